Source: an optimization exercise on an open RTL-to-GDS flow (aim: small area and a short achievable clock period). Production flows keep margins and buffers that such runs may drop. Only simulation tests tie the RTL to the original design; equivalence was not proved. Order is by start time. A run may have started before the one above it ended, and the first run may already hold edits. Not every run is shown, and edits may drop behaviour that the tests do not exercise. Power figures rest on the tool's default switching activity, not on a simulated workload.

==> flow/design.v <==
module address_decode_4_2
(
input wire[3:0] addr_raw,
input wire selector_enabled,
output wire[15:0] addr_selector
);
wire[4:0] r_0_addr;
wire[4:0] r_1_addr;
assign r_0_addr[0] = (addr_raw[1:0]==2'b00) ?1'b1:1'b0;
assign r_0_addr[1] = (addr_raw[1:0]==2'b01) ?1'b1:1'b0;
assign r_0_addr[2] = (addr_raw[1:0]==2'b10) ?1'b1:1'b0;
assign r_0_addr[3] = (addr_raw[1:0]==2'b11) ?1'b1:1'b0;
assign r_1_addr[0] = (addr_raw[3:2]==2'b00) ?1'b1:1'b0;
assign r_1_addr[1] = (addr_raw[3:2]==2'b01) ?1'b1:1'b0;
assign r_1_addr[2] = (addr_raw[3:2]==2'b10) ?1'b1:1'b0;
assign r_1_addr[3] = (addr_raw[3:2]==2'b11) ?1'b1:1'b0;
assign addr_selector = {r_1_addr[3]&r_0_addr[3]&selector_enabled,
r_1_addr[3]&r_0_addr[2]&selector_enabled,
r_1_addr[3]&r_0_addr[1]&selector_enabled,
r_1_addr[3]&r_0_addr[0]&selector_enabled,
r_1_addr[2]&r_0_addr[3]&selector_enabled,
r_1_addr[2]&r_0_addr[2]&selector_enabled,
r_1_addr[2]&r_0_addr[1]&selector_enabled,
r_1_addr[2]&r_0_addr[0]&selector_enabled,
r_1_addr[1]&r_0_addr[3]&selector_enabled,
r_1_addr[1]&r_0_addr[2]&selector_enabled,
r_1_addr[1]&r_0_addr[1]&selector_enabled,
r_1_addr[1]&r_0_addr[0]&selector_enabled,
r_1_addr[0]&r_0_addr[3]&selector_enabled,
r_1_addr[0]&r_0_addr[2]&selector_enabled,
r_1_addr[0]&r_0_addr[1]&selector_enabled,
r_1_addr[0]&r_0_addr[0]&selector_enabled};
endmodule
module memory_4
(input wire clk,
input wire write_en,
input wire[15:0] addr_selector_1,
input wire[15:0] addr_selector_2,
input wire[15:0] data_in,
output reg[15:0] data_out
);
reg[15:0] r_0_0;
reg[15:0] r_0_1;
reg[15:0] r_0_2;
reg[15:0] r_0_3;
reg[15:0] r_0_4;
reg[15:0] r_0_5;
reg[15:0] r_0_6;
reg[15:0] r_0_7;
reg[15:0] r_0_8;
reg[15:0] r_0_9;
reg[15:0] r_0_10;
reg[15:0] r_0_11;
reg[15:0] r_0_12;
reg[15:0] r_0_13;
reg[15:0] r_0_14;
reg[15:0] r_0_15;
reg[15:0] r_1_0;
reg[15:0] r_1_1;
reg[15:0] r_1_2;
reg[15:0] r_1_3;
reg[15:0] r_1_4;
reg[15:0] r_1_5;
reg[15:0] r_1_6;
reg[15:0] r_1_7;
reg[15:0] r_1_8;
reg[15:0] r_1_9;
reg[15:0] r_1_10;
reg[15:0] r_1_11;
reg[15:0] r_1_12;
reg[15:0] r_1_13;
reg[15:0] r_1_14;
reg[15:0] r_1_15;
reg[15:0] r_2_0;
reg[15:0] r_2_1;
reg[15:0] r_2_2;
reg[15:0] r_2_3;
reg[15:0] r_2_4;
reg[15:0] r_2_5;
reg[15:0] r_2_6;
reg[15:0] r_2_7;
reg[15:0] r_2_8;
reg[15:0] r_2_9;
reg[15:0] r_2_10;
reg[15:0] r_2_11;
reg[15:0] r_2_12;
reg[15:0] r_2_13;
reg[15:0] r_2_14;
reg[15:0] r_2_15;
reg[15:0] r_3_0;
reg[15:0] r_3_1;
reg[15:0] r_3_2;
reg[15:0] r_3_3;
reg[15:0] r_3_4;
reg[15:0] r_3_5;
reg[15:0] r_3_6;
reg[15:0] r_3_7;
reg[15:0] r_3_8;
reg[15:0] r_3_9;
reg[15:0] r_3_10;
reg[15:0] r_3_11;
reg[15:0] r_3_12;
reg[15:0] r_3_13;
reg[15:0] r_3_14;
reg[15:0] r_3_15;
reg[15:0] r_4_0;
reg[15:0] r_4_1;
reg[15:0] r_4_2;
reg[15:0] r_4_3;
reg[15:0] r_4_4;
reg[15:0] r_4_5;
reg[15:0] r_4_6;
reg[15:0] r_4_7;
reg[15:0] r_4_8;
reg[15:0] r_4_9;
reg[15:0] r_4_10;
reg[15:0] r_4_11;
reg[15:0] r_4_12;
reg[15:0] r_4_13;
reg[15:0] r_4_14;
reg[15:0] r_4_15;
reg[15:0] r_5_0;
reg[15:0] r_5_1;
reg[15:0] r_5_2;
reg[15:0] r_5_3;
reg[15:0] r_5_4;
reg[15:0] r_5_5;
reg[15:0] r_5_6;
reg[15:0] r_5_7;
reg[15:0] r_5_8;
reg[15:0] r_5_9;
reg[15:0] r_5_10;
reg[15:0] r_5_11;
reg[15:0] r_5_12;
reg[15:0] r_5_13;
reg[15:0] r_5_14;
reg[15:0] r_5_15;
reg[15:0] r_6_0;
reg[15:0] r_6_1;
reg[15:0] r_6_2;
reg[15:0] r_6_3;
reg[15:0] r_6_4;
reg[15:0] r_6_5;
reg[15:0] r_6_6;
reg[15:0] r_6_7;
reg[15:0] r_6_8;
reg[15:0] r_6_9;
reg[15:0] r_6_10;
reg[15:0] r_6_11;
reg[15:0] r_6_12;
reg[15:0] r_6_13;
reg[15:0] r_6_14;
reg[15:0] r_6_15;
reg[15:0] r_7_0;
reg[15:0] r_7_1;
reg[15:0] r_7_2;
reg[15:0] r_7_3;
reg[15:0] r_7_4;
reg[15:0] r_7_5;
reg[15:0] r_7_6;
reg[15:0] r_7_7;
reg[15:0] r_7_8;
reg[15:0] r_7_9;
reg[15:0] r_7_10;
reg[15:0] r_7_11;
reg[15:0] r_7_12;
reg[15:0] r_7_13;
reg[15:0] r_7_14;
reg[15:0] r_7_15;
reg[15:0] r_8_0;
reg[15:0] r_8_1;
reg[15:0] r_8_2;
reg[15:0] r_8_3;
reg[15:0] r_8_4;
reg[15:0] r_8_5;
reg[15:0] r_8_6;
reg[15:0] r_8_7;
reg[15:0] r_8_8;
reg[15:0] r_8_9;
reg[15:0] r_8_10;
reg[15:0] r_8_11;
reg[15:0] r_8_12;
reg[15:0] r_8_13;
reg[15:0] r_8_14;
reg[15:0] r_8_15;
reg[15:0] r_9_0;
reg[15:0] r_9_1;
reg[15:0] r_9_2;
reg[15:0] r_9_3;
reg[15:0] r_9_4;
reg[15:0] r_9_5;
reg[15:0] r_9_6;
reg[15:0] r_9_7;
reg[15:0] r_9_8;
reg[15:0] r_9_9;
reg[15:0] r_9_10;
reg[15:0] r_9_11;
reg[15:0] r_9_12;
reg[15:0] r_9_13;
reg[15:0] r_9_14;
reg[15:0] r_9_15;
reg[15:0] r_10_0;
reg[15:0] r_10_1;
reg[15:0] r_10_2;
reg[15:0] r_10_3;
reg[15:0] r_10_4;
reg[15:0] r_10_5;
reg[15:0] r_10_6;
reg[15:0] r_10_7;
reg[15:0] r_10_8;
reg[15:0] r_10_9;
reg[15:0] r_10_10;
reg[15:0] r_10_11;
reg[15:0] r_10_12;
reg[15:0] r_10_13;
reg[15:0] r_10_14;
reg[15:0] r_10_15;
reg[15:0] r_11_0;
reg[15:0] r_11_1;
reg[15:0] r_11_2;
reg[15:0] r_11_3;
reg[15:0] r_11_4;
reg[15:0] r_11_5;
reg[15:0] r_11_6;
reg[15:0] r_11_7;
reg[15:0] r_11_8;
reg[15:0] r_11_9;
reg[15:0] r_11_10;
reg[15:0] r_11_11;
reg[15:0] r_11_12;
reg[15:0] r_11_13;
reg[15:0] r_11_14;
reg[15:0] r_11_15;
reg[15:0] r_12_0;
reg[15:0] r_12_1;
reg[15:0] r_12_2;
reg[15:0] r_12_3;
reg[15:0] r_12_4;
reg[15:0] r_12_5;
reg[15:0] r_12_6;
reg[15:0] r_12_7;
reg[15:0] r_12_8;
reg[15:0] r_12_9;
reg[15:0] r_12_10;
reg[15:0] r_12_11;
reg[15:0] r_12_12;
reg[15:0] r_12_13;
reg[15:0] r_12_14;
reg[15:0] r_12_15;
reg[15:0] r_13_0;
reg[15:0] r_13_1;
reg[15:0] r_13_2;
reg[15:0] r_13_3;
reg[15:0] r_13_4;
reg[15:0] r_13_5;
reg[15:0] r_13_6;
reg[15:0] r_13_7;
reg[15:0] r_13_8;
reg[15:0] r_13_9;
reg[15:0] r_13_10;
reg[15:0] r_13_11;
reg[15:0] r_13_12;
reg[15:0] r_13_13;
reg[15:0] r_13_14;
reg[15:0] r_13_15;
reg[15:0] r_14_0;
reg[15:0] r_14_1;
reg[15:0] r_14_2;
reg[15:0] r_14_3;
reg[15:0] r_14_4;
reg[15:0] r_14_5;
reg[15:0] r_14_6;
reg[15:0] r_14_7;
reg[15:0] r_14_8;
reg[15:0] r_14_9;
reg[15:0] r_14_10;
reg[15:0] r_14_11;
reg[15:0] r_14_12;
reg[15:0] r_14_13;
reg[15:0] r_14_14;
reg[15:0] r_14_15;
reg[15:0] r_15_0;
reg[15:0] r_15_1;
reg[15:0] r_15_2;
reg[15:0] r_15_3;
reg[15:0] r_15_4;
reg[15:0] r_15_5;
reg[15:0] r_15_6;
reg[15:0] r_15_7;
reg[15:0] r_15_8;
reg[15:0] r_15_9;
reg[15:0] r_15_10;
reg[15:0] r_15_11;
reg[15:0] r_15_12;
reg[15:0] r_15_13;
reg[15:0] r_15_14;
reg[15:0] r_15_15;
always@(posedge clk)
begin
	data_out <= 16'd0;
	if (addr_selector_1[0]&addr_selector_2[0])
	begin
		data_out <= r_0_0;
		if (write_en==1'b1)
			r_0_0 <= data_in;
	end
	if (addr_selector_1[0]&addr_selector_2[1])
	begin
		data_out <= r_0_1;
		if (write_en==1'b1)
			r_0_1 <= data_in;
	end
	if (addr_selector_1[0]&addr_selector_2[2])
	begin
		data_out <= r_0_2;
		if (write_en==1'b1)
			r_0_2 <= data_in;
	end
	if (addr_selector_1[0]&addr_selector_2[3])
	begin
		data_out <= r_0_3;
		if (write_en==1'b1)
			r_0_3 <= data_in;
	end
	if (addr_selector_1[0]&addr_selector_2[4])
	begin
		data_out <= r_0_4;
		if (write_en==1'b1)
			r_0_4 <= data_in;
	end
	if (addr_selector_1[0]&addr_selector_2[5])
	begin
		data_out <= r_0_5;
		if (write_en==1'b1)
			r_0_5 <= data_in;
	end
	if (addr_selector_1[0]&addr_selector_2[6])
	begin
		data_out <= r_0_6;
		if (write_en==1'b1)
			r_0_6 <= data_in;
	end
	if (addr_selector_1[0]&addr_selector_2[7])
	begin
		data_out <= r_0_7;
		if (write_en==1'b1)
			r_0_7 <= data_in;
	end
	if (addr_selector_1[0]&addr_selector_2[8])
	begin
		data_out <= r_0_8;
		if (write_en==1'b1)
			r_0_8 <= data_in;
	end
	if (addr_selector_1[0]&addr_selector_2[9])
	begin
		data_out <= r_0_9;
		if (write_en==1'b1)
			r_0_9 <= data_in;
	end
	if (addr_selector_1[0]&addr_selector_2[10])
	begin
		data_out <= r_0_10;
		if (write_en==1'b1)
			r_0_10 <= data_in;
	end
	if (addr_selector_1[0]&addr_selector_2[11])
	begin
		data_out <= r_0_11;
		if (write_en==1'b1)
			r_0_11 <= data_in;
	end
	if (addr_selector_1[0]&addr_selector_2[12])
	begin
		data_out <= r_0_12;
		if (write_en==1'b1)
			r_0_12 <= data_in;
	end
	if (addr_selector_1[0]&addr_selector_2[13])
	begin
		data_out <= r_0_13;
		if (write_en==1'b1)
			r_0_13 <= data_in;
	end
	if (addr_selector_1[0]&addr_selector_2[14])
	begin
		data_out <= r_0_14;
		if (write_en==1'b1)
			r_0_14 <= data_in;
	end
	if (addr_selector_1[0]&addr_selector_2[15])
	begin
		data_out <= r_0_15;
		if (write_en==1'b1)
			r_0_15 <= data_in;
	end
	if (addr_selector_1[1]&addr_selector_2[0])
	begin
		data_out <= r_1_0;
		if (write_en==1'b1)
			r_1_0 <= data_in;
	end
	if (addr_selector_1[1]&addr_selector_2[1])
	begin
		data_out <= r_1_1;
		if (write_en==1'b1)
			r_1_1 <= data_in;
	end
	if (addr_selector_1[1]&addr_selector_2[2])
	begin
		data_out <= r_1_2;
		if (write_en==1'b1)
			r_1_2 <= data_in;
	end
	if (addr_selector_1[1]&addr_selector_2[3])
	begin
		data_out <= r_1_3;
		if (write_en==1'b1)
			r_1_3 <= data_in;
	end
	if (addr_selector_1[1]&addr_selector_2[4])
	begin
		data_out <= r_1_4;
		if (write_en==1'b1)
			r_1_4 <= data_in;
	end
	if (addr_selector_1[1]&addr_selector_2[5])
	begin
		data_out <= r_1_5;
		if (write_en==1'b1)
			r_1_5 <= data_in;
	end
	if (addr_selector_1[1]&addr_selector_2[6])
	begin
		data_out <= r_1_6;
		if (write_en==1'b1)
			r_1_6 <= data_in;
	end
	if (addr_selector_1[1]&addr_selector_2[7])
	begin
		data_out <= r_1_7;
		if (write_en==1'b1)
			r_1_7 <= data_in;
	end
	if (addr_selector_1[1]&addr_selector_2[8])
	begin
		data_out <= r_1_8;
		if (write_en==1'b1)
			r_1_8 <= data_in;
	end
	if (addr_selector_1[1]&addr_selector_2[9])
	begin
		data_out <= r_1_9;
		if (write_en==1'b1)
			r_1_9 <= data_in;
	end
	if (addr_selector_1[1]&addr_selector_2[10])
	begin
		data_out <= r_1_10;
		if (write_en==1'b1)
			r_1_10 <= data_in;
	end
	if (addr_selector_1[1]&addr_selector_2[11])
	begin
		data_out <= r_1_11;
		if (write_en==1'b1)
			r_1_11 <= data_in;
	end
	if (addr_selector_1[1]&addr_selector_2[12])
	begin
		data_out <= r_1_12;
		if (write_en==1'b1)
			r_1_12 <= data_in;
	end
	if (addr_selector_1[1]&addr_selector_2[13])
	begin
		data_out <= r_1_13;
		if (write_en==1'b1)
			r_1_13 <= data_in;
	end
	if (addr_selector_1[1]&addr_selector_2[14])
	begin
		data_out <= r_1_14;
		if (write_en==1'b1)
			r_1_14 <= data_in;
	end
	if (addr_selector_1[1]&addr_selector_2[15])
	begin
		data_out <= r_1_15;
		if (write_en==1'b1)
			r_1_15 <= data_in;
	end
	if (addr_selector_1[2]&addr_selector_2[0])
	begin
		data_out <= r_2_0;
		if (write_en==1'b1)
			r_2_0 <= data_in;
	end
	if (addr_selector_1[2]&addr_selector_2[1])
	begin
		data_out <= r_2_1;
		if (write_en==1'b1)
			r_2_1 <= data_in;
	end
	if (addr_selector_1[2]&addr_selector_2[2])
	begin
		data_out <= r_2_2;
		if (write_en==1'b1)
			r_2_2 <= data_in;
	end
	if (addr_selector_1[2]&addr_selector_2[3])
	begin
		data_out <= r_2_3;
		if (write_en==1'b1)
			r_2_3 <= data_in;
	end
	if (addr_selector_1[2]&addr_selector_2[4])
	begin
		data_out <= r_2_4;
		if (write_en==1'b1)
			r_2_4 <= data_in;
	end
	if (addr_selector_1[2]&addr_selector_2[5])
	begin
		data_out <= r_2_5;
		if (write_en==1'b1)
			r_2_5 <= data_in;
	end
	if (addr_selector_1[2]&addr_selector_2[6])
	begin
		data_out <= r_2_6;
		if (write_en==1'b1)
			r_2_6 <= data_in;
	end
	if (addr_selector_1[2]&addr_selector_2[7])
	begin
		data_out <= r_2_7;
		if (write_en==1'b1)
			r_2_7 <= data_in;
	end
	if (addr_selector_1[2]&addr_selector_2[8])
	begin
		data_out <= r_2_8;
		if (write_en==1'b1)
			r_2_8 <= data_in;
	end
	if (addr_selector_1[2]&addr_selector_2[9])
	begin
		data_out <= r_2_9;
		if (write_en==1'b1)
			r_2_9 <= data_in;
	end
	if (addr_selector_1[2]&addr_selector_2[10])
	begin
		data_out <= r_2_10;
		if (write_en==1'b1)
			r_2_10 <= data_in;
	end
	if (addr_selector_1[2]&addr_selector_2[11])
	begin
		data_out <= r_2_11;
		if (write_en==1'b1)
			r_2_11 <= data_in;
	end
	if (addr_selector_1[2]&addr_selector_2[12])
	begin
		data_out <= r_2_12;
		if (write_en==1'b1)
			r_2_12 <= data_in;
	end
	if (addr_selector_1[2]&addr_selector_2[13])
	begin
		data_out <= r_2_13;
		if (write_en==1'b1)
			r_2_13 <= data_in;
	end
	if (addr_selector_1[2]&addr_selector_2[14])
	begin
		data_out <= r_2_14;
		if (write_en==1'b1)
			r_2_14 <= data_in;
	end
	if (addr_selector_1[2]&addr_selector_2[15])
	begin
		data_out <= r_2_15;
		if (write_en==1'b1)
			r_2_15 <= data_in;
	end
	if (addr_selector_1[3]&addr_selector_2[0])
	begin
		data_out <= r_3_0;
		if (write_en==1'b1)
			r_3_0 <= data_in;
	end
	if (addr_selector_1[3]&addr_selector_2[1])
	begin
		data_out <= r_3_1;
		if (write_en==1'b1)
			r_3_1 <= data_in;
	end
	if (addr_selector_1[3]&addr_selector_2[2])
	begin
		data_out <= r_3_2;
		if (write_en==1'b1)
			r_3_2 <= data_in;
	end
	if (addr_selector_1[3]&addr_selector_2[3])
	begin
		data_out <= r_3_3;
		if (write_en==1'b1)
			r_3_3 <= data_in;
	end
	if (addr_selector_1[3]&addr_selector_2[4])
	begin
		data_out <= r_3_4;
		if (write_en==1'b1)
			r_3_4 <= data_in;
	end
	if (addr_selector_1[3]&addr_selector_2[5])
	begin
		data_out <= r_3_5;
		if (write_en==1'b1)
			r_3_5 <= data_in;
	end
	if (addr_selector_1[3]&addr_selector_2[6])
	begin
		data_out <= r_3_6;
		if (write_en==1'b1)
			r_3_6 <= data_in;
	end
	if (addr_selector_1[3]&addr_selector_2[7])
	begin
		data_out <= r_3_7;
		if (write_en==1'b1)
			r_3_7 <= data_in;
	end
	if (addr_selector_1[3]&addr_selector_2[8])
	begin
		data_out <= r_3_8;
		if (write_en==1'b1)
			r_3_8 <= data_in;
	end
	if (addr_selector_1[3]&addr_selector_2[9])
	begin
		data_out <= r_3_9;
		if (write_en==1'b1)
			r_3_9 <= data_in;
	end
	if (addr_selector_1[3]&addr_selector_2[10])
	begin
		data_out <= r_3_10;
		if (write_en==1'b1)
			r_3_10 <= data_in;
	end
	if (addr_selector_1[3]&addr_selector_2[11])
	begin
		data_out <= r_3_11;
		if (write_en==1'b1)
			r_3_11 <= data_in;
	end
	if (addr_selector_1[3]&addr_selector_2[12])
	begin
		data_out <= r_3_12;
		if (write_en==1'b1)
			r_3_12 <= data_in;
	end
	if (addr_selector_1[3]&addr_selector_2[13])
	begin
		data_out <= r_3_13;
		if (write_en==1'b1)
			r_3_13 <= data_in;
	end
	if (addr_selector_1[3]&addr_selector_2[14])
	begin
		data_out <= r_3_14;
		if (write_en==1'b1)
			r_3_14 <= data_in;
	end
	if (addr_selector_1[3]&addr_selector_2[15])
	begin
		data_out <= r_3_15;
		if (write_en==1'b1)
			r_3_15 <= data_in;
	end
	if (addr_selector_1[4]&addr_selector_2[0])
	begin
		data_out <= r_4_0;
		if (write_en==1'b1)
			r_4_0 <= data_in;
	end
	if (addr_selector_1[4]&addr_selector_2[1])
	begin
		data_out <= r_4_1;
		if (write_en==1'b1)
			r_4_1 <= data_in;
	end
	if (addr_selector_1[4]&addr_selector_2[2])
	begin
		data_out <= r_4_2;
		if (write_en==1'b1)
			r_4_2 <= data_in;
	end
	if (addr_selector_1[4]&addr_selector_2[3])
	begin
		data_out <= r_4_3;
		if (write_en==1'b1)
			r_4_3 <= data_in;
	end
	if (addr_selector_1[4]&addr_selector_2[4])
	begin
		data_out <= r_4_4;
		if (write_en==1'b1)
			r_4_4 <= data_in;
	end
	if (addr_selector_1[4]&addr_selector_2[5])
	begin
		data_out <= r_4_5;
		if (write_en==1'b1)
			r_4_5 <= data_in;
	end
	if (addr_selector_1[4]&addr_selector_2[6])
	begin
		data_out <= r_4_6;
		if (write_en==1'b1)
			r_4_6 <= data_in;
	end
	if (addr_selector_1[4]&addr_selector_2[7])
	begin
		data_out <= r_4_7;
		if (write_en==1'b1)
			r_4_7 <= data_in;
	end
	if (addr_selector_1[4]&addr_selector_2[8])
	begin
		data_out <= r_4_8;
		if (write_en==1'b1)
			r_4_8 <= data_in;
	end
	if (addr_selector_1[4]&addr_selector_2[9])
	begin
		data_out <= r_4_9;
		if (write_en==1'b1)
			r_4_9 <= data_in;
	end
	if (addr_selector_1[4]&addr_selector_2[10])
	begin
		data_out <= r_4_10;
		if (write_en==1'b1)
			r_4_10 <= data_in;
	end
	if (addr_selector_1[4]&addr_selector_2[11])
	begin
		data_out <= r_4_11;
		if (write_en==1'b1)
			r_4_11 <= data_in;
	end
	if (addr_selector_1[4]&addr_selector_2[12])
	begin
		data_out <= r_4_12;
		if (write_en==1'b1)
			r_4_12 <= data_in;
	end
	if (addr_selector_1[4]&addr_selector_2[13])
	begin
		data_out <= r_4_13;
		if (write_en==1'b1)
			r_4_13 <= data_in;
	end
	if (addr_selector_1[4]&addr_selector_2[14])
	begin
		data_out <= r_4_14;
		if (write_en==1'b1)
			r_4_14 <= data_in;
	end
	if (addr_selector_1[4]&addr_selector_2[15])
	begin
		data_out <= r_4_15;
		if (write_en==1'b1)
			r_4_15 <= data_in;
	end
	if (addr_selector_1[5]&addr_selector_2[0])
	begin
		data_out <= r_5_0;
		if (write_en==1'b1)
			r_5_0 <= data_in;
	end
	if (addr_selector_1[5]&addr_selector_2[1])
	begin
		data_out <= r_5_1;
		if (write_en==1'b1)
			r_5_1 <= data_in;
	end
	if (addr_selector_1[5]&addr_selector_2[2])
	begin
		data_out <= r_5_2;
		if (write_en==1'b1)
			r_5_2 <= data_in;
	end
	if (addr_selector_1[5]&addr_selector_2[3])
	begin
		data_out <= r_5_3;
		if (write_en==1'b1)
			r_5_3 <= data_in;
	end
	if (addr_selector_1[5]&addr_selector_2[4])
	begin
		data_out <= r_5_4;
		if (write_en==1'b1)
			r_5_4 <= data_in;
	end
	if (addr_selector_1[5]&addr_selector_2[5])
	begin
		data_out <= r_5_5;
		if (write_en==1'b1)
			r_5_5 <= data_in;
	end
	if (addr_selector_1[5]&addr_selector_2[6])
	begin
		data_out <= r_5_6;
		if (write_en==1'b1)
			r_5_6 <= data_in;
	end
	if (addr_selector_1[5]&addr_selector_2[7])
	begin
		data_out <= r_5_7;
		if (write_en==1'b1)
			r_5_7 <= data_in;
	end
	if (addr_selector_1[5]&addr_selector_2[8])
	begin
		data_out <= r_5_8;
		if (write_en==1'b1)
			r_5_8 <= data_in;
	end
	if (addr_selector_1[5]&addr_selector_2[9])
	begin
		data_out <= r_5_9;
		if (write_en==1'b1)
			r_5_9 <= data_in;
	end
	if (addr_selector_1[5]&addr_selector_2[10])
	begin
		data_out <= r_5_10;
		if (write_en==1'b1)
			r_5_10 <= data_in;
	end
	if (addr_selector_1[5]&addr_selector_2[11])
	begin
		data_out <= r_5_11;
		if (write_en==1'b1)
			r_5_11 <= data_in;
	end
	if (addr_selector_1[5]&addr_selector_2[12])
	begin
		data_out <= r_5_12;
		if (write_en==1'b1)
			r_5_12 <= data_in;
	end
	if (addr_selector_1[5]&addr_selector_2[13])
	begin
		data_out <= r_5_13;
		if (write_en==1'b1)
			r_5_13 <= data_in;
	end
	if (addr_selector_1[5]&addr_selector_2[14])
	begin
		data_out <= r_5_14;
		if (write_en==1'b1)
			r_5_14 <= data_in;
	end
	if (addr_selector_1[5]&addr_selector_2[15])
	begin
		data_out <= r_5_15;
		if (write_en==1'b1)
			r_5_15 <= data_in;
	end
	if (addr_selector_1[6]&addr_selector_2[0])
	begin
		data_out <= r_6_0;
		if (write_en==1'b1)
			r_6_0 <= data_in;
	end
	if (addr_selector_1[6]&addr_selector_2[1])
	begin
		data_out <= r_6_1;
		if (write_en==1'b1)
			r_6_1 <= data_in;
	end
	if (addr_selector_1[6]&addr_selector_2[2])
	begin
		data_out <= r_6_2;
		if (write_en==1'b1)
			r_6_2 <= data_in;
	end
	if (addr_selector_1[6]&addr_selector_2[3])
	begin
		data_out <= r_6_3;
		if (write_en==1'b1)
			r_6_3 <= data_in;
	end
	if (addr_selector_1[6]&addr_selector_2[4])
	begin
		data_out <= r_6_4;
		if (write_en==1'b1)
			r_6_4 <= data_in;
	end
	if (addr_selector_1[6]&addr_selector_2[5])
	begin
		data_out <= r_6_5;
		if (write_en==1'b1)
			r_6_5 <= data_in;
	end
	if (addr_selector_1[6]&addr_selector_2[6])
	begin
		data_out <= r_6_6;
		if (write_en==1'b1)
			r_6_6 <= data_in;
	end
	if (addr_selector_1[6]&addr_selector_2[7])
	begin
		data_out <= r_6_7;
		if (write_en==1'b1)
			r_6_7 <= data_in;
	end
	if (addr_selector_1[6]&addr_selector_2[8])
	begin
		data_out <= r_6_8;
		if (write_en==1'b1)
			r_6_8 <= data_in;
	end
	if (addr_selector_1[6]&addr_selector_2[9])
	begin
		data_out <= r_6_9;
		if (write_en==1'b1)
			r_6_9 <= data_in;
	end
	if (addr_selector_1[6]&addr_selector_2[10])
	begin
		data_out <= r_6_10;
		if (write_en==1'b1)
			r_6_10 <= data_in;
	end
	if (addr_selector_1[6]&addr_selector_2[11])
	begin
		data_out <= r_6_11;
		if (write_en==1'b1)
			r_6_11 <= data_in;
	end
	if (addr_selector_1[6]&addr_selector_2[12])
	begin
		data_out <= r_6_12;
		if (write_en==1'b1)
			r_6_12 <= data_in;
	end
	if (addr_selector_1[6]&addr_selector_2[13])
	begin
		data_out <= r_6_13;
		if (write_en==1'b1)
			r_6_13 <= data_in;
	end
	if (addr_selector_1[6]&addr_selector_2[14])
	begin
		data_out <= r_6_14;
		if (write_en==1'b1)
			r_6_14 <= data_in;
	end
	if (addr_selector_1[6]&addr_selector_2[15])
	begin
		data_out <= r_6_15;
		if (write_en==1'b1)
			r_6_15 <= data_in;
	end
	if (addr_selector_1[7]&addr_selector_2[0])
	begin
		data_out <= r_7_0;
		if (write_en==1'b1)
			r_7_0 <= data_in;
	end
	if (addr_selector_1[7]&addr_selector_2[1])
	begin
		data_out <= r_7_1;
		if (write_en==1'b1)
			r_7_1 <= data_in;
	end
	if (addr_selector_1[7]&addr_selector_2[2])
	begin
		data_out <= r_7_2;
		if (write_en==1'b1)
			r_7_2 <= data_in;
	end
	if (addr_selector_1[7]&addr_selector_2[3])
	begin
		data_out <= r_7_3;
		if (write_en==1'b1)
			r_7_3 <= data_in;
	end
	if (addr_selector_1[7]&addr_selector_2[4])
	begin
		data_out <= r_7_4;
		if (write_en==1'b1)
			r_7_4 <= data_in;
	end
	if (addr_selector_1[7]&addr_selector_2[5])
	begin
		data_out <= r_7_5;
		if (write_en==1'b1)
			r_7_5 <= data_in;
	end
	if (addr_selector_1[7]&addr_selector_2[6])
	begin
		data_out <= r_7_6;
		if (write_en==1'b1)
			r_7_6 <= data_in;
	end
	if (addr_selector_1[7]&addr_selector_2[7])
	begin
		data_out <= r_7_7;
		if (write_en==1'b1)
			r_7_7 <= data_in;
	end
	if (addr_selector_1[7]&addr_selector_2[8])
	begin
		data_out <= r_7_8;
		if (write_en==1'b1)
			r_7_8 <= data_in;
	end
	if (addr_selector_1[7]&addr_selector_2[9])
	begin
		data_out <= r_7_9;
		if (write_en==1'b1)
			r_7_9 <= data_in;
	end
	if (addr_selector_1[7]&addr_selector_2[10])
	begin
		data_out <= r_7_10;
		if (write_en==1'b1)
			r_7_10 <= data_in;
	end
	if (addr_selector_1[7]&addr_selector_2[11])
	begin
		data_out <= r_7_11;
		if (write_en==1'b1)
			r_7_11 <= data_in;
	end
	if (addr_selector_1[7]&addr_selector_2[12])
	begin
		data_out <= r_7_12;
		if (write_en==1'b1)
			r_7_12 <= data_in;
	end
	if (addr_selector_1[7]&addr_selector_2[13])
	begin
		data_out <= r_7_13;
		if (write_en==1'b1)
			r_7_13 <= data_in;
	end
	if (addr_selector_1[7]&addr_selector_2[14])
	begin
		data_out <= r_7_14;
		if (write_en==1'b1)
			r_7_14 <= data_in;
	end
	if (addr_selector_1[7]&addr_selector_2[15])
	begin
		data_out <= r_7_15;
		if (write_en==1'b1)
			r_7_15 <= data_in;
	end
	if (addr_selector_1[8]&addr_selector_2[0])
	begin
		data_out <= r_8_0;
		if (write_en==1'b1)
			r_8_0 <= data_in;
	end
	if (addr_selector_1[8]&addr_selector_2[1])
	begin
		data_out <= r_8_1;
		if (write_en==1'b1)
			r_8_1 <= data_in;
	end
	if (addr_selector_1[8]&addr_selector_2[2])
	begin
		data_out <= r_8_2;
		if (write_en==1'b1)
			r_8_2 <= data_in;
	end
	if (addr_selector_1[8]&addr_selector_2[3])
	begin
		data_out <= r_8_3;
		if (write_en==1'b1)
			r_8_3 <= data_in;
	end
	if (addr_selector_1[8]&addr_selector_2[4])
	begin
		data_out <= r_8_4;
		if (write_en==1'b1)
			r_8_4 <= data_in;
	end
	if (addr_selector_1[8]&addr_selector_2[5])
	begin
		data_out <= r_8_5;
		if (write_en==1'b1)
			r_8_5 <= data_in;
	end
	if (addr_selector_1[8]&addr_selector_2[6])
	begin
		data_out <= r_8_6;
		if (write_en==1'b1)
			r_8_6 <= data_in;
	end
	if (addr_selector_1[8]&addr_selector_2[7])
	begin
		data_out <= r_8_7;
		if (write_en==1'b1)
			r_8_7 <= data_in;
	end
	if (addr_selector_1[8]&addr_selector_2[8])
	begin
		data_out <= r_8_8;
		if (write_en==1'b1)
			r_8_8 <= data_in;
	end
	if (addr_selector_1[8]&addr_selector_2[9])
	begin
		data_out <= r_8_9;
		if (write_en==1'b1)
			r_8_9 <= data_in;
	end
	if (addr_selector_1[8]&addr_selector_2[10])
	begin
		data_out <= r_8_10;
		if (write_en==1'b1)
			r_8_10 <= data_in;
	end
	if (addr_selector_1[8]&addr_selector_2[11])
	begin
		data_out <= r_8_11;
		if (write_en==1'b1)
			r_8_11 <= data_in;
	end
	if (addr_selector_1[8]&addr_selector_2[12])
	begin
		data_out <= r_8_12;
		if (write_en==1'b1)
			r_8_12 <= data_in;
	end
	if (addr_selector_1[8]&addr_selector_2[13])
	begin
		data_out <= r_8_13;
		if (write_en==1'b1)
			r_8_13 <= data_in;
	end
	if (addr_selector_1[8]&addr_selector_2[14])
	begin
		data_out <= r_8_14;
		if (write_en==1'b1)
			r_8_14 <= data_in;
	end
	if (addr_selector_1[8]&addr_selector_2[15])
	begin
		data_out <= r_8_15;
		if (write_en==1'b1)
			r_8_15 <= data_in;
	end
	if (addr_selector_1[9]&addr_selector_2[0])
	begin
		data_out <= r_9_0;
		if (write_en==1'b1)
			r_9_0 <= data_in;
	end
	if (addr_selector_1[9]&addr_selector_2[1])
	begin
		data_out <= r_9_1;
		if (write_en==1'b1)
			r_9_1 <= data_in;
	end
	if (addr_selector_1[9]&addr_selector_2[2])
	begin
		data_out <= r_9_2;
		if (write_en==1'b1)
			r_9_2 <= data_in;
	end
	if (addr_selector_1[9]&addr_selector_2[3])
	begin
		data_out <= r_9_3;
		if (write_en==1'b1)
			r_9_3 <= data_in;
	end
	if (addr_selector_1[9]&addr_selector_2[4])
	begin
		data_out <= r_9_4;
		if (write_en==1'b1)
			r_9_4 <= data_in;
	end
	if (addr_selector_1[9]&addr_selector_2[5])
	begin
		data_out <= r_9_5;
		if (write_en==1'b1)
			r_9_5 <= data_in;
	end
	if (addr_selector_1[9]&addr_selector_2[6])
	begin
		data_out <= r_9_6;
		if (write_en==1'b1)
			r_9_6 <= data_in;
	end
	if (addr_selector_1[9]&addr_selector_2[7])
	begin
		data_out <= r_9_7;
		if (write_en==1'b1)
			r_9_7 <= data_in;
	end
	if (addr_selector_1[9]&addr_selector_2[8])
	begin
		data_out <= r_9_8;
		if (write_en==1'b1)
			r_9_8 <= data_in;
	end
	if (addr_selector_1[9]&addr_selector_2[9])
	begin
		data_out <= r_9_9;
		if (write_en==1'b1)
			r_9_9 <= data_in;
	end
	if (addr_selector_1[9]&addr_selector_2[10])
	begin
		data_out <= r_9_10;
		if (write_en==1'b1)
			r_9_10 <= data_in;
	end
	if (addr_selector_1[9]&addr_selector_2[11])
	begin
		data_out <= r_9_11;
		if (write_en==1'b1)
			r_9_11 <= data_in;
	end
	if (addr_selector_1[9]&addr_selector_2[12])
	begin
		data_out <= r_9_12;
		if (write_en==1'b1)
			r_9_12 <= data_in;
	end
	if (addr_selector_1[9]&addr_selector_2[13])
	begin
		data_out <= r_9_13;
		if (write_en==1'b1)
			r_9_13 <= data_in;
	end
	if (addr_selector_1[9]&addr_selector_2[14])
	begin
		data_out <= r_9_14;
		if (write_en==1'b1)
			r_9_14 <= data_in;
	end
	if (addr_selector_1[9]&addr_selector_2[15])
	begin
		data_out <= r_9_15;
		if (write_en==1'b1)
			r_9_15 <= data_in;
	end
	if (addr_selector_1[10]&addr_selector_2[0])
	begin
		data_out <= r_10_0;
		if (write_en==1'b1)
			r_10_0 <= data_in;
	end
	if (addr_selector_1[10]&addr_selector_2[1])
	begin
		data_out <= r_10_1;
		if (write_en==1'b1)
			r_10_1 <= data_in;
	end
	if (addr_selector_1[10]&addr_selector_2[2])
	begin
		data_out <= r_10_2;
		if (write_en==1'b1)
			r_10_2 <= data_in;
	end
	if (addr_selector_1[10]&addr_selector_2[3])
	begin
		data_out <= r_10_3;
		if (write_en==1'b1)
			r_10_3 <= data_in;
	end
	if (addr_selector_1[10]&addr_selector_2[4])
	begin
		data_out <= r_10_4;
		if (write_en==1'b1)
			r_10_4 <= data_in;
	end
	if (addr_selector_1[10]&addr_selector_2[5])
	begin
		data_out <= r_10_5;
		if (write_en==1'b1)
			r_10_5 <= data_in;
	end
	if (addr_selector_1[10]&addr_selector_2[6])
	begin
		data_out <= r_10_6;
		if (write_en==1'b1)
			r_10_6 <= data_in;
	end
	if (addr_selector_1[10]&addr_selector_2[7])
	begin
		data_out <= r_10_7;
		if (write_en==1'b1)
			r_10_7 <= data_in;
	end
	if (addr_selector_1[10]&addr_selector_2[8])
	begin
		data_out <= r_10_8;
		if (write_en==1'b1)
			r_10_8 <= data_in;
	end
	if (addr_selector_1[10]&addr_selector_2[9])
	begin
		data_out <= r_10_9;
		if (write_en==1'b1)
			r_10_9 <= data_in;
	end
	if (addr_selector_1[10]&addr_selector_2[10])
	begin
		data_out <= r_10_10;
		if (write_en==1'b1)
			r_10_10 <= data_in;
	end
	if (addr_selector_1[10]&addr_selector_2[11])
	begin
		data_out <= r_10_11;
		if (write_en==1'b1)
			r_10_11 <= data_in;
	end
	if (addr_selector_1[10]&addr_selector_2[12])
	begin
		data_out <= r_10_12;
		if (write_en==1'b1)
			r_10_12 <= data_in;
	end
	if (addr_selector_1[10]&addr_selector_2[13])
	begin
		data_out <= r_10_13;
		if (write_en==1'b1)
			r_10_13 <= data_in;
	end
	if (addr_selector_1[10]&addr_selector_2[14])
	begin
		data_out <= r_10_14;
		if (write_en==1'b1)
			r_10_14 <= data_in;
	end
	if (addr_selector_1[10]&addr_selector_2[15])
	begin
		data_out <= r_10_15;
		if (write_en==1'b1)
			r_10_15 <= data_in;
	end
	if (addr_selector_1[11]&addr_selector_2[0])
	begin
		data_out <= r_11_0;
		if (write_en==1'b1)
			r_11_0 <= data_in;
	end
	if (addr_selector_1[11]&addr_selector_2[1])
	begin
		data_out <= r_11_1;
		if (write_en==1'b1)
			r_11_1 <= data_in;
	end
	if (addr_selector_1[11]&addr_selector_2[2])
	begin
		data_out <= r_11_2;
		if (write_en==1'b1)
			r_11_2 <= data_in;
	end
	if (addr_selector_1[11]&addr_selector_2[3])
	begin
		data_out <= r_11_3;
		if (write_en==1'b1)
			r_11_3 <= data_in;
	end
	if (addr_selector_1[11]&addr_selector_2[4])
	begin
		data_out <= r_11_4;
		if (write_en==1'b1)
			r_11_4 <= data_in;
	end
	if (addr_selector_1[11]&addr_selector_2[5])
	begin
		data_out <= r_11_5;
		if (write_en==1'b1)
			r_11_5 <= data_in;
	end
	if (addr_selector_1[11]&addr_selector_2[6])
	begin
		data_out <= r_11_6;
		if (write_en==1'b1)
			r_11_6 <= data_in;
	end
	if (addr_selector_1[11]&addr_selector_2[7])
	begin
		data_out <= r_11_7;
		if (write_en==1'b1)
			r_11_7 <= data_in;
	end
	if (addr_selector_1[11]&addr_selector_2[8])
	begin
		data_out <= r_11_8;
		if (write_en==1'b1)
			r_11_8 <= data_in;
	end
	if (addr_selector_1[11]&addr_selector_2[9])
	begin
		data_out <= r_11_9;
		if (write_en==1'b1)
			r_11_9 <= data_in;
	end
	if (addr_selector_1[11]&addr_selector_2[10])
	begin
		data_out <= r_11_10;
		if (write_en==1'b1)
			r_11_10 <= data_in;
	end
	if (addr_selector_1[11]&addr_selector_2[11])
	begin
		data_out <= r_11_11;
		if (write_en==1'b1)
			r_11_11 <= data_in;
	end
	if (addr_selector_1[11]&addr_selector_2[12])
	begin
		data_out <= r_11_12;
		if (write_en==1'b1)
			r_11_12 <= data_in;
	end
	if (addr_selector_1[11]&addr_selector_2[13])
	begin
		data_out <= r_11_13;
		if (write_en==1'b1)
			r_11_13 <= data_in;
	end
	if (addr_selector_1[11]&addr_selector_2[14])
	begin
		data_out <= r_11_14;
		if (write_en==1'b1)
			r_11_14 <= data_in;
	end
	if (addr_selector_1[11]&addr_selector_2[15])
	begin
		data_out <= r_11_15;
		if (write_en==1'b1)
			r_11_15 <= data_in;
	end
	if (addr_selector_1[12]&addr_selector_2[0])
	begin
		data_out <= r_12_0;
		if (write_en==1'b1)
			r_12_0 <= data_in;
	end
	if (addr_selector_1[12]&addr_selector_2[1])
	begin
		data_out <= r_12_1;
		if (write_en==1'b1)
			r_12_1 <= data_in;
	end
	if (addr_selector_1[12]&addr_selector_2[2])
	begin
		data_out <= r_12_2;
		if (write_en==1'b1)
			r_12_2 <= data_in;
	end
	if (addr_selector_1[12]&addr_selector_2[3])
	begin
		data_out <= r_12_3;
		if (write_en==1'b1)
			r_12_3 <= data_in;
	end
	if (addr_selector_1[12]&addr_selector_2[4])
	begin
		data_out <= r_12_4;
		if (write_en==1'b1)
			r_12_4 <= data_in;
	end
	if (addr_selector_1[12]&addr_selector_2[5])
	begin
		data_out <= r_12_5;
		if (write_en==1'b1)
			r_12_5 <= data_in;
	end
	if (addr_selector_1[12]&addr_selector_2[6])
	begin
		data_out <= r_12_6;
		if (write_en==1'b1)
			r_12_6 <= data_in;
	end
	if (addr_selector_1[12]&addr_selector_2[7])
	begin
		data_out <= r_12_7;
		if (write_en==1'b1)
			r_12_7 <= data_in;
	end
	if (addr_selector_1[12]&addr_selector_2[8])
	begin
		data_out <= r_12_8;
		if (write_en==1'b1)
			r_12_8 <= data_in;
	end
	if (addr_selector_1[12]&addr_selector_2[9])
	begin
		data_out <= r_12_9;
		if (write_en==1'b1)
			r_12_9 <= data_in;
	end
	if (addr_selector_1[12]&addr_selector_2[10])
	begin
		data_out <= r_12_10;
		if (write_en==1'b1)
			r_12_10 <= data_in;
	end
	if (addr_selector_1[12]&addr_selector_2[11])
	begin
		data_out <= r_12_11;
		if (write_en==1'b1)
			r_12_11 <= data_in;
	end
	if (addr_selector_1[12]&addr_selector_2[12])
	begin
		data_out <= r_12_12;
		if (write_en==1'b1)
			r_12_12 <= data_in;
	end
	if (addr_selector_1[12]&addr_selector_2[13])
	begin
		data_out <= r_12_13;
		if (write_en==1'b1)
			r_12_13 <= data_in;
	end
	if (addr_selector_1[12]&addr_selector_2[14])
	begin
		data_out <= r_12_14;
		if (write_en==1'b1)
			r_12_14 <= data_in;
	end
	if (addr_selector_1[12]&addr_selector_2[15])
	begin
		data_out <= r_12_15;
		if (write_en==1'b1)
			r_12_15 <= data_in;
	end
	if (addr_selector_1[13]&addr_selector_2[0])
	begin
		data_out <= r_13_0;
		if (write_en==1'b1)
			r_13_0 <= data_in;
	end
	if (addr_selector_1[13]&addr_selector_2[1])
	begin
		data_out <= r_13_1;
		if (write_en==1'b1)
			r_13_1 <= data_in;
	end
	if (addr_selector_1[13]&addr_selector_2[2])
	begin
		data_out <= r_13_2;
		if (write_en==1'b1)
			r_13_2 <= data_in;
	end
	if (addr_selector_1[13]&addr_selector_2[3])
	begin
		data_out <= r_13_3;
		if (write_en==1'b1)
			r_13_3 <= data_in;
	end
	if (addr_selector_1[13]&addr_selector_2[4])
	begin
		data_out <= r_13_4;
		if (write_en==1'b1)
			r_13_4 <= data_in;
	end
	if (addr_selector_1[13]&addr_selector_2[5])
	begin
		data_out <= r_13_5;
		if (write_en==1'b1)
			r_13_5 <= data_in;
	end
	if (addr_selector_1[13]&addr_selector_2[6])
	begin
		data_out <= r_13_6;
		if (write_en==1'b1)
			r_13_6 <= data_in;
	end
	if (addr_selector_1[13]&addr_selector_2[7])
	begin
		data_out <= r_13_7;
		if (write_en==1'b1)
			r_13_7 <= data_in;
	end
	if (addr_selector_1[13]&addr_selector_2[8])
	begin
		data_out <= r_13_8;
		if (write_en==1'b1)
			r_13_8 <= data_in;
	end
	if (addr_selector_1[13]&addr_selector_2[9])
	begin
		data_out <= r_13_9;
		if (write_en==1'b1)
			r_13_9 <= data_in;
	end
	if (addr_selector_1[13]&addr_selector_2[10])
	begin
		data_out <= r_13_10;
		if (write_en==1'b1)
			r_13_10 <= data_in;
	end
	if (addr_selector_1[13]&addr_selector_2[11])
	begin
		data_out <= r_13_11;
		if (write_en==1'b1)
			r_13_11 <= data_in;
	end
	if (addr_selector_1[13]&addr_selector_2[12])
	begin
		data_out <= r_13_12;
		if (write_en==1'b1)
			r_13_12 <= data_in;
	end
	if (addr_selector_1[13]&addr_selector_2[13])
	begin
		data_out <= r_13_13;
		if (write_en==1'b1)
			r_13_13 <= data_in;
	end
	if (addr_selector_1[13]&addr_selector_2[14])
	begin
		data_out <= r_13_14;
		if (write_en==1'b1)
			r_13_14 <= data_in;
	end
	if (addr_selector_1[13]&addr_selector_2[15])
	begin
		data_out <= r_13_15;
		if (write_en==1'b1)
			r_13_15 <= data_in;
	end
	if (addr_selector_1[14]&addr_selector_2[0])
	begin
		data_out <= r_14_0;
		if (write_en==1'b1)
			r_14_0 <= data_in;
	end
	if (addr_selector_1[14]&addr_selector_2[1])
	begin
		data_out <= r_14_1;
		if (write_en==1'b1)
			r_14_1 <= data_in;
	end
	if (addr_selector_1[14]&addr_selector_2[2])
	begin
		data_out <= r_14_2;
		if (write_en==1'b1)
			r_14_2 <= data_in;
	end
	if (addr_selector_1[14]&addr_selector_2[3])
	begin
		data_out <= r_14_3;
		if (write_en==1'b1)
			r_14_3 <= data_in;
	end
	if (addr_selector_1[14]&addr_selector_2[4])
	begin
		data_out <= r_14_4;
		if (write_en==1'b1)
			r_14_4 <= data_in;
	end
	if (addr_selector_1[14]&addr_selector_2[5])
	begin
		data_out <= r_14_5;
		if (write_en==1'b1)
			r_14_5 <= data_in;
	end
	if (addr_selector_1[14]&addr_selector_2[6])
	begin
		data_out <= r_14_6;
		if (write_en==1'b1)
			r_14_6 <= data_in;
	end
	if (addr_selector_1[14]&addr_selector_2[7])
	begin
		data_out <= r_14_7;
		if (write_en==1'b1)
			r_14_7 <= data_in;
	end
	if (addr_selector_1[14]&addr_selector_2[8])
	begin
		data_out <= r_14_8;
		if (write_en==1'b1)
			r_14_8 <= data_in;
	end
	if (addr_selector_1[14]&addr_selector_2[9])
	begin
		data_out <= r_14_9;
		if (write_en==1'b1)
			r_14_9 <= data_in;
	end
	if (addr_selector_1[14]&addr_selector_2[10])
	begin
		data_out <= r_14_10;
		if (write_en==1'b1)
			r_14_10 <= data_in;
	end
	if (addr_selector_1[14]&addr_selector_2[11])
	begin
		data_out <= r_14_11;
		if (write_en==1'b1)
			r_14_11 <= data_in;
	end
	if (addr_selector_1[14]&addr_selector_2[12])
	begin
		data_out <= r_14_12;
		if (write_en==1'b1)
			r_14_12 <= data_in;
	end
	if (addr_selector_1[14]&addr_selector_2[13])
	begin
		data_out <= r_14_13;
		if (write_en==1'b1)
			r_14_13 <= data_in;
	end
	if (addr_selector_1[14]&addr_selector_2[14])
	begin
		data_out <= r_14_14;
		if (write_en==1'b1)
			r_14_14 <= data_in;
	end
	if (addr_selector_1[14]&addr_selector_2[15])
	begin
		data_out <= r_14_15;
		if (write_en==1'b1)
			r_14_15 <= data_in;
	end
	if (addr_selector_1[15]&addr_selector_2[0])
	begin
		data_out <= r_15_0;
		if (write_en==1'b1)
			r_15_0 <= data_in;
	end
	if (addr_selector_1[15]&addr_selector_2[1])
	begin
		data_out <= r_15_1;
		if (write_en==1'b1)
			r_15_1 <= data_in;
	end
	if (addr_selector_1[15]&addr_selector_2[2])
	begin
		data_out <= r_15_2;
		if (write_en==1'b1)
			r_15_2 <= data_in;
	end
	if (addr_selector_1[15]&addr_selector_2[3])
	begin
		data_out <= r_15_3;
		if (write_en==1'b1)
			r_15_3 <= data_in;
	end
	if (addr_selector_1[15]&addr_selector_2[4])
	begin
		data_out <= r_15_4;
		if (write_en==1'b1)
			r_15_4 <= data_in;
	end
	if (addr_selector_1[15]&addr_selector_2[5])
	begin
		data_out <= r_15_5;
		if (write_en==1'b1)
			r_15_5 <= data_in;
	end
	if (addr_selector_1[15]&addr_selector_2[6])
	begin
		data_out <= r_15_6;
		if (write_en==1'b1)
			r_15_6 <= data_in;
	end
	if (addr_selector_1[15]&addr_selector_2[7])
	begin
		data_out <= r_15_7;
		if (write_en==1'b1)
			r_15_7 <= data_in;
	end
	if (addr_selector_1[15]&addr_selector_2[8])
	begin
		data_out <= r_15_8;
		if (write_en==1'b1)
			r_15_8 <= data_in;
	end
	if (addr_selector_1[15]&addr_selector_2[9])
	begin
		data_out <= r_15_9;
		if (write_en==1'b1)
			r_15_9 <= data_in;
	end
	if (addr_selector_1[15]&addr_selector_2[10])
	begin
		data_out <= r_15_10;
		if (write_en==1'b1)
			r_15_10 <= data_in;
	end
	if (addr_selector_1[15]&addr_selector_2[11])
	begin
		data_out <= r_15_11;
		if (write_en==1'b1)
			r_15_11 <= data_in;
	end
	if (addr_selector_1[15]&addr_selector_2[12])
	begin
		data_out <= r_15_12;
		if (write_en==1'b1)
			r_15_12 <= data_in;
	end
	if (addr_selector_1[15]&addr_selector_2[13])
	begin
		data_out <= r_15_13;
		if (write_en==1'b1)
			r_15_13 <= data_in;
	end
	if (addr_selector_1[15]&addr_selector_2[14])
	begin
		data_out <= r_15_14;
		if (write_en==1'b1)
			r_15_14 <= data_in;
	end
	if (addr_selector_1[15]&addr_selector_2[15])
	begin
		data_out <= r_15_15;
		if (write_en==1'b1)
			r_15_15 <= data_in;
	end
end
endmodule
module block_address_decode_2
(
input wire[1:0] addr_raw,
output wire[3:0] addr_selector
);
wire[4:0] r_0_addr;
assign r_0_addr[0] = (addr_raw[1:0]==2'b00) ?1'b1:1'b0;
assign r_0_addr[1] = (addr_raw[1:0]==2'b01) ?1'b1:1'b0;
assign r_0_addr[2] = (addr_raw[1:0]==2'b10) ?1'b1:1'b0;
assign r_0_addr[3] = (addr_raw[1:0]==2'b11) ?1'b1:1'b0;
assign addr_selector = {r_0_addr[3],
r_0_addr[2],
r_0_addr[1],
r_0_addr[0]};
endmodule
module memory_bulk_4
(input wire clk,
input wire write_en,
input wire[9:0] addr_selector,
input wire[15:0] data_in,
output wire[15:0] data_out
);
wire[1:0] block_addr = addr_selector[9:8];
wire[3:0] addr_1 = addr_selector[7:4];
wire[3:0] addr_2 = addr_selector[3:0];
wire[3:0] block_addr_sel;
wire[15:0] addr_sel_1_0;
wire[15:0] addr_sel_1_1;
wire[15:0] addr_sel_1_2;
wire[15:0] addr_sel_1_3;
wire[15:0] addr_sel_2;
block_address_decode_2 block_addr_decode(block_addr, block_addr_sel);
address_decode_4_2  column_addr_decode   (addr_2,1'b1,addr_sel_2);
address_decode_4_2  decod_0 (addr_1,block_addr_sel[0],addr_sel_1_0);
address_decode_4_2  decod_1 (addr_1,block_addr_sel[1],addr_sel_1_1);
address_decode_4_2  decod_2 (addr_1,block_addr_sel[2],addr_sel_1_2);
address_decode_4_2  decod_3 (addr_1,block_addr_sel[3],addr_sel_1_3);
wire[15:0] data_out_0;
wire[15:0] data_out_1;
wire[15:0] data_out_2;
wire[15:0] data_out_3;
memory_4 mem_0 (clk, write_en,addr_sel_1_0,addr_sel_2, data_in, data_out_0);
memory_4 mem_1 (clk, write_en,addr_sel_1_1,addr_sel_2, data_in, data_out_1);
memory_4 mem_2 (clk, write_en,addr_sel_1_2,addr_sel_2, data_in, data_out_2);
memory_4 mem_3 (clk, write_en,addr_sel_1_3,addr_sel_2, data_in, data_out_3);
assign data_out = {data_out_0[15]|data_out_1[15]|data_out_2[15]|data_out_3[15],
data_out_0[14]|data_out_1[14]|data_out_2[14]|data_out_3[14],
data_out_0[13]|data_out_1[13]|data_out_2[13]|data_out_3[13],
data_out_0[12]|data_out_1[12]|data_out_2[12]|data_out_3[12],
data_out_0[11]|data_out_1[11]|data_out_2[11]|data_out_3[11],
data_out_0[10]|data_out_1[10]|data_out_2[10]|data_out_3[10],
data_out_0[9]|data_out_1[9]|data_out_2[9]|data_out_3[9],
data_out_0[8]|data_out_1[8]|data_out_2[8]|data_out_3[8],
data_out_0[7]|data_out_1[7]|data_out_2[7]|data_out_3[7],
data_out_0[6]|data_out_1[6]|data_out_2[6]|data_out_3[6],
data_out_0[5]|data_out_1[5]|data_out_2[5]|data_out_3[5],
data_out_0[4]|data_out_1[4]|data_out_2[4]|data_out_3[4],
data_out_0[3]|data_out_1[3]|data_out_2[3]|data_out_3[3],
data_out_0[2]|data_out_1[2]|data_out_2[2]|data_out_3[2],
data_out_0[1]|data_out_1[1]|data_out_2[1]|data_out_3[1],
data_out_0[0]|data_out_1[0]|data_out_2[0]|data_out_3[0]};
endmodule
==> flow/run.sh <==
#!/bin/bash
# synth_recipe.tcl (not shown) runs the flow's synth.tcl, then flattens the netlist and writes it again
# the make line also repeats each setting of config.mk as NAME=value (left out here)
make -C /OpenROAD-flow-scripts/flow DESIGN_CONFIG=/design/flow/config.mk WORK_HOME=/design/flow/orfs CLKGATE_MAP_FILE= SYNTH_SCRIPT=/design/flow/synth_recipe.tcl finish
==> flow/config.mk <==
export PLATFORM = sky130hd
export DESIGN_NAME = memory_bulk_4
export DESIGN_NICKNAME = memory_bulk_4
export VERILOG_FILES = /design/flow/design.v
export SDC_FILE = /design/flow/constraint.sdc
export NUM_CORES = 8
export LEC_CHECK = 0
export CAP_MARGIN = 40
export CORE_MARGIN = 2
export CORE_UTILIZATION = 30
export PLACE_DENSITY = 0.35
export SETUP_SLACK_MARGIN = 0.5
export SLEW_MARGIN = 40
==> flow/constraint.sdc <==
create_clock -name core_clock -period 8.0 [get_ports {clk}]
set_input_delay 1.6000 -clock core_clock [delete_from_list [all_inputs] [get_ports {clk}]]
set_output_delay 1.6000 -clock core_clock [all_outputs]
set_load 0.01 [all_outputs]
==> reports/results.tsv, run 1 <==
metric	value	unit
share of cells above drive strength 1	19.0	%
crit path capture type	register	
VDD IR max	0.260	mV
Worst-path clk slew	0.06	ns
Final Util	36.5	%
Routed Antenna Nets	0	
WHS	0.342	ns
Switching Power	50300	µW
compound-cell area share of the yosys netlist	15.7	%
Synth Instances	46400	
WL/cell	52.8	µm
switching share of power	25.2	%
number of core rows	548	
Cell variety after synth	115	
first-pass GRT wire length	5490000	µm
die area	2240000	µm²
worst path buffer plus inverter count	7	
via count	531000	
simple-gate share of the synthesized area	7.12	%
placed cells	77900	
Iter 0 DRT Violations	97000	
CTS resizes	0	
I/O Buffers	43	
Int Power	149000	µW
Worst Path Class, Setup	in2reg	
CTS H-tree lvls	8	
outcome	finished clean	
number of setup buffers added after CTS	0	
Fmax achieved	0.137	GHz
post-route clock period utilization	90.9	%
XOR/XNOR share of the synthesized area	0.00374	%
CTS tree	built	
setup violators final	0	
cell taking the most area after synthesis	edfxtp_1	
Clock Latency Late Sink	1.67	ns
global route overflow	0	
clock root buffer	clkbuf_16	
cell breakdown of the critical path	clkdlybuf4s50_1 > buf_4 > nand2_4 > buf_4 > nor2_4 > buf_4 > nand2_1 > o22a_1 > nand4_1 > inv_1 > a21oi_1 > o2111ai_2 > o221ai_2 > buf_4 > nor3b_2 > buf_4 > a211o_1	
number of global-route vias before repair	490000	
R2R depth	14	
hold depth	1	
die width	1500	µm
dpl hpwl	3010000	µm
Yosys Warn Count	1	
DR DRC count	0	
IO Pins	44	
Gate power share	6.3	%
Post-Syn Area per Cell	14.4	µm²
Critical Path RT	9.57	ns
DR pass1 iterations	8	
core area	2230000	µm²
Critical Path Stages	17	
fin. max-slew vios	0	
Slowest cell on crit path	o221ai_2	
# clock sinks	16400	
Tmin final	7.27	ns
Die Span Y	1500	µm
Hold Path Class	in2reg	
final setup margin	0.725	ns
Seq cells post-synth	16400	
clock share of power	46.1	%
Layout Cells excl Fill	82400	
final layout net count	50300	
worst relative slew slack	13.5	%
Mapped Area	669000	µm²
critical path peak fanout	35	
top-count cell post-synth	edfxtp_1	
max-cap viol count	0	
RSZ-0062 raised after global routing	no	
routability-driven placement congestion ratio	0.942	
main combinational cell family by area after synthesis	compound AO/OA/AOI/OAI gates	
initial core utilization	30.1	%
share of the synthesized area in the top cell type	73.5	%
Setup WS pre-CTS	-0.804	ns
clock tree buffer depth	6	
Final Skew	0.0910	ns
Worst setup SP type	input port	
vias per std cell	6.44	
Pwr Density	246	nW/µm²
post-synth net total	46400	
slew at the pin closest to its max-slew limit	1.30	ns
max incr delay on CP	0.76	ns
Post-Synth Adder-Cell Area	0	%
Hold-fix buffers, CTS	0	
initial antenna violation count	843	
gr usage total	37.2	%
Post-synth EDFFs	16400	
total wire length	4350000	µm
fraction of synthesized area in multiplexers	1.27	%
largest net degree at the start of global routing	123	
total negative setup slack	0	ns
Hold Vio Cnt, Final	0	
post-synthesis sequential area ratio	73.7	%
CTS buffer count	2072	
top cells by count, synth	edfxtp_1 (16400), nor2_1 (3418), o21ai_0 (3373), a21oi_1 (2973), nand2_1 (2805)	
top_reg_cell synth	edfxtp_1	
async set-or-reset flop fraction in the synthesized netlist	0	%
Area Growth Syn to Fin	21.5	%
Lkg Pwr	0.261	µW
share of power burned in registers	47.6	%
largest cells by area after synthesis	edfxtp_1 (74%), o21ai_0 (2.5%), a21oi_1 (2.2%)	
CP delay by family, top	buffers and inverters	
Data arrival, critical path	8.85	ns
cell mode on critical path	buf_4	
-- cells by family after synthesis --
group / after synthesis
compound gates: 15600
xor+xnor: 2
buf+inv: 3284
flops: 16400
mux: 788
simple gates: 10200
-- worst reg2reg max path, delay by kind of cell, from the launching register on --
kind                   cells  cell delay (ns)
AO/OA/AOI/OAI              9             3.63
buffers and inverters      4             1.21
flip-flops                 1             0.35
AND/OR/NAND/NOR            1             0.12
-- worst paths after layout --
check / start / endpoint / slack, ns
max reg2reg: mem_3.r_2_6[12]$_DFFE_PP_ / mem_3.data_out[12]$_DFF_P_ / 2.55
min reg2reg: mem_1.r_15_14[14]$_DFFE_PP_ / mem_1.data_out[14]$_DFF_P_ / 0.49
min: data_in[7] / mem_1.r_14_2[7]$_DFFE_PP_ / 0.34
max: addr_selector[5] / mem_0.data_out[9]$_DFF_P_ / 0.73
-- stage by stage --
stage               cell area [µm²]  total power (µW)
finish                       813000            200000
CTS                          810000            200000
global placement             741000            109000
detailed placement           746000            109000
floorplan                    669000             99500
global route                 812000            203000
-- final cells by class --
class	count	area [µm²]
diodes	914	2290
clock inverters	952	8420
well taps	29700	37200
clock buffers	2684	55500
repair buffers	5022	48800
inverters	42	193
multi-input cells	26700	168000
fillers	213000	1410000
flip-flops and latches	16400	493000
-- power groups by stage --
stage | clock network, µW | registers (µW) | logic (µW)
after floorplan | 0 | 96700 | 2800
after global routing | 95600 | 95100 | 12100
after detailed placement | 0 | 96900 | 11900
after CTS | 92500 | 95100 | 12000
after global placement | 0 | 96900 | 11800
final | 92100 | 95100 | 12500
-- layout by cell type, fill, tap and decap left out, drive strengths merged, types with 93 or more instances in the layout --
cell type	instances
o22ai	1911
and2	203
nor4	301
or3	143
a211o	107
inv	141
edfxtp	16400
a2111oi	303
o221ai	709
o22a	160
o2111ai	278
a22o	234
diode	914
buf	4996
mux2i	514
nand4	306
nor2b	206
o31ai	172
a31oi	381
nand2b	93
a21oi	2973
a21o	170
mux2	252
o21a	136
bufinv	97
clkbuf	2689
nor3	807
nand3	781
nand2	2815
a22oi	1239
and3	708
a211oi	591
nor2	3452
o211ai	509
a221o	307
clkinv	738
a221oi	986
a222oi	166
o21ai	3390
-- routing by layer --
layer	global-route usage, %	up-vias	wire length, µm
met5	0	-	1710
met4	20.0	252	256000
met3	9.06	7493	445000
met2	55.9	39700	1910000
met1	49.8	285000	1730000
li1	-	198000	-
==> run 2: changes to the inputs <==
==> flow/design.v (replaced) <==
module mb_ao22 (input wire a1, input wire a2, input wire b1, input wire b2, output wire y);
  assign y = (a1 & a2) | (b1 & b2);
endmodule
module mb_hold16 (input wire [15:0] a1, input wire a2, input wire [15:0] b1, input wire b2, output wire [15:0] y);
  genvar i;
  generate for (i = 0; i < 16; i = i + 1) begin : h
    mb_ao22 u (a1[i], a2, b1[i], b2, y[i]);
  end endgenerate
endmodule
module mb_wdec (input wire a, input wire b, input wire a_n, input wire b_n, output wire y, output wire y_n);
  assign y = ~(a_n | b_n);
  assign y_n = ~(a & b);
endmodule
module mb_dec5 (input wire [4:0] a, output wire [31:0] y);
  assign y = 32'd1 << a;
endmodule
module mb_aoi222 (input wire a1, input wire a2, input wire b1, input wire b2,
                  input wire c1, input wire c2, output wire y);
  assign y = ~((a1 & a2) | (b1 & b2) | (c1 & c2));
endmodule
module mb_aoi22 (input wire a1, input wire a2, input wire b1, input wire b2, output wire y);
  assign y = ~((a1 & a2) | (b1 & b2));
endmodule
module mb_nand4 (input wire a, input wire b, input wire c, input wire d, output wire y);
  assign y = ~(a & b & c & d);
endmodule
module mb_nand3 (input wire a, input wire b, input wire c, output wire y);
  assign y = ~(a & b & c);
endmodule
module mb_nand2 (input wire a, input wire b, output wire y);
  assign y = ~(a & b);
endmodule
module mb_nor2 (input wire a, input wire b, output wire y);
  assign y = ~(a | b);
endmodule
module mb_oai31 (input wire a1, input wire a2, input wire a3, input wire b1, output wire y);
  assign y = ~((a1 | a2 | a3) & b1);
endmodule
module mb_rowbit (input wire [31:0] d, input wire [31:0] col, input wire row, output wire y_n);
  wire [10:0] g;
  genvar i;
  generate for (i = 0; i < 10; i = i + 1) begin : t
    mb_aoi222 u (d[3*i], col[3*i], d[3*i+1], col[3*i+1], d[3*i+2], col[3*i+2], g[i]);
  end endgenerate
  mb_aoi22 u10 (d[30], col[30], d[31], col[31], g[10]);
  wire p0, p1, p2;
  mb_nand4 n0 (g[0], g[1], g[2], g[3], p0);
  mb_nand4 n1 (g[4], g[5], g[6], g[7], p1);
  mb_nand3 n2 (g[8], g[9], g[10], p2);
  mb_oai31 o (p0, p1, p2, row, y_n);
endmodule
module mb_or32n (input wire [31:0] x_n, output wire y);
  wire [15:0] l1;
  wire [7:0] l2;
  wire [3:0] l3;
  wire [1:0] l4;
  genvar i;
  generate
    for (i = 0; i < 16; i = i + 1) begin : a mb_nand2 u (x_n[2*i], x_n[2*i+1], l1[i]); end
    for (i = 0; i < 8; i = i + 1) begin : b mb_nor2 u (l1[2*i], l1[2*i+1], l2[i]); end
    for (i = 0; i < 4; i = i + 1) begin : c mb_nand2 u (l2[2*i], l2[2*i+1], l3[i]); end
    for (i = 0; i < 2; i = i + 1) begin : d mb_nor2 u (l3[2*i], l3[2*i+1], l4[i]); end
  endgenerate
  mb_nand2 e (l4[0], l4[1], y);
endmodule
module memory_bulk_4
(input wire clk,
input wire write_en,
input wire[9:0] addr_selector,
input wire[15:0] data_in,
output wire[15:0] data_out
);
wire [31:0] row;
mb_dec5 rdec (addr_selector[9:5], row);
wire [31:0] colq [0:3];
genvar q4;
generate for (q4 = 0; q4 < 4; q4 = q4 + 1) begin : cd
  mb_dec5 u (addr_selector[4:0], colq[q4]);
end endgenerate
wire [31:0] wrow_d, wcol;
mb_dec5 wrdec (addr_selector[9:5], wrow_d);
mb_dec5 wcdec (addr_selector[4:0], wcol);
wire [31:0] wrow = {32{write_en}} & wrow_d;
wire [16*1024-1:0] flat;
genvar r, c, b;
generate for (r = 0; r < 32; r = r + 1) begin : wr
  for (c = 0; c < 32; c = c + 1) begin : wc
    wire wsel, wsel_n;
    mb_wdec s (wrow[r], wcol[c], ~wrow[r], ~wcol[c], wsel, wsel_n);
    reg [15:0] q;
    wire [15:0] d;
    mb_hold16 h (data_in, wsel, q, wsel_n, d);
    always @(posedge clk) q <= d;
    assign flat[16*(32*r+c) +: 16] = q;
  end
end endgenerate
wire [15:0] rd;
generate for (b = 0; b < 16; b = b + 1) begin : rb
  wire [31:0] rowterm_n;
  for (r = 0; r < 32; r = r + 1) begin : rr
    wire [31:0] dv;
    for (c = 0; c < 32; c = c + 1) begin : rc
      assign dv[c] = flat[16*(32*r+c) + b];
    end
    mb_rowbit u (dv, colq[r/8], row[r], rowterm_n[r]);
  end
  mb_or32n t (rowterm_n, rd[b]);
end endgenerate
reg [15:0] dout;
always @(posedge clk) dout <= rd;
assign data_out = dout;
endmodule
==> flow/config.mk (replaced) <==
export PLATFORM = sky130hd
export DESIGN_NAME = memory_bulk_4
export DESIGN_NICKNAME = memory_bulk_4
export VERILOG_FILES = /design/flow/design.v
export SDC_FILE = /design/flow/constraint.sdc
export NUM_CORES = 8
export LEC_CHECK = 0
export CAP_MARGIN = 20
export CORE_MARGIN = 2
export CORE_UTILIZATION = 40
export CTS_CLUSTER_DIAMETER = 80
export CTS_CLUSTER_SIZE = 24
export PLACE_DENSITY = 0.5
export SETUP_SLACK_MARGIN = 4.6
export SLEW_MARGIN = 20
export SYNTH_HIERARCHICAL = 1
export SYNTH_MINIMUM_KEEP_SIZE = 0
==> reports/results.tsv, run 2 <==
metric	value	unit	change
WL/cell	43.7	µm	was 52.8 µm
placed cells	64000		was 77900
Tmin final	4.89	ns	was 7.27 ns
CTS buffer count	813		was 2072
vias per std cell	7.55		was 6.44
Post-synth EDFFs	0		was 16400
routability-driven placement congestion ratio	0.913		was 0.942
crit path capture type	register		unchanged
cell taking the most area after synthesis	dfxtp_1		was edfxtp_1
async set-or-reset flop fraction in the synthesized netlist	0	%	unchanged
Fmax achieved	0.205	GHz	was 0.137 GHz
post-synth net total	43500		was 46400
Final Skew	0.121	ns	was 0.0910 ns
commonest non-fill, non-tap cells in the layout	a22o_1 (16400), dfxtp_1 (16400), a222oi_1 (5120)		was edfxtp_1 (16400), buf_4 (4091), o21ai_0 (3260)
initial antenna violation count	172		was 843
Hold Vio Cnt, Final	0		unchanged
post-route clock period utilization	61.1	%	was 90.9%
max-cap viol count	0		unchanged
Largest Register	wr.wc.q		
DR pass1 iterations	17		was 8
slew at the pin closest to its max-slew limit	1.44	ns	was 1.30 ns
Area Growth Syn to Fin	16.5	%	was 21.5%
total wire length	2890000	µm	was 4350000 µm
outcome	finished clean		unchanged
core area	1390000	µm²	was 2230000 µm²
worst relative slew slack	3.87	%	was 13.5%
Worst setup SP type	input port		unchanged
hold depth	1		unchanged
top cells by count, synth	dfxtp_1 (16400), a22o_1 (16400), a222oi_1 (5120), nor2_1 (1408), nand2_1 (1399)		was edfxtp_1 (16400), nor2_1 (3418), o21ai_0 (3373), a21oi_1 (2973), nand2_1 (2805)
Lkg Pwr	0.237	µW	was 0.261 µW
CTS tree	built		unchanged
final layout net count	47100		was 50300
die area	1400000	µm²	was 2240000 µm²
Clock Latency Late Sink	1.30	ns	was 1.67 ns
I/O Buffers	43		unchanged
Iter 0 DRT Violations	99700		was 97000
gr usage total	38.4	%	was 37.2%
clock root buffer	clkbuf_16		unchanged
CTS H-tree lvls	6		was 8
Layout Cells excl Fill	66100		was 82400
# clock sinks	16400		about the same
Data arrival, critical path	6.06	ns	was 8.85 ns
Hold Path Class	reg2reg		was in2reg
Fillers	122000		was 213000
DR DRC count	0		unchanged
Worst Path Class, Setup	in2reg		unchanged
top_reg_cell synth	dfxtp_1		was edfxtp_1
critical path peak fanout	61		was 35
multi-input combinational cell area	238000	µm²	was 168000 µm²
Die Span Y	1180	µm	was 1500 µm
Routed Antenna Nets	0		unchanged
share of the synthesized area in the top cell type	59.0	%	was 73.5%
setup violators final	0		unchanged
largest net degree at the start of global routing	133		was 123
dpl hpwl	1670000	µm	was 3010000 µm
RSZ-0062 raised after global routing	yes		was no
R2R depth	8		was 14
die width	1180	µm	was 1500 µm
clock tree buffer depth	5		was 6
Seq cells post-synth	16400		about the same
largest registers	wr.wc.q x16384, dout x16		
Synth Instances	43400		was 46400
number of core rows	433		was 548
Setup WS pre-CTS	-0.404	ns	was -0.804 ns
number of global-route vias before repair	454000		was 490000
Post-Syn Area per Cell	12.8	µm²	was 14.4 µm²
final setup margin	3.11	ns	was 0.725 ns
Critical Path RT	9.18	ns	was 9.57 ns
top-count cell post-synth	dfxtp_1		was edfxtp_1
VDD IR max	0.214	mV	was 0.260 mV
Storage cell area	328000	µm²	was 493000 µm²
share of cells above drive strength 1	14.7	%	was 19.0%
global route overflow	0		unchanged
Mapped Area	556000	µm²	was 669000 µm²
Yosys Warn Count	7		was 1
total negative setup slack	0	ns	unchanged
IO Pins	44		unchanged
Pwr Density	215	nW/µm²	was 246 nW/µm²
fin. max-slew vios	0		unchanged
via count	499000		was 531000
largest cells by area after synthesis	dfxtp_1 (59%), a22o_1 (26%), a222oi_1 (9.2%)		was edfxtp_1 (74%), o21ai_0 (2.5%), a21oi_1 (2.2%)
Cell variety after synth	19		was 115
post-synthesis sequential area ratio	59.0	%	was 73.7%
Worst-path clk slew	0.10	ns	was 0.06 ns
max reg flops	16400		
initial core utilization	40.1	%	was 30.1%
first-pass GRT wire length	3880000	µm	was 5490000 µm
run 2: path summary, 6_finish.rpt:
check                                    from                  endpoint  slack [ns]
hold reg to reg      wr[9].wc[3].q[2]$_DFF_P_  wr[9].wc[3].q[2]$_DFF_P_        0.48
setup reg to reg  wr[25].wc[21].q[15]$_DFF_P_          dout[15]$_DFF_P_        4.34
hold / removal       wr[9].wc[3].q[2]$_DFF_P_  wr[9].wc[3].q[2]$_DFF_P_        0.48
setup / recovery             addr_selector[2]          dout[15]$_DFF_P_        3.11
run 2: metal layers:
| layer | vias to the layer above | routed length (µm) | share of wire, % | track usage [%] |
|---|---|---|---|---|
| met5 | - | 823 | 0.028 | 0.0980 |
| li1 | 198000 | - | - | - |
| met1 | 255000 | 1120000 | 39 | 50.8 |
| met3 | 6414 | 376000 | 13 | 12.2 |
| met2 | 40100 | 1180000 | 41 | 53.4 |
| met4 | 124 | 210000 | 7.3 | 25.2 |
run 2: cell type report:
| cell class | count | area share, % |
|---|---|---|
| Sequential cell | 16400 | 50.7 |
| Multi-Input combinational cell | 27000 | 36.8 |
| Timing Repair Buffer | 2848 | 5.01 |
| Tap cell | 18500 | 3.57 |
| Clock buffer | 923 | 3.34 |
| Clock inverter | 220 | 0.438 |
| Inverter | 32 | 0.0973 |
| Antenna cell | 209 | 0.0807 |
| Timing Repair inverter | 4 | 0.00734 |
run 2: Yosys stat by module (local to each module, per instance), a selection:
module     times used  cell area (µm²)  cells  flip-flops and latches
mb_oai31          512             12.5      1                       0
mb_dec5             7              214     47                       0
mb_aoi222        5120             10.0      1                       0
mb_wdec          1024             7.51      2                       0
mb_nand4         1024             6.26      1                       0
mb_aoi22          512             12.5      1                       0
mb_nor2           160             3.75      1                       0
run 2: stage by stage:
stage	hold slack (ns)	power (µW)	cell area, µm²	utilization [%]
after floorplan	0.442	86800	558000	-
after global placement	0.455	90600	600000	43.2
after global routing	0.489	142000	648000	46.6
after detailed placement	0.454	90700	601000	43.3
final	0.479	139000	648000	46.7
after CTS	0.481	139000	642000	46.2
run 2: critical path: stages:
cell and delay, ns:
buf_16 0.18, buf_16 0.23, nand2b_4 0.25, buf_12 0.12, nor2_4 0.11, clkbuf_16 0.24
a222oi_1 0.57, nand4_1 0.27, o31ai_2 0.69, nand2_1 0.40, nor2_1 0.28, nand2_1 0.21
nor2_4 0.39, nand2_2 0.11
run 2: kinds of logic after synthesis:
kind of cell	after synthesis	synth area share, %
buf+inv	60	0.0479
compound gates	22500	37.3
simple gates	4452	3.64
flops	16400	59.0
run 2: where the power goes:
part | internal [µW] | switching [µW]
logic | 1580 | 4460
registers | 82900 | 770
clock network | 20600 | 28900
run 2: repair_timing:
item / CTS / global route
hold buffers: 0 / 0
cloned: 100 / 38
endpoints found under the setup margin: 16400 / 8154
pin swaps: 669 / 352
gates resized for setup: 2420 / 610
buffers inserted: 408 / 219

[re-timing with driven ports]
The flow's constraints put no driver on any port. The routed layouts listed below were extracted and timed again, unchanged, in two steps. Step 1, drivers: a clkbuf_16 drives clk and a buf_2 each remaining input, both assumed. Step 2 also shifts input and output timing later by t, the mid clock arrival at the registers, as if the neighbouring blocks saw the same clock. a / b / c = ideal ports / drivers / drivers and shift; a / b = the first two.
run	t, ns	slack for setup (ns)	pins driven straight from the clock port
run 1	1.865	0.725 / 0.929 / -0.936	1
run 2	1.473	3.114 / 2.945 / 1.473	1
With both steps, setup timing fails in run 1, where it was met with ideal ports. The setup slack of run 1, which loses most, moves by +0.204 ns with the drivers and by -1.661 ns with both steps.
